This is an optimization exercise on Yosys and OpenROAD, whose aim is small area, not a production implementation.
Function was checked by simulation only, so behaviour that the tests miss may differ from the original.
The runs stand in the order in which they began. Some may have run side by side, so a run need not build on the results above it, and the first need not be the original design.
The series may have gaps, and a smaller design here may also do less where the tests do not look.

**design/flow/run.sh**
```bash
#!/bin/bash
# synth_recipe.tcl (not shown) runs the flow's synth.tcl, then flattens the netlist and writes it again
# the make line also repeats each setting of config.mk as NAME=value (left out here)
make -C /OpenROAD-flow-scripts/flow DESIGN_CONFIG=/design/flow/config.mk WORK_HOME=/design/flow/orfs CLKGATE_MAP_FILE= SYNTH_SCRIPT=/design/flow/synth_recipe.tcl finish
```
**design/flow/config.mk**
```make
export PLATFORM = sky130hd
export DESIGN_NAME = audio_fx
export DESIGN_NICKNAME = audio_fx
export VERILOG_FILES = /design/flow/design.v
export SDC_FILE = /design/flow/constraint.sdc
export NUM_CORES = 4
export LEC_CHECK = 0
export CAP_MARGIN = 20
export CORE_MARGIN = 2
export CORE_UTILIZATION = 40
export SLEW_MARGIN = 20
```
**design/flow/constraint.sdc**
```tcl
create_clock -name core_clock -period 200.0 [get_ports {CLK}]
set_input_delay 40.0000 -clock core_clock [delete_from_list [all_inputs] [get_ports {CLK}]]
set_output_delay 40.0000 -clock core_clock [all_outputs]
set_load 0.01 [all_outputs]
```
**design/flow/design.v**
```verilog
module distortion_controller(
	input key3,
	input key2,
	input [9:0] SW,
	input CLK,
	input rst,
	output logic signed [15:0] gain,
	output logic signed [31:0] threshold,
	output logic disabled
	);
	logic key3State;
	logic key2State;
	logic flag;
	always @(posedge CLK)begin
		if(rst)begin
			flag <= 0;
			key3State <= 1;
			key2State <= 1;
			disabled <= 1;
			gain <= 1;
			threshold <= 50;
		end
		else if(flag == 0)begin
			gain <= 1;
			flag <= 1;
			threshold <= 50;  
		end
		else begin
			if(SW[3:0] == 1)begin
				if(key3State == 0 && key3 == 1)begin
					key3State <= 1;
				end
				else if(key3State == 1 && key3 == 0)begin
					if(gain > 1)begin
						gain <= gain - 1;
					end
					key3State <= 0;
				end
				if(key2State == 0 && key2 == 1)begin
					key2State <= 1;
				end
				else if(key2State == 1 && key2 == 0)begin
					if(gain < 50)begin
						gain <= gain + 1;
					end
					key2State <= 0;
				end
			end
			else if(SW[3:0] == 0)begin
				if(key3State == 0 && key3 == 1)begin
					key3State <= 1;
				end
				else if(key3State == 1 && key3 == 0)begin
					if(threshold > 20)begin
						if(threshold <= 100)begin
							threshold <= threshold - 10;
						end
						else if(threshold <= 500)begin
							threshold <= threshold - 50;
						end
						else if(threshold <= 1000)begin
							threshold <= threshold - 100;
						end
						else begin
							threshold <= threshold - 500;
						end
					end
					key3State <= 0;
				end
				if(key2State == 0 && key2 == 1)begin
					key2State <= 1;
				end
				else if(key2State == 1 && key2 == 0)begin
					if(threshold < 32000)begin
						if(threshold <= 100 && threshold > 20)begin
							threshold <= threshold + 10;
						end
						else if(threshold <= 500)begin
							threshold <= threshold + 50;
						end
						else if(threshold <= 1000)begin
							threshold <= threshold + 100;
						end
						else begin
							threshold <= threshold + 500;
						end
					end
					key2State <= 0;
				end
			end
			if(SW[9] == 0)begin	 
				disabled <= 1;
			end
			else begin
				disabled <= 0;
			end
		end
	end
endmodule
module tremolo_controller(
	input key3,
	input key2,
	input [9:0] SW,
	input CLK,
	input rst,
	output logic [31:0] frequency,
	output logic disabled
	);
	logic key3State;
	logic key2State;
	logic flag;
	logic [31:0] divisor;
	always @(posedge CLK)begin : seq
		logic [31:0] frequency_v;
		logic disabled_v;
		logic [31:0] divisor_v;
		frequency_v = frequency;
		disabled_v = disabled;
		divisor_v = divisor;
		if(rst)begin
			flag = 0;
			key3State = 1;
			key2State = 1;
			disabled_v = 1;
			frequency_v = 19531;
			divisor_v = 2560;
		end
		else if(flag == 0)begin
			flag = 1;
			frequency_v = 19531;
			divisor_v = 2560;
		end
		else begin
			if(SW[3:0] == 2)begin
				if(key3State == 0 && key3 == 1)begin
					key3State = 1;
				end
				else if(key3State == 1 && key3 == 0)begin
					if(divisor_v > 256)begin
						divisor_v = divisor_v - 256;
						frequency_v = 50000000 / divisor_v;
					end
					key3State = 0;
				end
				if(key2State == 0 && key2 == 1)begin
					key2State = 1;
				end
				else if(key2State == 1 && key2 == 0)begin
					if(divisor_v < 5120)begin
						divisor_v = divisor_v + 256;
						frequency_v = 50000000 / divisor_v;
					end
					key2State = 0;
				end
			end
			if(SW[8] == 0)begin
				disabled_v = 1;
			end
			else begin
				disabled_v = 0;
			end
		end
		frequency <= frequency_v;
		disabled <= disabled_v;
		divisor <= divisor_v;
	end
endmodule
module ring_modulation_controller(
	input key3,
	input key2,
	input [9:0] SW,
	input CLK,
	input rst,
	output logic [31:0] frequency,
	output logic disabled
	);
	logic key3State;
	logic key2State;
	logic flag;
	logic [31:0] note;
	always @(posedge CLK)begin : seq
		logic [31:0] frequency_v;
		logic disabled_v;
		logic [31:0] note_v;
		frequency_v = frequency;
		disabled_v = disabled;
		note_v = note;
		if(rst)begin
			flag = 0;
			key3State = 1;
			key2State = 1;
			disabled_v = 1;
			note_v = 440;
			frequency_v = 3551;
		end
		else if(flag == 0)begin
			flag = 1;
			frequency_v = 3551;
		end
		else begin
			if(SW[3:0] == 3)begin
				if(key3State == 0 && key3 == 1)begin
					key3State = 1;
				end
				else if(key3State == 1 && key3 == 0)begin			
					if(note_v > 80)begin
						note_v = (note_v * 1000) / 1059;
						frequency_v = 1562500 / note_v;
					end
					key3State = 0;
				end
				if(key2State == 0 && key2 == 1)begin
					key2State = 1;
				end
				else if(key2State == 1 && key2 == 0)begin			
					if(note_v < 2000)begin
						note_v = (note_v * 1059) / 1000;
						frequency_v = 1562500 / note_v;
					end
					key2State = 0;
				end
			end
			if(SW[7] == 0)begin
				disabled_v = 1;
			end
			else begin
				disabled_v = 0;
			end
		end
		frequency <= frequency_v;
		disabled <= disabled_v;
		note <= note_v;
	end
endmodule
module volume_controller(
	input [9:0] SW,
	input CLK,
	input rst,
	input key3,
	input key2,
	output logic signed [31:0] gain
	);
	logic flag;
	logic key3State;
	logic key2State;
	always @(posedge CLK)begin
		if(rst)begin
			flag <= 0;
			key3State <= 1;
			key2State <= 1;
			gain <= 1;
		end
		else if(flag == 0)begin
			gain <= 1;
			flag <= 1;
		end
		else begin
			if(SW[3:0] == 8)begin
				if(key3State == 0 && key3 == 1)begin
					key3State <= 1;
				end
				else if(key3State == 1 && key3 == 0)begin
					if(gain > 1)begin
						gain <= gain - 1;
					end
					key3State <= 0;
				end
				if(key2State == 0 && key2 == 1)begin
					key2State <= 1;
				end
				else if(key2State == 1 && key2 == 0)begin
					if(gain < 50)begin
						gain <= gain + 1;
					end
					key2State <= 0;
				end
			end
		end
	end
endmodule
module sin_generator(
	input CLK,
	input rst,
	output logic signed [31:0] sin,
	input [31:0] frequency
	);
	logic [31:0] x;
	logic CLK_Sin;
	logic [31:0] counter;
	always @(posedge CLK)begin	
		if(rst)begin
			counter <= 0;
			CLK_Sin <= 0;
		end
		else if(counter < frequency)begin  
			counter <= counter + 1;
		end
		else begin
			counter <= 0;
			CLK_Sin <= ~CLK_Sin;
		end
	end
	always @(posedge CLK)begin
		if(rst)begin
			x <= 0;
			sin <= 0;
		end
		else if(CLK_Sin == 0 && !(counter < frequency))begin
			case(x)
				0 : sin <= 0;
				1 : sin <= 6;
				2 : sin <= 11;
				3 : sin <= 15;
				4 : sin <= 16;
				5 : sin <= 15;
				6 : sin <= 11;
				7 : sin <= 6;
				8 : sin <= 0;
				9 : sin <= -6;
				10 : sin <= -11;
				11 : sin <= -15;
				12 : sin <= -16;
				13 : sin <= -15;
				14 : sin <= -11;
				15 : sin <= -6;
			endcase
			if(x < 16)begin
				x <= x + 1;
			end
			else begin
				x <= 1;
				sin <= 0;
			end
		end
	end
endmodule
module distortion(
	input signed [15:0] leftSampleIn,
	input signed [15:0] rightSampleIn,
	output logic signed [15:0] leftSampleOut,
	output logic signed [15:0] rightSampleOut,
	input signed [15:0] gain,		 
	input signed [31:0] threshold,  
	input disabled
	);
	logic signed [31:0] left_Local;
	logic signed [31:0] right_Local;
	always @*begin
		left_Local = 0;
		right_Local = 0;
		leftSampleOut = leftSampleIn;
		rightSampleOut = rightSampleIn;
		if(disabled == 1)begin			 
			leftSampleOut = leftSampleIn;
			rightSampleOut = rightSampleIn;
		end
		else begin		 
			left_Local = leftSampleIn;
			right_Local = rightSampleIn;
			if(left_Local > threshold)begin
				left_Local = threshold * gain;
				if(left_Local > 32767)begin
					leftSampleOut = 16'd32767;
				end
				else begin
					leftSampleOut = left_Local[15:0];
				end
			end
			else if(left_Local < -threshold)begin
				left_Local = -threshold * gain;
				if(left_Local < -32768)begin
					leftSampleOut = -16'd32768;
				end
				else begin
					leftSampleOut = left_Local[15:0];
				end
			end
			else begin
				left_Local = left_Local * gain;
				if(left_Local > 32767)begin
					leftSampleOut = 16'd32767;
				end
				if(left_Local < -32768)begin
					leftSampleOut = -16'd32768;
				end
				else begin
					leftSampleOut = left_Local[15:0];
				end
			end
			if(right_Local > threshold)begin
				right_Local = threshold * gain;
				if(right_Local > 32767)begin
					rightSampleOut = 16'd32767;
				end
				else begin
					rightSampleOut = right_Local[15:0];
				end
			end
			else if(right_Local < -threshold)begin
				right_Local = -threshold * gain;
				if(right_Local < -32768)begin
					rightSampleOut = -16'd32768;
				end
				else begin
					rightSampleOut = right_Local[15:0];
				end
			end
			else begin
				right_Local = right_Local * gain;
				if(right_Local > 32767)begin
					rightSampleOut = 16'd32767;
				end
				if(right_Local < -32768)begin
					rightSampleOut = -16'd32768;
				end
				else begin
					rightSampleOut = right_Local[15:0];
				end
			end
		end
	end
endmodule
module tremolo(
	input signed [15:0] leftSampleIn,
	input signed [15:0] rightSampleIn,
	output logic signed [15:0] leftSampleOut,
	output logic signed [15:0] rightSampleOut,
	input [31:0] frequency,
	input disabled,
	input CLK,
	input rst
	);
	logic signed [31:0] left_Local;
	logic signed [31:0] right_Local;
	logic [31:0] counter;
	logic CLK_Tr;	 
	logic CLK_Tr_next;
	logic signed [31:0] triangleNum;
	logic direction;  
	always @*begin
		CLK_Tr_next = CLK_Tr;
		if(disabled == 0)begin
			if(!(counter < frequency))begin
				CLK_Tr_next = ~CLK_Tr;
			end
		end
		else begin
			CLK_Tr_next = 0;
		end
	end
	always @(posedge CLK)begin
		if(rst)begin
			counter <= 0;
			CLK_Tr <= 0;
		end
		else begin
			if(disabled == 0)begin
				if(counter < frequency)begin  
					counter <= counter + 1;
				end
				else begin
					counter <= 0;
				end
			end
			CLK_Tr <= CLK_Tr_next;
		end
	end
	always @(posedge CLK)begin
		if(rst)begin
			triangleNum <= 1;
			direction <= 0;
		end
		else if(CLK_Tr == 0 && CLK_Tr_next == 1)begin
			if(direction == 1)begin
				if(triangleNum < 128)begin
					triangleNum <= triangleNum + 1;
				end
				else begin
					direction <= 0;
					triangleNum <= triangleNum - 1;
				end
			end
			else begin
				if(triangleNum > 1)begin
					triangleNum <= triangleNum - 1;
				end
				else begin
					direction <= 1;
					triangleNum <= triangleNum + 1;
				end
			end
		end
	end
	always @*begin
		left_Local = 0;
		right_Local = 0;
		if(disabled == 0)begin
			left_Local = leftSampleIn;
			right_Local = rightSampleIn;
			left_Local = (left_Local * triangleNum) >>> 7;
			right_Local = (right_Local * triangleNum) >>> 7;
			leftSampleOut = left_Local[15:0];
			rightSampleOut = right_Local[15:0];
		end
		else begin
			leftSampleOut = leftSampleIn;
			rightSampleOut = rightSampleIn;
		end
	end
endmodule
module ring_modulation(
	input signed [15:0] leftSampleIn,
	input signed [15:0] rightSampleIn,
	input signed [31:0] sin,
	output logic signed [15:0] leftSampleOut,
	output logic signed [15:0] rightSampleOut,
	input disabled
	);
	logic signed [31:0] left_Local;
	logic signed [31:0] right_Local;
	always @*begin
		left_Local = 0;
		right_Local = 0;
		if(disabled == 0)begin
			left_Local = leftSampleIn;
			right_Local = rightSampleIn;
			left_Local = (left_Local * sin) >>> 4;
			right_Local = (right_Local * sin) >>> 4;
			leftSampleOut = left_Local[15:0];
			rightSampleOut = right_Local[15:0];
		end
		else begin
			leftSampleOut = leftSampleIn;
			rightSampleOut = rightSampleIn;
		end
	end
endmodule
module volume(
	input signed [15:0] leftSampleIn,
	input signed [15:0] rightSampleIn,
	output logic signed [15:0] leftSampleOut,
	output logic signed [15:0] rightSampleOut,
	input signed [31:0] gain
	);
	logic signed [31:0] left_Local;
	logic signed [31:0] right_Local;
	always @*begin
		left_Local = leftSampleIn;
		right_Local = rightSampleIn;
		left_Local = left_Local * gain;
		right_Local = right_Local * gain;
		leftSampleOut = left_Local[15:0];
		rightSampleOut = right_Local[15:0];
	end
endmodule
module audio_fx(
	input CLK,
	input rst,
	input key3,
	input key2,
	input [9:0] SW,
	input signed [15:0] leftSampleIn,
	input signed [15:0] rightSampleIn,
	output logic signed [15:0] leftSampleOut,
	output logic signed [15:0] rightSampleOut
	);
	logic signed [15:0] dist_gain;
	logic signed [31:0] dist_threshold;
	logic dist_disabled;
	logic [31:0] tr_frequency;
	logic tr_disabled;
	logic [31:0] ring_frequency;
	logic ring_disabled;
	logic signed [31:0] ring_sin;
	logic signed [31:0] vol_gain;
	logic signed [15:0] dist_l, dist_r, tr_l, tr_r, ring_l, ring_r, vol_l, vol_r;
	distortion_controller u_dist_ctrl(.key3(key3), .key2(key2), .SW(SW), .CLK(CLK), .rst(rst),
		.gain(dist_gain), .threshold(dist_threshold), .disabled(dist_disabled));
	tremolo_controller u_tr_ctrl(.key3(key3), .key2(key2), .SW(SW), .CLK(CLK), .rst(rst),
		.frequency(tr_frequency), .disabled(tr_disabled));
	ring_modulation_controller u_ring_ctrl(.key3(key3), .key2(key2), .SW(SW), .CLK(CLK), .rst(rst),
		.frequency(ring_frequency), .disabled(ring_disabled));
	volume_controller u_vol_ctrl(.SW(SW), .CLK(CLK), .rst(rst), .key3(key3), .key2(key2),
		.gain(vol_gain));
	sin_generator u_sin(.CLK(CLK), .rst(rst), .sin(ring_sin), .frequency(ring_frequency));
	distortion u_dist(.leftSampleIn(leftSampleIn), .rightSampleIn(rightSampleIn),
		.leftSampleOut(dist_l), .rightSampleOut(dist_r),
		.gain(dist_gain), .threshold(dist_threshold), .disabled(dist_disabled));
	tremolo u_tr(.leftSampleIn(dist_l), .rightSampleIn(dist_r),
		.leftSampleOut(tr_l), .rightSampleOut(tr_r),
		.frequency(tr_frequency), .disabled(tr_disabled), .CLK(CLK), .rst(rst));
	ring_modulation u_ring(.leftSampleIn(tr_l), .rightSampleIn(tr_r), .sin(ring_sin),
		.leftSampleOut(ring_l), .rightSampleOut(ring_r), .disabled(ring_disabled));
	volume u_vol(.leftSampleIn(ring_l), .rightSampleIn(ring_r),
		.leftSampleOut(vol_l), .rightSampleOut(vol_r), .gain(vol_gain));
	always @(posedge CLK)begin
		if(rst)begin
			leftSampleOut <= 0;
			rightSampleOut <= 0;
		end
		else begin
			leftSampleOut <= vol_l;
			rightSampleOut <= vol_r;
		end
	end
endmodule
```
==> summary.md, run 1 <==
| Metric | Value |
|---|---|
| Vias/cell | 5.61 |
| Status | finished clean |
| Max-slew violation count | 0 |
| Post_cts resized | 0 |
| Slew margin rel. | 0.131 |
| Reg2Reg Setup Slack | approximately 31 ns |
| Synth Area in Compound Gates | 0.212 |
| Hold slack final | around 0.46 ns |
| Skew final | roughly 0.08 ns |
| Dominant cell type by area after synthesis | fa_1 |
| Synth Area in Simple Gates | 0.192 |
| Area of the multi-input gates | 176000 µm² |
| Vias post-DR | 180000 |
| Hold Vio Cnt, Final | 0 |
| Worst r2r src | u_ring_ctrl.note[1] |
| Clock slew at reported path FFs | about 0.070 ns |
| Clock Tree Root | clkbuf_16 |
| Sequential element share of the synthesized area | 0.0383 |
| Maxcap violations | 0 |
| Gr usage total | 0.230 |
| Data required time at the worst endpoint | around 200 ns |
| Initial antenna violation count | 16 |
| Sequential Area | roughly 7700 µm² |
| Final nets | 30100 |
| Post-route ant nets | 0 |
| Syn Std Cell Area | approximately 200000 µm² |
| Worst hold path endpoint | u_tr_ctrl.frequency[25] |
| Die X | approximately 700 µm |
| Number of synthesized flops with an enable pin | 0 |
| Io pins | slightly below 80 |
| Cell family with most CP delay | compound AO/OA/AOI/OAI gates |
| Area Overhead vs Synth | 5.41% |
| Setup CP Type | in2reg |
| Post-CTS setup buffers | 0 |
| Synth Instances | ~26000 |
| Crit path DAT | 177.42 ns |
| H-tree depth | 2 |
| Most common cell on crit path | a21oi_1 |
| Largest net degree at the start of global routing | 72 |
| Final GP Congestion | approximately 0.93 |
| Min-Delay Path Depth | 2 |
| Clk Latency, worst-skew pair | 0.75 ns |
| Worst setup path endpoint | u_ring_ctrl.frequency[0] |
| Number of clock sinks | 380 |
| Final Setup Violations | 0 |
| Hold WC Path Type | reg2reg |
| Worst path bufs/invs | 42 |
| Area of the core | roughly 500000 µm² |
| Post-Synth XOR/XNOR Area | 0.0808 |
| Crit-path max cell delay | 0.86 ns |
| CP max-delay cell | a2111oi_0 |
| Top-area cell type share of the netlist area | 0.199 |
| Reg2reg path depth | about 740 |
| Hold_buf cts | 0 |
| Vias in the first global route | between 150k and 200k |
| CP startpoint kind | primary input |
| CTS Buffer Depth | 3 |
| Drt pass-1 iters | 6 |
| DRC Markers | 0 |
| Critical hold path startpoint | u_tr_ctrl.frequency[25] |
| Fmax | around 0.0057 GHz |
| YS warnings | 10 |
| Layout cells sized above 1 | 0.0602 |
| Worst slew pin tran | about 1.3 ns |
| DRT Wirelength | a little under 600000 µm |
| Top_reg_cell synth | dfxtp_1 |
| Starting Density | 0.402 |
| Critical Path Start | key3 |
| Post-synthesis mux area share | 0.0366 |
| Most frequent cells in the layout | 3031 x inv_1, 2586 x ha_1, 2481 x nand2_1 |
| Cts bufs inserted | 50 |
| Port Buf Inserts | 74 |
| R2R Path End | u_ring_ctrl.frequency[0] |
| Commonest non-fill, non-tap cell in the layout | inv_1 |
| Yosys cell types | 150 |
| CTS tree | yes |
| Hpwl dp | 461000 µm |
| Die Height | ~700 µm |
| Tmin final | about 180 ns |
| Post-synthesis adder-cell area fraction | 0.362 |
| Die area | 502000 µm² |
| WP depth | roughly 640 |
| Synthesized flop and latch total | between 300 and 400 |
| First-pass GRT wire length | between 900000 and 1000000 µm |
| Setup TNS | 0 ns |
| Largest family of logic cells by synthesized area | adder cells |
| Ys async rst share | 0 |
| Fill cells | between 50000 and 60000 |
| Remaining global-route overflow | 0 |
| CP Capture Type | flip-flop |
| Max FO, Critical Path | 44 |
| Final period utilization | 0.884 |
| Largest cells by area after synthesis | fa_1 20%, ha_1 16%, inv_1 5.7% |
| Initial drt markers | 11100 |
| Synth Area per Inst | about 7.7 µm² |
| Drt wl/cell | roughly 18 µm |
| Num rows | between 200 and 300 |
| RSZ-0062 raised after global routing | false |
-- layout make-up --
cell class	instances	area share
well taps	6500	0.0389
diodes	14	0.000167
flip-flops and latches	380	0.0366
multi-input cells	21400	0.842
clock inverters	26	0.00154
repair buffers	515	0.0193
inverters	3071	0.0551
clock buffers	67	0.00686
-- through the flow --
stage	util	cell area (µm²)	std cells	setup slack, ns
floorplan	-	199000	25900	39.24
global placement	0.420	207000	31900	25.96
detailed placement	0.420	207000	31900	23.88
CTS	0.424	209000	32000	24.14
global route	0.424	209000	32000	11.83
finish	0.424	209000	32000	23.13
-- state kept, by name, summed over array words and instances, names as in the netlist, 6 cells and up --
name	flops
leftSampleOut	16
rightSampleOut	16
u_dist_ctrl.gain	16
u_dist_ctrl.threshold	31
u_ring_ctrl.frequency	32
u_ring_ctrl.note	32
u_sin.counter	32
u_sin.sin	6
u_sin.x	32
u_tr.counter	32
u_tr.triangleNum	32
u_tr_ctrl.divisor	24
u_tr_ctrl.frequency	32
u_vol_ctrl.gain	32
-- kinds of logic after synthesis --
kind of cell             count (synthesis)
XOR/XNOR                              1827
adder cells (fa/ha/maj)               4562
flip-flops                             380
multiplexers                           658
other                                    1
AND/OR/NAND/NOR                       7958
AO/OA/AOI/OAI                         6435
buffers and inverters                 4076
-- layer usage --
layer,global-route usage,up-vias,part of all wire
met1,0.305,87100,0.45
met3,0.0172,841,0.046
met4,0.0640,6,0.031
met5,0,-,0.000063
met2,0.400,4142,0.48
li1,-,87500,-
-- synth_stat cells, types with 380 or more instances --
cell and count:
mux2_2 513, nand2b_1 419, clkbuf_1 817, nand2_1 2484, fa_1 1970, xor2_1 548
nor2_1 1993, xnor2_1 1273, o21ai_0 979, o21a_1 633, o21bai_1 414, a21oi_1 1998
ha_1 2586, and2_1 830, dfxtp_1 380, inv_1 3033, a21o_1 658, nor3_1 528
Power of run 1 is not shown: the default activity estimate is doubtful for this run.
==> run 2: too many edits to list; what changed since run 1 <==
design/flow/design.v: 606 -> 1369 lines; modules unchanged: 0
  audio_fx: edited, 51 -> 1361 lines, shown in part
  fa_cell: new, 4 lines
  ha_cell: new, 4 lines
  removed: distortion_controller, tremolo_controller, ring_modulation_controller, volume_controller, sin_generator, distortion, tremolo, ring_modulation, volume
==> module audio_fx as of run 2, first 46 of 1361 lines <==
module audio_fx(
	input CLK,
	input rst,
	input key3,
	input key2,
	input [9:0] SW,
	input signed [15:0] leftSampleIn,
	input signed [15:0] rightSampleIn,
	output logic signed [15:0] leftSampleOut,
	output logic signed [15:0] rightSampleOut
	);
	logic flag;                       
	logic d_k3, d_k2, t_k3, t_k2, r_k3, r_k2, v_k3, v_k2;
	logic d_dis, t_dis, r_dis;
	logic [5:0] d_gain, v_gain;       
	logic [13:0] thr;                 
	logic [4:0] tk;                   
	logic [11:0] note;                
	wire selD0 = SW[3:0] == 4'd0;
	wire selD1 = SW[3:0] == 4'd1;
	wire selD  = selD0 | selD1;
	wire selT  = SW[3:0] == 4'd2;
	wire selR  = SW[3:0] == 4'd3;
	wire selV  = SW[3:0] == 4'd8;
	wire dp3 = flag & selD & d_k3 & ~key3;
	wire dp2 = flag & selD & d_k2 & ~key2;
	wire tp3 = flag & selT & t_k3 & ~key3;
	wire tp2 = flag & selT & t_k2 & ~key2;
	wire rp3 = flag & selR & r_k3 & ~key3;
	wire rp2 = flag & selR & r_k2 & ~key2;
	wire vp3 = flag & selV & v_k3 & ~key3;
	wire vp2 = flag & selV & v_k2 & ~key2;
	wire th_up = selD0 & dp2 & (thr < 14'd16000);
	wire th_dn = selD0 & dp3 & (thr > 14'd10);
	wire th_le100 = thr <= 14'd50;
	wire th_le500 = thr <= 14'd250;
	wire th_le1000 = thr <= 14'd500;
	wire [13:0] th_step_up = (th_le100 && thr > 14'd10) ? 14'd5 : th_le500 ? 14'd25 : th_le1000 ? 14'd50 : 14'd250;
	wire [13:0] th_step_dn = th_le100 ? 14'd5 : th_le500 ? 14'd25 : th_le1000 ? 14'd50 : 14'd250;
	wire [13:0] thr_d = th_up ? th_step_up : th_dn ? -th_step_dn : 14'd0;
	wire dg_up = selD1 & dp2 & (d_gain < 6'd50);
	wire dg_dn = selD1 & dp3 & (d_gain > 6'd1) & ~dg_up;
	wire [5:0] dg_d = {{5{dg_dn}}, dg_up | dg_dn};
	wire vg_up = vp2 & (v_gain < 6'd50);
	wire vg_dn = vp3 & (v_gain > 6'd1) & ~vg_up;
	wire [5:0] vg_d = {{5{vg_dn}}, vg_up | vg_dn};
==> module fa_cell as of run 2 <==
module fa_cell(input a, input b, input c, output s, output co);
	assign s = a ^ b ^ c;
	assign co = (a & b) | (a & c) | (b & c);
endmodule
==> module ha_cell as of run 2 <==
module ha_cell(input a, input b, output s, output co);
	assign s = a ^ b;
	assign co = a & b;
endmodule
--- a/design/flow/config.mk
+++ b/design/flow/config.mk
@@ -9,3 +9,5 @@
 export CORE_MARGIN = 2
 export CORE_UTILIZATION = 40
 export SLEW_MARGIN = 20
+export SYNTH_HIERARCHICAL = 1
+export SYNTH_MINIMUM_KEEP_SIZE = 0
==> summary.md, run 2 <==
| Metric | Value |
|---|---|
| Status | finished clean |
| CP max-delay cell | mux2i_1 |
| RSZ-0062 raised after global routing | false |
| DRT Wirelength | around 84000 µm |
| Setup TNS | 0 ns |
| Hold WC Path Type | reg2reg |
| Largest cells by area after synthesis | fa_1 53%, dfxtp_1 7.9%, and2_1 7.1% |
| Vias post-DR | between 20000 and 25000 |
| Port Buf Inserts | 74 |
| Most frequent cells in the layout | 902 x fa_1, 546 x nor2_1, 389 x and2_1 |
| Final Setup Violations | 0 |
| Vias/cell | approximately 5.3 |
| Synth top cells by count | 902 x fa_1, 550 x nor2_1, 389 x and2_1, 195 x nand2_1, 150 x clkbuf_1 |
| Clk Latency, worst-skew pair | 0.46 ns |
| Data required time at the worst endpoint | between 200 and 250 ns |
| CP startpoint kind | primary input |
| Ys async rst share | 0 |
| Gr usage total | 0.202 |
| Antenna fix cells | 0 |
| Synth Area per Inst | around 10 µm² |
| Layout cells sized above 1 | 0.0515 |
| Cts bufs inserted | 17 |
| Num rows | 107 |
| Top-area cell type share of the netlist area | 0.528 |
| YS warnings | 7 |
| Synthesized flop and latch total | approximately 140 |
| Top reg by flops | tr_cnt |
| Yosys cell types | 90 |
| Max reg flops | 18 |
| Setup CP Type | in2reg |
| Syn Std Cell Area | 34200 µm² |
| Number of clock sinks | around 140 |
| Largest regs | tr_cnt: 18 flops, leftSampleOut: 16 flops, rightSampleOut: 16 flops |
| Post-route ant nets | 0 |
| Die X | 296 µm |
| Worst r2r src | thr[5] |
| Hold_buf cts | 0 |
| H-tree depth | 4 |
| Maxcap violations | 0 |
| Starting Density | 0.403 |
| Tmin final | a little over 80 ns |
| Die Height | between 200 and 300 µm |
| Dominant cell type by area after synthesis | fa_1 |
| CTS Buffer Depth | 2 |
| Drt pass-1 iters | 5 |
| CTS tree | yes |
| Initial drt markers | 1598 |
| Hold Vio Cnt, Final | 0 |
| Initial antenna violation count | 0 |
| Max-slew violation count | 0 |
| Fill cells | 8247 |
| CP Capture Type | flip-flop |
| Area Overhead vs Synth | 7.35% |
| Synth Instances | approximately 3300 |
| Critical Path Start | rightSampleIn[15] |
| First-pass GRT wire length | 140000 µm |
| Most frequent cell after synthesis | fa_1 |
| Worst slew pin tran | 0.964 ns |
| Final GP Congestion | 0.878 |
| Clock Tree Root | clkbuf_16 |
| Sequential element share of the synthesized area | 0.0791 |
| Crit-path max cell delay | between 0.7 and 0.8 ns |
| Area of the core | ~85000 µm² |
| Max FO, Critical Path | 45 |
| Number of synthesized flops with an enable pin | 0 |
| Final nets | between 4000 and 5000 |
| Critical hold path startpoint | r_k2 |
| Fmax | about 0.012 GHz |
| Top_reg_cell synth | dfxtp_1 |
| Skew final | ~0.013 ns |
| Io pins | ~80 |
| Drt wl/cell | 18.8 µm |
| Largest net degree at the start of global routing | 55 |
| Hpwl dp | between 60000 and 70000 µm |
| Die area | between 80000 and 90000 µm² |
| Crit path DAT | 83.19 ns |
| Final period utilization | 0.414 |
| Vias in the first global route | 25900 |
| Most common cell on crit path | fa_1 |
| Commonest non-fill, non-tap cell in the layout | fa_1 |
| Clock slew at reported path FFs | ~0.060 ns |
| Post_cts resized | 0 |
| DRC Markers | 0 |
| Slew margin rel. | 0.356 |
| Post-CTS setup buffers | 0 |
| Remaining global-route overflow | 0 |
==> run 2: cell types whose count changed after synthesis, sizes merged, moves of 671 or more <==
cell and change:
a21oi -1974, clkbuf -671, fa -1068, ha -2467
inv -2971, nand2 -2290, nor2 -1443, o21ai -966
xnor2 -1254
==> run 2: logic make-up (layout without fill, tap and decap cells) <==
kind of cell,Yosys count,in the layout,share of synthesized area
AO/OA/AOI/OAI,387,387,0.0814
other,1,16,0.000110
buffers and inverters,278,249,0.0346
multiplexers,53,53,0.0155
AND/OR/NAND/NOR,1356,1356,0.195
XOR/XNOR,59,59,0.0151
adder cells (fa/ha/maj),1046,1046,0.579
flip-flops,135,135,0.0791
==> run 2: metal layers <==
layer  up-vias  track usage  share of wire
li1      10700            -              -
met1     12300        0.276           0.44
met2       633        0.338           0.48
met3       106       0.0202          0.042
met4         0       0.0642          0.029
met5         -            0              0
==> run 2: area by class of cell <==
| cell class | count | area, µm² | area share |
|---|---|---|---|
| multi-input cells | 2917 | 30400 | 0.829 |
| repair buffers | 139 | 1210 | 0.0331 |
| flip-flops and latches | 135 | 2700 | 0.0737 |
| clock buffers | 17 | 425 | 0.0116 |
| inverters | 79 | 297 | 0.00808 |
| well taps | 1144 | 1430 | 0.0390 |
| clock inverters | 14 | 211 | 0.00576 |
==> run 2: worst max-delay path, delay by kind of cell <==
kind | cells | cell delay, ns
and+or+nand+nor | 13 | 2.61
AOI/OAI and AO/OA | 9 | 1.53
buffers and inverters | 3 | 1.20
adders and majority gates | 88 | 36.86
muxes | 1 | 0.74
xor gates and xnor gates | 1 | 0.22
==> run 2: metrics by stage <==
stage	cells	instance area, µm²	hold slack [ns]	setup slack [ns]	util
floorplan	3330	34200	0.435	119.71	-
global placement	4414	36000	0.449	116.72	0.424
detailed placement	4414	36000	0.462	116.52	0.425
CTS	4445	36700	0.472	116.97	0.432
global route	4445	36700	0.502	115.45	0.432
finish	4445	36700	0.468	117.12	0.432
==> run 2: path summary, 6_finish.rpt <==
| kind | end | slack (ns) | cells after the start |
|---|---|---|---|
| worst max register to register | rightSampleOut[15] | 156.88 | 113 |
| worst min register to register | r_k2 | 0.47 | 2 |
| worst min-delay path | r_k2 | 0.47 | 2 |
| worst max-delay path | rightSampleOut[15] | 117.12 | 115 |
==> run 2: modules after synthesis, one instance, submodules excluded <==
module    cell area, µm²  flops+latches  times used  cells
audio_fx           15000            135           1   2323
ha_cell             12.5              0          90      1
fa_cell             20.0              0         902      1
Power of run 2 is not shown: the default activity estimate is doubtful for this run.
==> run 3: too many edits to list; what changed since run 2 <==
design/flow/design.v: 1369 -> 1221 lines; modules unchanged: 2
  audio_fx: edited, 1361 -> 1213 lines, shown in part
==> module audio_fx, changes in run 3, first 24 of 1687 lines <==
@@ -129,10 +129,18 @@
 			end
 		end
 	end
-	wire [4:0] smag = sidx[2:0] == 3'd0 ? 5'd0 : sidx[2:0] == 3'd1 ? 5'd6 : sidx[2:0] == 3'd2 ? 5'd11 :
-		sidx[2:0] == 3'd3 ? 5'd15 : sidx[2:0] == 3'd4 ? 5'd16 : sidx[2:0] == 3'd5 ? 5'd15 :
-		sidx[2:0] == 3'd6 ? 5'd11 : 5'd6;
-	wire [5:0] rs = r_dis ? 6'd16 : szero ? 6'd0 : sidx[3] ? -{1'b0, smag} : {1'b0, smag};
+	wire rneg = ~r_dis & sidx[3];
+	wire m0 = ~r_dis & (szero | sidx[2:0] == 3'd0);
+	wire m6 = ~r_dis & ~szero & (sidx[2:0] == 3'd1 || sidx[2:0] == 3'd7);
+	wire m11 = ~r_dis & ~szero & (sidx[2:0] == 3'd2 || sidx[2:0] == 3'd6);
+	wire m15 = ~r_dis & ~szero & (sidx[2:0] == 3'd3 || sidx[2:0] == 3'd5);
+	wire ra4 = ~m0 & ~m6 & ~m11;      
+	wire reA = ~m0;
+	wire rnA = rneg;
+	wire reB = m6 | m11;
+	wire rnB = rneg ^ m6;
+	wire reC = m11 | m15;
+	wire rnC = rneg ^ m15;
 	wire d_en = ~d_dis;
 	wire [5:0] dg = {d_gain[5:1] & {5{d_en}}, d_gain[0] | d_dis};
 	wire t_byp = t_dis | (tri7 == 7'd0);
@@ -140,7 +148,8 @@
--- a/design/flow/config.mk
+++ b/design/flow/config.mk
@@ -5,6 +5,7 @@
 export SDC_FILE = /design/flow/constraint.sdc
 export NUM_CORES = 4
 export LEC_CHECK = 0
+export ABC_AREA = 1
 export CAP_MARGIN = 20
 export CORE_MARGIN = 2
 export CORE_UTILIZATION = 40
==> summary.md, run 3 <==
| Metric | Value |
|---|---|
| Cts bufs inserted | 17 |
| Post_cts resized | 0 |
| Clk Latency, worst-skew pair | about 0.44 ns |
| Setup TNS | 0 ns |
| Status | finished clean |
| Skew final | between 0.01 and 0.015 ns |
| Die area | ~80000 µm² |
| Synth Area in Compound Gates | 0.144 |
| Vias/cell | 5.42 |
| Number of synthesized flops with an enable pin | 0 |
| Io pins | between 70 and 80 |
| Remaining global-route overflow | 0 |
| CP startpoint kind | primary input |
| Number of clock sinks | approximately 140 |
| Fmax | approximately 0.013 GHz |
| Layout cells sized above 1 | 0.0416 |
| Antenna fix cells | 0 |
| Yosys cell types | 63 |
| Data required time at the worst endpoint | 200.29 ns |
| Max reg flops | 18 |
| Syn Std Cell Area | a little over 30000 µm² |
| Synth Instances | about 4000 |
| DRC Markers | 0 |
| Worst slew pin tran | around 1.0 ns |
| YS warnings | 7 |
| Most common cell on crit path | fa_1 |
| CTS tree | yes |
| Maxcap violations | 0 |
| Finished Cell Area | between 30000 and 40000 µm² |
| Post-synthesis mux area share | 0.000323 |
| Ys async rst share | 0 |
| Max FO, Critical Path | 33 |
| Top_reg_cell synth | dfxtp_1 |
| CP max-delay cell | fa_1 |
| H-tree depth | 4 |
| Post-CTS setup buffers | 0 |
| Dpl cell area | 32800 µm² |
| Max-slew violation count | 0 |
| Vias in the first global route | roughly 27000 |
| Crit path DAT | 76.81 ns |
| Area of the core | 77100 µm² |
| Hpwl dp | slightly below 70000 µm |
| Final Setup Violations | 0 |
| First-pass GRT wire length | approximately 140000 µm |
| Hold WC Path Type | reg2reg |
| Synth Area in Simple Gates | 0.219 |
| Dominant cell type by area after synthesis | fa_1 |
| Setup CP Type | in2reg |
| Post-Synth XOR/XNOR Area | 0.00932 |
| Synth Area per Inst | 7.88 µm² |
| Hold Vio Cnt, Final | 0 |
| Most frequent cells in the layout | 1019 x nand2_1, 596 x fa_1, 513 x inv_1 |
| Starting Density | 0.402 |
| Vias post-DR | 26900 |
| DRT Wirelength | about 87000 µm |
| Largest regs | tr_cnt: 18 flops, leftSampleOut: 16 flops, rightSampleOut: 16 flops |
| Hold_buf cts | 0 |
| Initial drt markers | roughly 2200 |
| Top-area cell type share of the netlist area | 0.385 |
| Initial antenna violation count | 0 |
| Die X | 282 µm |
| Largest net degree at the start of global routing | 65 |
| Synth top cells by count | 1019 x nand2_1, 596 x fa_1, 513 x inv_1, 274 x nand3_1, 264 x nor2_1 |
| Post-synthesis adder-cell area fraction | 0.454 |
| Clock slew at reported path FFs | 0.06 ns |
| Die Height | 282 µm |
| Area Overhead vs Synth | 7.62% |
| Drt pass-1 iters | 6 |
| Final GP Congestion | about 0.9 |
| Top reg by flops | tr_cnt |
| Synthesized flop and latch total | around 140 |
| Clock Tree Root | clkbuf_16 |
| RSZ-0062 raised after global routing | false |
| Largest family of logic cells by synthesized area | adder cells |
| Final period utilization | 0.383 |
| Most frequent cell after synthesis | nand2_1 |
| Post-route ant nets | 0 |
| Gr usage total | 0.225 |
| Num rows | approximately 100 |
| Crit-path max cell delay | 0.64 ns |
| CP Capture Type | flip-flop |
| Port Buf Inserts | 74 |
| Sequential element share of the synthesized area | 0.0871 |
| Final nets | about 4700 |
| Drt wl/cell | about 18 µm |
| CTS Buffer Depth | 2 |
| Commonest non-fill, non-tap cell in the layout | nand2_1 |
| Slew margin rel. | 0.298 |
| Tmin final | 76.52 ns |
| Largest cells by area after synthesis | fa_1 38%, nand2_1 12%, dfxtp_1 8.7% |
-- run 3: path summary, 6_finish.rpt --
kind,cells past startpoint,slack (ns),endpoint,startpoint
worst max-delay path,128,123.48,leftSampleOut[15],leftSampleIn[15]
worst min-delay path,2,0.47,szero,szero
worst min register to register,2,0.47,szero,szero
worst max register to register,127,163.41,leftSampleOut[15],thr[0]
-- run 3: final cells by class --
cell class	count	area, µm²
inverter	532	2000
clock buffer	18	439
timing repair buffer	123	1100
multi-input combinational	3102	25700
clock inverter	11	129
tap	1040	1300
fill	7794	43700
sequential	135	2700
-- run 3: cell families (layout without fill, tap and decap cells) --
group | Yosys count | in the layout
fa+ha+maj | 768 | 768
buf+inv | 702 | 684
mux | 1 | 1
xor+xnor | 33 | 33
other cells | 1 | 2
flops | 135 | 135
simple gates | 1648 | 1648
compound gates | 650 | 650
-- run 3: modules after synthesis (local to each module, per instance) --
module / cell area, µm² / cells
audio_fx: 17600 / 3227
fa_cell: 20.0 / 1
ha_cell: 12.5 / 1
-- run 3: metrics by stage --
step,utilization,hold slack [ns],instances,setup WS (ns)
floorplan,-,0.439,3939,126.69
global placement,0.426,0.455,4932,123.17
detailed placement,0.426,0.464,4932,123.01
CTS,0.433,0.474,4961,123.39
global route,0.433,0.499,4961,121.41
finish,0.433,0.468,4961,123.48
-- run 3: routing by layer --
layer,track usage,vias to the layer above,share of wire
met3,0.0167,139,0.046
met2,0.370,845,0.46
met1,0.314,13100,0.46
met5,0,-,0
met4,0.0794,0,0.033
li1,-,12800,-
-- run 3: critical path, delay by kind of cell --
kind / cells / cell delay [ns]
AO/OA/AOI/OAI: 14 / 2.29
buffers and inverters: 13 / 2.16
AND/OR/NAND/NOR: 20 / 2.75
adder cells (fa/ha/maj): 81 / 29.52
Power of run 3 is not shown: the default activity estimate is doubtful for this run.
--- run 4: outline of the changes from run 3 ---
design/flow/design.v: 1221 -> 2277 lines; modules unchanged: 2
  audio_fx: edited, 1213 -> 2266 lines, shown in part
  r4seln: new, 3 lines
==> module audio_fx as of run 4, first 46 of 2266 lines <==
module audio_fx(
	input CLK,
	input rst,
	input key3,
	input key2,
	input [9:0] SW,
	input signed [15:0] leftSampleIn,
	input signed [15:0] rightSampleIn,
	output logic signed [15:0] leftSampleOut,
	output logic signed [15:0] rightSampleOut
	);
	logic flag;                       
	logic d_k3, d_k2, t_k3, t_k2, r_k3, r_k2, v_k3, v_k2;
	logic d_dis, t_dis, r_dis;
	logic [5:0] d_gain, v_gain;       
	logic [13:0] thr;                 
	logic [4:0] tk;                   
	logic [11:0] note;                
	wire selD0 = SW[3:0] == 4'd0;
	wire selD1 = SW[3:0] == 4'd1;
	wire selD  = selD0 | selD1;
	wire selT  = SW[3:0] == 4'd2;
	wire selR  = SW[3:0] == 4'd3;
	wire selV  = SW[3:0] == 4'd8;
	wire dp3 = flag & selD & d_k3 & ~key3;
	wire dp2 = flag & selD & d_k2 & ~key2;
	wire tp3 = flag & selT & t_k3 & ~key3;
	wire tp2 = flag & selT & t_k2 & ~key2;
	wire rp3 = flag & selR & r_k3 & ~key3;
	wire rp2 = flag & selR & r_k2 & ~key2;
	wire vp3 = flag & selV & v_k3 & ~key3;
	wire vp2 = flag & selV & v_k2 & ~key2;
	wire th_up = selD0 & dp2 & (thr < 14'd16000);
	wire th_dn = selD0 & dp3 & (thr > 14'd10);
	wire th_le100 = thr <= 14'd50;
	wire th_le500 = thr <= 14'd250;
	wire th_le1000 = thr <= 14'd500;
	wire [13:0] th_step_up = (th_le100 && thr > 14'd10) ? 14'd5 : th_le500 ? 14'd25 : th_le1000 ? 14'd50 : 14'd250;
	wire [13:0] th_step_dn = th_le100 ? 14'd5 : th_le500 ? 14'd25 : th_le1000 ? 14'd50 : 14'd250;
	wire [13:0] thr_d = th_up ? th_step_up : th_dn ? -th_step_dn : 14'd0;
	wire dg_up = selD1 & dp2 & (d_gain < 6'd50);
	wire dg_dn = selD1 & dp3 & (d_gain > 6'd1) & ~dg_up;
	wire [5:0] dg_d = {{5{dg_dn}}, dg_up | dg_dn};
	wire vg_up = vp2 & (v_gain < 6'd50);
	wire vg_dn = vp3 & (v_gain > 6'd1) & ~vg_up;
	wire [5:0] vg_d = {{5{vg_dn}}, vg_up | vg_dn};
==> module r4seln as of run 4 <==
module r4seln(input d1, input d2, input d3, input a, input b, input c, output yn);
	assign yn = ~((d1 & a) | (d2 & b) | (d3 & c));
endmodule
--- a/design/flow/config.mk
+++ b/design/flow/config.mk
@@ -5,7 +5,6 @@
 export SDC_FILE = /design/flow/constraint.sdc
 export NUM_CORES = 4
 export LEC_CHECK = 0
-export ABC_AREA = 1
 export CAP_MARGIN = 20
 export CORE_MARGIN = 2
 export CORE_UTILIZATION = 40
==> summary.md, run 4 <==
| Metric | Value |
|---|---|
| Cts bufs inserted | 17 |
| Dominant cell type by area after synthesis | fa_1 |
| Largest regs | tr_cnt: 18 flops, leftSampleOut: 16 flops, rightSampleOut: 16 flops |
| Post-route ant nets | 0 |
| Vias/cell | 6.16 |
| Data required time at the worst endpoint | 200.33 ns |
| Post-CTS setup buffers | 0 |
| Fmax | roughly 0.013 GHz |
| Initial drt markers | approximately 4500 |
| Setup TNS | 0 ns |
| YS warnings | 7 |
| Largest cells by area after synthesis | fa_1 38%, a222oi_1 13%, dfxtp_1 8.9% |
| Fill cells | around 7300 |
| Number of clock sinks | 135 |
| Synth Instances | 3071 |
| Clk Latency, worst-skew pair | between 0.4 and 0.5 ns |
| Io pins | ~80 |
| Gr usage total | 0.223 |
| CP max-delay cell | o21ai_0 |
| RSZ-0062 raised after global routing | false |
| Layout cells sized above 1 | 0.0669 |
| Vias in the first global route | ~26000 |
| Final period utilization | 0.394 |
| DRC Markers | 0 |
| Most frequent cell after synthesis | fa_1 |
| Yosys cell types | 103 |
| Hold_buf cts | 0 |
| Drt pass-1 iters | 15 |
| Starting Density | 0.402 |
| CTS Buffer Depth | 2 |
| Syn Std Cell Area | 30400 µm² |
| Slew margin rel. | 0.245 |
| CTS tree | yes |
| DRT Wirelength | 85200 µm |
| Most frequent cells in the layout | 575 x fa_1, 405 x a222oi_1, 384 x inv_1 |
| Tmin final | 78.72 ns |
| Crit-path max cell delay | around 0.90 ns |
| Hold WC Path Type | reg2reg |
| Number of synthesized flops with an enable pin | 0 |
| Skew final | 0.0169 ns |
| Initial antenna violation count | 1 |
| Maxcap violations | 0 |
| Synth top cells by count | 575 x fa_1, 405 x a222oi_1, 384 x inv_1, 231 x nand2_1, 177 x ha_1 |
| H-tree depth | 4 |
| Drt wl/cell | just over 20 µm |
| Dpl cell area | about 33000 µm² |
| Vias post-DR | around 26000 |
| Top_reg_cell synth | dfxtp_1 |
| Top reg by flops | tr_cnt |
| Final nets | 3971 |
| Final Setup Violations | 0 |
| Clock Tree Root | clkbuf_16 |
| Commonest non-fill, non-tap cell in the layout | fa_1 |
| Status | finished clean |
| Final core utilization | 0.441 |
| Sequential element share of the synthesized area | 0.0889 |
| Post_cts resized | 0 |
| Max FO, Critical Path | 43 |
| Max-slew violation count | 0 |
| Die X | about 280 µm |
| Synthesized flop and latch total | around 140 |
| Crit path DAT | 79.05 ns |
| Largest net degree at the start of global routing | 71 |
| Worst slew pin tran | between 1 and 1.5 ns |
| Port Buf Inserts | 74 |
| Die Height | around 280 µm |
| Hold Vio Cnt, Final | 0 |
| Area of the core | 75600 µm² |
| Setup CP Type | in2reg |
| Num rows | about 100 |
| Final GP Congestion | 0.862 |
| Synth Area per Inst | roughly 9.9 µm² |
| CP startpoint kind | primary input |
| CP Capture Type | flip-flop |
| Most common cell on crit path | fa_1 |
| Max reg flops | 18 |
| Ys async rst share | 0 |
| Remaining global-route overflow | 0 |
| Area Overhead vs Synth | 9.60% |
| Finished Cell Area | 33300 µm² |
| First-pass GRT wire length | around 140000 µm |
| Die area | 78300 µm² |
| Clock slew at reported path FFs | about 0.07 ns |
| Top-area cell type share of the netlist area | 0.378 |
| Hpwl dp | roughly 65000 µm |
==> run 4: cell count changes in the layout (fill, tap and decap cells not counted), sizes merged, moves of 52 or more <==
cell and delta:
mux2i +87, nor2 -139, xnor2 +59, conb +52
a21oi -73, o221ai -240, nor2b +52, nand2 -799
inv -130, a222oi +405, nand3 -263
==> run 4: final timing paths <==
| check | startpoint | to | slack, ns | depth (start not counted) |
|---|---|---|---|---|
| worst max register to register | d_dis | rightSampleOut[15] | 160.98 | 148 |
| worst min-delay path | t_k2 | t_k2 | 0.47 | 2 |
| worst min register to register | t_k2 | t_k2 | 0.47 | 2 |
| worst max-delay path | rightSampleIn[15] | rightSampleOut[15] | 121.28 | 152 |
==> run 4: per-stage QoR <==
step           instances  setup WS (ns)  hold WS (ns)
5_1_grt             4165         119.30         0.496
4_1_cts             4163         121.42         0.472
6_report            4165         121.28         0.466
3_5_place_dp        4131         121.12         0.454
2_1_floorplan       3123         124.34         0.433
3_3_place_gp        4131         121.14         0.446
==> run 4: worst max-delay path, delay by kind of cell <==
kind	cells	cell delay, ns
muxes	1	0.28
and+or+nand+nor	6	1.03
AOI/OAI and AO/OA	11	5.25
buffers and inverters	53	3.69
adders and majority gates	81	28.75
==> run 4: per-module statistics from Yosys (local to each module, per instance) <==
module / cells inside / copies in the design / area (µm²)
audio_fx: 2015 / 1 / 13900
fa_cell: 1 / 575 / 20.0
ha_cell: 1 / 77 / 12.5
r4seln: 1 / 404 / 10.0
==> run 4: cells by family after synthesis <==
logic type	Yosys count	share of synthesized area
compound gates	866	0.235
xor+xnor	73	0.0210
fa+ha+maj	764	0.455
buf+inv	514	0.0668
flops	135	0.0889
mux	102	0.0343
other cells	2	0.000247
simple gates	615	0.0989
==> run 4: layout make-up <==
cell class | instances | area (µm²) | share of cell area
Multi-Input combinational cell | 2474 | 26000 | 0.781
Sequential cell | 135 | 2700 | 0.0811
Inverter | 387 | 1450 | 0.0436
Timing Repair Buffer | 158 | 1360 | 0.0407
Tap cell | 978 | 1220 | 0.0367
Clock buffer | 18 | 429 | 0.0129
Clock inverter | 14 | 136 | 0.00409
Antenna cell | 1 | 2.50 | 0.0000751
==> run 4: metal layers <==
metal  part of all wire  global-route usage
met1               0.44               0.314
met5                  0                   0
met3              0.064              0.0223
met2               0.48               0.369
met4              0.018              0.0536
Power of run 4 is not shown: the default activity estimate is doubtful for this run.
--- run 5: outline of the changes from run 4 ---
design/flow/design.v: 2277 -> 2214 lines; modules unchanged: 3
  audio_fx: edited, 2266 -> 2203 lines, shown in part
==> module audio_fx as of run 5, first 46 of 2203 lines <==
module audio_fx(
	input CLK,
	input rst,
	input key3,
	input key2,
	input [9:0] SW,
	input signed [15:0] leftSampleIn,
	input signed [15:0] rightSampleIn,
	output logic signed [15:0] leftSampleOut,
	output logic signed [15:0] rightSampleOut
	);
	logic flag;                       
	logic d_k3, d_k2, t_k3, t_k2, r_k3, r_k2, v_k3, v_k2;
	logic d_dis, t_dis, r_dis;
	logic [5:0] d_gain, v_gain;       
	logic [13:0] thr;                 
	logic [4:0] tk;                   
	logic [11:0] note;                
	wire selD0 = SW[3:0] == 4'd0;
	wire selD1 = SW[3:0] == 4'd1;
	wire selD  = selD0 | selD1;
	wire selT  = SW[3:0] == 4'd2;
	wire selR  = SW[3:0] == 4'd3;
	wire selV  = SW[3:0] == 4'd8;
	wire dp3 = flag & selD & d_k3 & ~key3;
	wire dp2 = flag & selD & d_k2 & ~key2;
	wire tp3 = flag & selT & t_k3 & ~key3;
	wire tp2 = flag & selT & t_k2 & ~key2;
	wire rp3 = flag & selR & r_k3 & ~key3;
	wire rp2 = flag & selR & r_k2 & ~key2;
	wire vp3 = flag & selV & v_k3 & ~key3;
	wire vp2 = flag & selV & v_k2 & ~key2;
	wire th_up = selD0 & dp2 & (thr < 14'd16000);
	wire th_dn = selD0 & dp3 & (thr > 14'd10);
	wire th_le100 = thr <= 14'd50;
	wire th_le500 = thr <= 14'd250;
	wire th_le1000 = thr <= 14'd500;
	wire [13:0] th_step_up = (th_le100 && thr > 14'd10) ? 14'd5 : th_le500 ? 14'd25 : th_le1000 ? 14'd50 : 14'd250;
	wire [13:0] th_step_dn = th_le100 ? 14'd5 : th_le500 ? 14'd25 : th_le1000 ? 14'd50 : 14'd250;
	wire [13:0] thr_d = th_up ? th_step_up : th_dn ? -th_step_dn : 14'd0;
	wire dg_up = selD1 & dp2 & (d_gain < 6'd50);
	wire dg_dn = selD1 & dp3 & (d_gain > 6'd1) & ~dg_up;
	wire [5:0] dg_d = {{5{dg_dn}}, dg_up | dg_dn};
	wire vg_up = vp2 & (v_gain < 6'd50);
	wire vg_dn = vp3 & (v_gain > 6'd1) & ~vg_up;
	wire [5:0] vg_d = {{5{vg_dn}}, vg_up | vg_dn};
==> summary.md, run 5 <==
| Metric | Value |
|---|---|
| Status | finished clean |
| Crit-path max cell delay | around 0.74 ns |
| First-pass GRT wire length | roughly 130000 µm |
| Worst slew pin tran | approximately 1.1 ns |
| Most frequent cells in the layout | 569 x fa_1, 370 x inv_1, 365 x a222oi_1 |
| Gr usage total | 0.205 |
| Layout cells sized above 1 | 0.0665 |
| Synth top cells by count | 569 x fa_1, 370 x inv_1, 365 x a222oi_1, 210 x nand2_1, 176 x ha_1 |
| DRC Markers | 0 |
| Hpwl dp | 58100 µm |
| Post_cts resized | 0 |
| Final nets | 3863 |
| RSZ-0062 raised after global routing | false |
| Maxcap violations | 0 |
| Cts bufs inserted | 17 |
| Top-area cell type share of the netlist area | 0.382 |
| Number of clock sinks | between 100 and 150 |
| Final period utilization | 0.395 |
| Max reg flops | 18 |
| Post-CTS setup buffers | 0 |
| Vias post-DR | around 25000 |
| Fill cells | ~7200 |
| Synthesized flop and latch total | approximately 140 |
| Largest cells by area after synthesis | fa_1 38%, a222oi_1 12%, dfxtp_1 9.1% |
| CTS tree | yes |
| Synth Area per Inst | between 9 and 10 µm² |
| Die X | ~280 µm |
| Data required time at the worst endpoint | approximately 200 ns |
| Ys async rst share | 0 |
| Worst path bufs/invs | between 50 and 60 |
| Commonest non-fill, non-tap cell in the layout | fa_1 |
| DRT Wirelength | slightly below 80000 µm |
| Hold_buf cts | 0 |
| Max-slew violation count | 0 |
| Num rows | 100 |
| Top reg by flops | tr_cnt |
| Hold WC Path Type | reg2reg |
| Drt wl/cell | roughly 19 µm |
| Setup TNS | 0 ns |
| CP Capture Type | flip-flop |
| Remaining global-route overflow | 0 |
| Largest regs | tr_cnt: 18 flops, leftSampleOut: 16 flops, rightSampleOut: 16 flops |
| Port Buf Inserts | 74 |
| Dominant cell type by area after synthesis | fa_1 |
| Area of the core | roughly 74000 µm² |
| Clk Latency, worst-skew pair | 0.47 ns |
| Sequential element share of the synthesized area | 0.0907 |
| Tmin final | 79.06 ns |
| YS warnings | 7 |
| Worst r2r src | thr[0] |
| CP max-delay cell | o31ai_1 |
| H-tree depth | 4 |
| Top_reg_cell synth | dfxtp_1 |
| Yosys cell types | 88 |
| Final Setup Violations | 0 |
| Final GP Congestion | 0.874 |
| Critical Path Start | leftSampleIn[15] |
| Cell family with most CP delay | adder cells |
| Die Height | 277 µm |
| Crit path DAT | between 70 and 80 ns |
| Largest net degree at the start of global routing | between 70 and 80 |
| Vias in the first global route | 24900 |
| Max FO, Critical Path | 54 |
| Area Overhead vs Synth | 9.21% |
| Initial drt markers | between 4000 and 5000 |
| Slew margin rel. | 0.233 |
| Antenna fix cells | 0 |
| CP startpoint kind | primary input |
| Hold Vio Cnt, Final | 0 |
| Clock Tree Root | clkbuf_16 |
| Vias/cell | roughly 6.1 |
| Starting Density | 0.402 |
| CTS Buffer Depth | 2 |
| Initial antenna violation count | 0 |
| Drt pass-1 iters | 15 |
| Post-route ant nets | 0 |
| Syn Std Cell Area | roughly 30000 µm² |
| Fmax | about 0.013 GHz |
| Skew final | between 0.01 and 0.015 ns |
| Number of synthesized flops with an enable pin | 0 |
| Most frequent cell after synthesis | fa_1 |
| Setup CP Type | in2reg |
| Die area | 76700 µm² |
| Io pins | just under 80 |
| Synth Instances | between 3000 and 4000 |
| Clock slew at reported path FFs | 0.06 ns |
| Critical hold path startpoint | t_k3 |
## run 5: changes by cell type after synthesis, moves of 12 or more
| cell | before | now |
|---|---|---|
| xor2_1 | 13 | 61 |
| nor2_1 | 132 | 159 |
| mux2i_1 | 87 | 75 |
| a21oi_1 | 85 | 70 |
| nand3_1 | 19 | 36 |
| nand4b_1 | 0 | 20 |
| a222oi_1 | 405 | 365 |
| inv_1 | 384 | 370 |
| nand2_1 | 231 | 210 |
| a22o_1 | 18 | 3 |
| a31oi_1 | 48 | 21 |
## run 5: path summary, 6_finish.rpt
kind | slack, ns | to | cells after the start
max | 120.94 | leftSampleOut[15] | 161
min | 0.46 | t_k3 | 2
max reg2reg | 160.70 | leftSampleOut[15] | 159
min reg2reg | 0.46 | t_k3 | 2
## run 5: tightest hold or removal path, delay by kind of cell (launching register included)
| family | cells | cell delay (ns) |
|---|---|---|
| mux | 1 | 0.06 |
| simple gates | 1 | 0.05 |
| flops | 1 | 0.32 |
## run 5: cell families (layout without fill, tap and decap cells)
| group | Yosys count | count (layout) | share of synthesized area |
|---|---|---|---|
| adders and majority gates | 761 | 761 | 0.461 |
| AOI/OAI and AO/OA | 752 | 752 | 0.206 |
| and+or+nand+nor | 659 | 659 | 0.110 |
| buffers and inverters | 497 | 566 | 0.0649 |
| DFF | 135 | 135 | 0.0907 |
| xor gates and xnor gates | 124 | 124 | 0.0364 |
| muxes | 88 | 88 | 0.0301 |
## run 5: cell type report
class                   instances  area, µm²  share of cell area
multi-input cells            2384      25300               0.777
flip-flops and latches        135       2700              0.0830
repair buffers                164       1410              0.0434
inverters                     370       1390              0.0427
well taps                     969       1210              0.0372
clock buffers                  19        443              0.0136
clock inverters                13        100             0.00307
## run 5: through the flow
step / utilization / hold WS (ns) / area [µm²] / cells / setup slack (ns)
floorplan: - / 0.434 / 29800 / 3016 / 123.51
global placement: 0.432 / 0.447 / 32000 / 4021 / 120.19
detailed placement: 0.432 / 0.449 / 32000 / 4021 / 120.60
CTS: 0.439 / 0.467 / 32500 / 4053 / 120.93
global route: 0.439 / 0.485 / 32600 / 4054 / 118.63
finish: 0.439 / 0.464 / 32600 / 4054 / 120.94
## run 5: routing by layer
metal	track usage	up-vias	routed length (µm)
li1	-	11200	-
met1	0.279	12400	32700
met2	0.334	1136	37000
met3	0.0288	162	5420
met4	0.0736	0	2610
met5	0	-	0
## run 5: modules after synthesis, one instance, submodules excluded
module | times used | flops+latches | area, µm² | cells inside
fa_cell | 569 | 0 | 20.0 | 1
r4seln | 364 | 0 | 10.0 | 1
audio_fx | 1 | 135 | 13800 | 2007
ha_cell | 76 | 0 | 12.5 | 1
Power of run 5 is not shown: the default activity estimate is doubtful for this run.
==> run 6, diff against run 5 <==
--- a/design/flow/config.mk
+++ b/design/flow/config.mk
@@ -8,6 +8,7 @@
 export CAP_MARGIN = 20
 export CORE_MARGIN = 2
 export CORE_UTILIZATION = 40
+export CTS_BUF_LIST = sky130_fd_sc_hd__clkbuf_8
 export SLEW_MARGIN = 20
 export SYNTH_HIERARCHICAL = 1
 export SYNTH_MINIMUM_KEEP_SIZE = 0
==> summary.md, run 6 <==
| Metric | Value |
|---|---|
| Status | finished clean |
| Top reg by flops | tr_cnt |
| H-tree depth | 4 |
| Port Buf Inserts | between 70 and 80 |
| Synth Area per Inst | about 9.9 µm² |
| WP depth | approximately 160 |
| Synth Instances | between 3000 and 4000 |
| Final nets | 3863 |
| DRT Wirelength | ~78000 µm |
| Gr usage total | 0.205 |
| Initial drt markers | 4469 |
| Synth Area in Compound Gates | 0.206 |
| Die X | between 200 and 300 µm |
| Final GP Congestion | 0.874 |
| Most frequent cell after synthesis | fa_1 |
| Max-slew violation count | 0 |
| Die area | ~77000 µm² |
| Hpwl dp | 58100 µm |
| Final period utilization | 0.395 |
| Clock slew at reported path FFs | ~0.080 ns |
| Crit-path max cell delay | about 0.73 ns |
| Clock Tree Root | clkbuf_8 |
| Worst slew pin tran | 1.10 ns |
| Area of the core | around 74000 µm² |
| Cts bufs inserted | 17 |
| CP max-delay cell | o31ai_1 |
| Hold Vio Cnt, Final | 0 |
| Max FO, Critical Path | 54 |
| Largest cells by area after synthesis | fa_1 38%, a222oi_1 12%, dfxtp_1 9.1% |
| Drt pass-1 iters | 17 |
| Syn Std Cell Area | around 30000 µm² |
| Max reg flops | 18 |
| Io pins | 78 |
| Initial antenna violation count | 1 |
| Sequential element share of the synthesized area | 0.0907 |
| Commonest non-fill, non-tap cell in the layout | fa_1 |
| Worst path bufs/invs | 55 |
| Synthesized flop and latch total | approximately 140 |
| Post-CTS setup buffers | 0 |
| Remaining global-route overflow | 0 |
| Die Height | roughly 280 µm |
| RSZ-0062 raised after global routing | false |
| Reg2reg path depth | approximately 160 |
| Drt wl/cell | about 19 µm |
| CP startpoint kind | primary input |
| Largest net degree at the start of global routing | 74 |
| Worst setup path endpoint | leftSampleOut[15] |
| CP Capture Type | flip-flop |
| Maxcap violations | 0 |
| Number of clock sinks | 135 |
| Layout cells sized above 1 | 0.0665 |
| R2R Path End | leftSampleOut[15] |
| GR Util met3 | 0.0286 |
| Num rows | 100 |
| Reg2Reg Setup Slack | roughly 160 ns |
| Setup TNS | 0 ns |
| Fmax | 0.0127 GHz |
| Largest family of logic cells by synthesized area | adder cells |
| Top_reg_cell synth | dfxtp_1 |
| Area Overhead vs Synth | 8.58% |
| Busiest grt layer | met2 |
| Synth top cells by count | 569 x fa_1, 370 x inv_1, 365 x a222oi_1, 210 x nand2_1, 176 x ha_1 |
| Post-route ant nets | 0 |
| Met1 usage | 0.279 |
| Post_cts resized | 0 |
| Yosys cell types | between 80 and 90 |
| Post-Synth XOR/XNOR Area | 0.0364 |
| Number of synthesized flops with an enable pin | 0 |
| Starting Density | 0.402 |
| Skew final | roughly 0.021 ns |
| Dominant cell type by area after synthesis | fa_1 |
| Vias in the first global route | ~25000 |
| Synth Area in Simple Gates | 0.110 |
| Post-synthesis mux area share | 0.0301 |
| First-pass GRT wire length | roughly 130000 µm |
| Data required time at the worst endpoint | 200.42 ns |
| Worst r2r src | thr[0] |
| YS warnings | 7 |
| Tmin final | between 70 and 80 ns |
| Cell family with most CP delay | adder cells |
| Post-synthesis adder-cell area fraction | 0.461 |
| Ys async rst share | 0 |
| Top-area cell type share of the netlist area | 0.382 |
| Hold_buf cts | 0 |
| Final Setup Violations | 0 |
| Slew margin rel. | 0.262 |
| Hold WC Path Type | reg2reg |
| Most frequent cells in the layout | 569 x fa_1, 371 x inv_1, 365 x a222oi_1 |
| Largest regs | tr_cnt: 18 flops, leftSampleOut: 16 flops, rightSampleOut: 16 flops |
| CTS Buffer Depth | 2 |
| DRC Markers | 0 |
| Vias/cell | approximately 6.1 |
| Critical Path Start | leftSampleIn[15] |
| Crit path DAT | between 70 and 80 ns |
| CTS tree | yes |
| Met2 Use GR | 0.334 |
| Vias post-DR | about 25000 |
| Clk Latency, worst-skew pair | approximately 0.52 ns |
| Setup CP Type | in2reg |
-- run 6: cell counts after synthesis --
No cell type changed its count.
-- run 6: worst min-delay path by stage --
stage,from,to,slack [ns],cells past startpoint
after floorplan,t_k3,t_k3,0.43,2
after global placement,tri_up,tri_up,0.45,2
after detailed placement,t_k3,t_k3,0.45,2
after CTS,tri_up,tri_up,0.47,2
after global routing,r_k2,r_k2,0.49,2
final,t_k3,t_k3,0.47,2
-- run 6: routing by layer --
layer | share of wire | wire length [µm]
met1 | 0.42 | 32600
met2 | 0.48 | 37200
met3 | 0.068 | 5290
met4 | 0.031 | 2440
met5 | 0 | 0
-- run 6: cell families (layout without fill, tap and decap cells) --
| kind of cell | count (synthesis) | in the layout |
|---|---|---|
| adder cells (fa/ha/maj) | 761 | 761 |
| AO/OA/AOI/OAI | 752 | 752 |
| AND/OR/NAND/NOR | 659 | 659 |
| buffers and inverters | 497 | 566 |
| flip-flops | 135 | 135 |
| XOR/XNOR | 124 | 124 |
| multiplexers | 88 | 88 |
| other | 0 | 1 |
-- run 6: modules after synthesis (local to each module, per instance) --
module	cells	copies in the design	cell area, µm²
r4seln	1	364	10.0
audio_fx	2007	1	13800
fa_cell	1	569	20.0
ha_cell	1	76	12.5
-- run 6: area by class of cell --
| class | instances | area [µm²] |
|---|---|---|
| Tap cell | 969 | 1210 |
| Clock buffer | 18 | 248 |
| Sequential cell | 135 | 2700 |
| Timing Repair Buffer | 164 | 1410 |
| Clock inverter | 14 | 104 |
| Fill cell | 7187 | 41700 |
| Multi-Input combinational cell | 2384 | 25300 |
| Antenna cell | 1 | 2.50 |
| Inverter | 370 | 1390 |
-- run 6: worst reg2reg max path, delay by kind of cell, from the launching register on --
kind | cells | cell delay, ns
buffers and inverters | 51 | 3.04
adder cells (fa/ha/maj) | 82 | 29.06
AND/OR/NAND/NOR | 7 | 1.37
XOR/XNOR | 1 | 0.22
flip-flops | 1 | 0.66
AO/OA/AOI/OAI | 18 | 4.90
-- run 6: metrics by stage --
step	utilization	cells	hold slack, ns	worst slack, ns	cell area [µm²]
final	0.437	4055	0.468	121.01	32400
after floorplan	-	3016	0.434	123.51	29800
after detailed placement	0.432	4021	0.449	120.60	32000
after global placement	0.432	4021	0.447	120.19	32000
after CTS	0.436	4053	0.470	121.00	32300
after global routing	0.437	4055	0.491	118.71	32400
Power of run 6 is not shown: the default activity estimate is doubtful for this run.
==> run 7, diff against run 6 <==
==> design/flow/flow/run.sh (new file) <==
#!/bin/bash
set -e
export BUFFER_PORTS_ARGS="-buffer_cell sky130_fd_sc_hd__buf_1"
bash standard.sh > standard.log 2>&1
==> design/flow/standard.sh (new file) <==
#!/bin/bash
# synth_recipe.tcl (not shown) runs the flow's synth.tcl, then flattens the netlist and writes it again
# the make line also repeats each setting of config.mk as NAME=value (left out here)
make -C /OpenROAD-flow-scripts/flow DESIGN_CONFIG=/design/flow/config.mk WORK_HOME=/design/flow/orfs CLKGATE_MAP_FILE= SYNTH_SCRIPT=/design/flow/synth_recipe.tcl "${@:-finish}"
removed: design/flow/run.sh
==> summary.md, run 7 <==
| Metric | Value |
|---|---|
| Status | finished clean |
| Gr usage total | 0.209 |
| First-pass GRT wire length | 133000 µm |
| Num rows | 100 |
| Post-route ant nets | 0 |
| Vias in the first global route | 25300 |
| H-tree depth | 4 |
| Final core utilization | 0.432 |
| Synthesized flop and latch total | ~140 |
| CTS Buffer Depth | 2 |
| Max FO, Critical Path | 54 |
| Worst path bufs/invs | 52 |
| Post-Synth XOR/XNOR Area | 0.0364 |
| Syn Std Cell Area | 29800 µm² |
| Commonest non-fill, non-tap cell in the layout | fa_1 |
| Slew margin rel. | 0.231 |
| Reg2reg path depth | 158 |
| Tmin final | approximately 79 ns |
| CP startpoint kind | primary input |
| Crit-path max cell delay | roughly 0.7 ns |
| Data required time at the worst endpoint | roughly 200 ns |
| Hold Vio Cnt, Final | 0 |
| Initial antenna violation count | 1 |
| Clock slew at reported path FFs | 0.09 ns |
| Most frequent cells in the layout | 569 x fa_1, 370 x inv_1, 365 x a222oi_1 |
| Most common cell on crit path | fa_1 |
| Hold slack final | between 0.4 and 0.5 ns |
| Skew final | roughly 0.024 ns |
| Cell family with most CP delay | adder cells |
| Die Height | 277 µm |
| Area of the core | approximately 74000 µm² |
| Dominant cell type by area after synthesis | fa_1 |
| CP max-delay cell | fa_1 |
| Min-Delay Path Depth | 2 |
| Synth Area in Simple Gates | 0.110 |
| DRT Wirelength | around 78000 µm |
| CTS tree | yes |
| Dpl ws | ~120 ns |
| Die X | between 200 and 300 µm |
| Drt wl/cell | roughly 19 µm |
| Area Overhead vs Synth | 7.39% |
| Final Setup Violations | 0 |
| Max-slew violation count | 0 |
| Crit path DAT | slightly below 80 ns |
| Top_reg_cell synth | dfxtp_1 |
| Worst setup margin | 120.87 ns |
| Worst slew pin tran | ~1.1 ns |
| Vias/cell | between 6 and 7 |
| RSZ-0062 raised after global routing | false |
| Most frequent cell after synthesis | fa_1 |
| Top-area cell type share of the netlist area | 0.382 |
| Worst hold path endpoint | tri_up |
| Largest cells by area after synthesis | fa_1 38%, a222oi_1 12%, dfxtp_1 9.1% |
| Ys async rst share | 0 |
| Critical hold path startpoint | tri_up |
| DRC Markers | 0 |
| Remaining global-route overflow | 0 |
| Port Buf Inserts | 74 |
| Final nets | between 3000 and 4000 |
| Worst r2r src | thr[0] |
| Sequential element share of the synthesized area | 0.0907 |
| Synth Area in Compound Gates | 0.206 |
| Post-synthesis adder-cell area fraction | 0.461 |
| Largest family of logic cells by synthesized area | adder cells |
| YS warnings | 7 |
| Hpwl dp | between 50000 and 60000 µm |
| Number of clock sinks | approximately 140 |
| Synth top cells by count | 569 x fa_1, 370 x inv_1, 365 x a222oi_1, 210 x nand2_1, 176 x ha_1 |
| Number of synthesized flops with an enable pin | 0 |
| Reg2Reg Setup Slack | 160.40 ns |
| Layout cells sized above 1 | 0.0665 |
| Post-synthesis mux area share | 0.0301 |
| Clk Latency, worst-skew pair | roughly 0.53 ns |
| Initial drt markers | between 4000 and 5000 |
| Cts bufs inserted | 17 |
| Io pins | 78 |
| Largest net degree at the start of global routing | 74 |
| Post-CTS setup buffers | 0 |
| Setup CP Type | in2reg |
| Setup TNS | 0 ns |
| Largest regs | tr_cnt: 18 flops, leftSampleOut: 16 flops, rightSampleOut: 16 flops |
| Clock Tree Root | clkbuf_8 |
| Fmax | around 0.013 GHz |
| Post_cts resized | 0 |
| Drt pass-1 iters | 15 |
| Max reg flops | 18 |
| Final GP Congestion | slightly below 0.9 |
| Final period utilization | 0.396 |
| Hold_buf cts | 0 |
| Top reg by flops | tr_cnt |
| Maxcap violations | 0 |
| Starting Density | 0.402 |
| Hold WC Path Type | reg2reg |
| CP Capture Type | flip-flop |
| Synth Area per Inst | 9.88 µm² |
| Yosys cell types | 88 |
| Die area | 76700 µm² |
| Synth Instances | just over 3000 |
| R2R Path End | leftSampleOut[15] |
| Vias post-DR | between 20000 and 25000 |
## run 7: changes by cell type in the layout (fill, tap and decap cells not counted), moves of 4 or more
cell | previous run | this run
buf_1 | 0 | 71
clkdlybuf4s50_1 | 71 | 0
clkinv_4 | 6 | 1
bufinv_16 | 0 | 4
## run 7: metal layers
| layer | track usage | up-vias | part of all wire |
|---|---|---|---|
| met3 | 0.0251 | 111 | 0.066 |
| met4 | 0.0566 | 0 | 0.021 |
| met2 | 0.351 | 1053 | 0.49 |
| li1 | - | 11200 | - |
| met5 | 0 | - | 0 |
| met1 | 0.284 | 12500 | 0.43 |
## run 7: cell families after synthesis
logic type	Yosys count
adder cells (fa/ha/maj)	761
AO/OA/AOI/OAI	752
AND/OR/NAND/NOR	659
buffers and inverters	497
flip-flops	135
XOR/XNOR	124
multiplexers	88
## run 7: worst max-delay path by stage
stage,startpoint,cells after the start,endpoint
after CTS,leftSampleIn[15],159,leftSampleOut[15]
after detailed placement,leftSampleIn[15],159,leftSampleOut[15]
final,leftSampleIn[15],159,leftSampleOut[15]
after global placement,leftSampleIn[15],158,leftSampleOut[15]
after global routing,leftSampleIn[15],159,leftSampleOut[15]
after floorplan,leftSampleIn[15],161,leftSampleOut[15]
## run 7: modules after synthesis (local to each module, per instance)
module / cells / flip-flops and latches
r4seln: 1 / 0
audio_fx: 2007 / 135
fa_cell: 1 / 0
ha_cell: 1 / 0
## run 7: area by class of cell
| cell class | instances | area [µm²] |
|---|---|---|
| Clock buffer | 19 | 262 |
| Tap cell | 969 | 1210 |
| Fill cell | 7276 | 42100 |
| Inverter | 370 | 1390 |
| Clock inverter | 13 | 191 |
| Sequential cell | 135 | 2700 |
| Multi-Input combinational cell | 2384 | 25300 |
| Timing Repair Buffer | 163 | 967 |
| Antenna cell | 1 | 2.50 |
## run 7: worst register-to-register path, delay by kind of cell, from the launching register on
kind	cells	cell delay, ns
compound gates	18	5.01
xor+xnor	1	0.18
fa+ha+maj	82	29.02
buf+inv	50	2.77
flops	1	0.66
simple gates	7	1.86
## run 7: metrics by stage
stage | cell area, µm² | std cells
2_1_floorplan | 29800 | 3016
3_3_place_gp | 31500 | 4019
3_5_place_dp | 31500 | 4019
4_1_cts | 32000 | 4051
5_1_grt | 32000 | 4054
6_report | 32000 | 4054
Power of run 7 is not shown: the default activity estimate is doubtful for this run.

afterwards: timing with drivers on the ports:
No port has a modelled driver above. Below, the same layouts with a new extraction and two added sets of constraints. Step 1: set_driving_cell puts a clkbuf_16 on CLK and a buf_2 on each other input, an assumption about the parent block. Step 2 also shifts input and output timing later by t, the mid clock arrival at the registers, as if the neighbouring blocks saw the same clock. Three values: ideal ports, drivers, drivers and shift; two values: the first two.
run	t (ns)	setup WS [ns]	latest minus earliest clock arrival (ns)	worst slew at a driven data input, ns
run 1	0.798	23.131 / 23.199 / 22.401	0.091 / 0.090	0.22
run 2	0.513	117.123 / 117.160 / 116.647	0.014 / 0.014	0.06
run 3	0.493	123.477 / 123.507 / 123.013	0.013 / 0.013	0.07
run 4	0.498	121.280 / 121.265 / 120.766	0.017 / 0.017	0.10
run 5	0.522	120.942 / 120.984 / 120.462	0.015 / 0.015	0.04
run 6	0.567	121.010 / 121.047 / 120.480	0.022 / 0.022	0.04
run 7	0.578	120.870 / 120.910 / 120.332	0.024 / 0.024	0.09
After both steps setup and hold are still met in every run listed. The setup slack of run 1, which loses most, moves by +0.068 ns with the drivers and by -0.730 ns with both steps.
